Source: an optimization exercise on an open RTL-to-GDS flow (aim: small area, a short achievable clock period and few clock cycles). Production flows keep margins and buffers that such runs may drop.
Where RTL was checked, it was by simulation tests only, not by an equivalence proof against the original.
Runs are listed by start time; runs that overlapped did not see each other's results, and the first one shown may already differ from the original design.
Not every run is shown, and edits may drop behaviour that the tests do not exercise.
Only the layout flow was run in runs 1 to 3, 5, 7 and 8; the RTL was not checked for function there.
Power is estimated from default activity; no workload was simulated.

===== flow/run.sh =====
#!/bin/bash
# synth_recipe.tcl (not shown) runs the flow's synth.tcl, then flattens the netlist and writes it again
# the make line also repeats each setting of config.mk as NAME=value (left out here)
make -C /OpenROAD-flow-scripts/flow DESIGN_CONFIG=/design/flow/config.mk WORK_HOME=/design/flow/orfs CLKGATE_MAP_FILE= SYNTH_SCRIPT=/design/flow/synth_recipe.tcl finish

===== flow/config.mk =====
export PLATFORM = sky130hd
export DESIGN_NAME = top_module
export DESIGN_NICKNAME = top_module
export VERILOG_FILES = /design/flow/design.v
export SDC_FILE = /design/flow/constraint.sdc
export NUM_CORES = 4
export LEC_CHECK = 0
export ABC_CLOCK_PERIOD_IN_PS = 3000
export CAP_MARGIN = 20
export CORE_MARGIN = 2
export CORE_UTILIZATION = 40
export PLACE_DENSITY = 0.6
export SETUP_SLACK_MARGIN = 5
export SLEW_MARGIN = 20

===== flow/constraint.sdc =====
create_clock -name core_clock -period 9.0 [get_ports {clk}]
set_input_delay 1.8000 -clock core_clock [delete_from_list [all_inputs] [get_ports {clk}]]
set_output_delay 1.8000 -clock core_clock [all_outputs]
set_load 0.01 [all_outputs]

===== flow/design.v =====
`timescale 1ns / 1ps
module ALU (
    input  [31:0] a,
    input  [31:0] b,
    input         sub,
    input         op_and,
    input         op_or,
    output [31:0] y
);
wire [31:0] sum = a + (b ^ {32{sub}}) + {31'b0, sub};
assign y = op_and ? (a & b) : op_or ? (a | b) : sum;
endmodule
`timescale 1ns / 1ps
module RegFile (
    input         clk,
    input  [4:0]  ra1,
    input  [4:0]  ra2,
    output [31:0] rd1,
    output [31:0] rd2,
    input         we,
    input  [4:0]  wa,
    input  [31:0] wd
);
reg [31:0] regmemory [0:31];
assign rd1 = regmemory[ra1];
assign rd2 = regmemory[ra2];
always @(posedge clk)
    if (we) regmemory[wa] <= wd;
endmodule
`timescale 1ns / 1ps
module top_module(
    input clk,
    input reset,
    output [9:0] mem_addr,
    output [31:0] mem_wdata,
    output mem_we,
    input [31:0] mem_rdata
    );
reg  [9:0]  addr;       
reg  [9:0]  rpc;        
reg         mcyc;       
reg         we;         
reg  [31:0] wd;         
reg         m_lw;       
reg  [4:0]  m_dest;     
reg         x_wb;       
reg         x_lw, x_sw, x_beq;
reg         x_sub, x_and, x_or;
reg         x_bimm;     
reg  [4:0]  x_dest, x_rs, x_rt;
reg  [9:0]  x_imm;
reg  [9:0]  x_btgt;
reg  [31:0] A, B;
assign mem_addr  = addr;
assign mem_we    = we;
assign mem_wdata = wd;
wire [31:0] ins  = mem_rdata;
wire [5:0]  op   = ins[31:26];
wire [4:0]  f_rs = ins[25:21];
wire [4:0]  f_rt = ins[20:16];
wire [4:0]  f_rd = ins[15:11];
wire [5:0]  fn   = ins[5:0];
wire f_r    = (op == 6'b000000);
wire f_addi = (op == 6'b001000);
wire f_lw   = (op == 6'b100011);
wire f_sw   = (op == 6'b101011);
wire f_beq  = (op == 6'b000100);
wire f_j    = (op == 6'b000010);
wire [31:0] alu;
ALU alu_u (.a(A), .b(B), .sub(x_sub), .op_and(x_and), .op_or(x_or), .y(alu));
wire        x_eq     = (A == B);
wire        redirect = x_beq & x_eq;
wire        x_mem    = x_lw | x_sw;
wire [9:0]  daddr    = A[9:0] + x_imm;
wire [31:0] rf1, rf2;
wire        rf_we = mcyc ? m_lw : x_wb;
wire [4:0]  rf_wa = mcyc ? m_dest : x_dest;
wire [31:0] rf_wd = mcyc ? mem_rdata : alu;
RegFile regfile (.clk(clk), .ra1(f_rs), .ra2(f_rt), .rd1(rf1), .rd2(rf2),
                 .we(rf_we), .wa(rf_wa), .wd(rf_wd));
wire        byp1 = x_wb & (x_dest == f_rs);
wire        byp2 = x_wb & (x_dest == f_rt);
wire [31:0] f_a  = byp1 ? alu : rf1;
wire [31:0] f_b  = f_addi ? {{16{ins[15]}}, ins[15:0]} : (byp2 ? alu : rf2);
wire [9:0]  addr_p1 = addr + 10'd1;
wire [9:0]  f_next  = f_j ? ins[9:0] : addr_p1;
always @(posedge clk) begin
    wd     <= B;
    m_dest <= x_dest;
    m_lw   <= x_lw;
    if (reset) begin
        addr  <= 10'd0;
        mcyc  <= 1'b0;
        we    <= 1'b0;
        x_wb  <= 1'b0;
        x_lw  <= 1'b0;
        x_sw  <= 1'b0;
        x_beq <= 1'b0;
    end else if (mcyc) begin
        addr <= rpc;
        mcyc <= 1'b0;
        we   <= 1'b0;
        if (m_lw && m_dest == x_rs) A <= mem_rdata;
        if (m_lw && m_dest == x_rt && !x_bimm) B <= mem_rdata;
    end else begin
        if (redirect) begin
            addr <= x_btgt;
        end else if (x_mem) begin
            addr <= daddr;
            rpc  <= f_next;
        end else begin
            addr <= f_next;
        end
        mcyc  <= x_mem;
        we    <= x_sw;
        x_wb  <= ~redirect & (f_r | f_addi);
        x_lw  <= ~redirect & f_lw;
        x_sw  <= ~redirect & f_sw;
        x_beq <= ~redirect & f_beq;
        x_sub <= f_r & (fn == 6'b100010);
        x_and <= f_r & (fn == 6'b100100);
        x_or  <= f_r & (fn != 6'b100000) & (fn != 6'b100010) & (fn != 6'b100100);
        x_bimm <= f_addi;
        x_dest <= f_r ? f_rd : f_rt;
        x_rs   <= f_rs;
        x_rt   <= f_rt;
        x_imm  <= ins[9:0];
        x_btgt <= addr_p1 + ins[9:0];
        A <= f_a;
        B <= f_b;
    end
end
endmodule

==> results of run 1 <==
## kinds of logic (layout without fill, tap and decap cells)
family | Yosys count | count (layout) | synth area share [%]
XOR/XNOR | 93 | 93 | 1.39
flip-flops | 1191 | 1191 | 60.2
adder cells (fa/ha/maj) | 119 | 119 | 2.58
buffers and inverters | 315 | 520 | 2.24
AO/OA/AOI/OAI | 367 | 377 | 3.93
other | 0 | 3 | 0
AND/OR/NAND/NOR | 417 | 417 | 3.25
multiplexers | 737 | 737 | 26.4
## layout make-up
| class | count | area [um^2] |
|---|---|---|
| flip-flops and latches | 1191 | 35200 |
| inverters | 93 | 350 |
| diodes | 3 | 7.51 |
| multi-input cells | 1743 | 22800 |
| well taps | 1917 | 2400 |
| fillers | 12199 | 78200 |
| repair buffers | 205 | 2410 |
| clock inverters | 79 | 810 |
| clock buffers | 143 | 3200 |
## final timing paths
kind	startpoint	to	slack (ns)
worst max-delay path	x_sub$_DFFE_PP_	regfile.regmemory[19][19]$_DFFE_PP_	4.98
worst min-delay path	x_lw$_SDFFE_PP0N_	m_lw$_DFF_P_	0.45
worst max register to register	x_sub$_DFFE_PP_	regfile.regmemory[19][19]$_DFFE_PP_	4.98
worst min register to register	x_lw$_SDFFE_PP0N_	m_lw$_DFF_P_	0.45
## through the flow
stage,hold WS (ns),power [mW],instances,util [%]
floorplan,0.359,7.69,3239,-
global placement,0.437,8.27,5092,42.5
detailed placement,0.440,8.29,5094,42.6
CTS,0.451,13.5,5346,45.8
global route,0.456,13.9,5371,46.2
finish,0.450,13.5,5374,46.2
## power breakdown
part	total [mW]	internal (mW)	switching, mW
combinational	1.89	0.753	1.14
sequential	6.49	6.41	0.0829
clock	5.14	2.96	2.18
## flip-flops by register name, summed over array words and instances (netlist names), 5 cells and up
signal             cells
x_rs                   5
A                     32
x_btgt                10
x_imm                 10
B                     32
m_dest                 5
wd                    32
addr                  10
x_dest                 5
x_rt                   5
rpc                   10
regfile.regmemory   1024
## per-layer routing
layer	vias to the layer above	global-route usage (%)	share of wire, %
li1	13808	-	-
met1	18462	33.7	39
met2	2048	38.6	47
met3	340	4.84	10
met4	0	8.55	3.5
met5	-	0	0
## worst max-delay path, delay by kind of cell, from the launching register on
kind | cells | cell delay [ns]
fa+ha+maj | 1 | 0.36
simple gates | 1 | 0.12
compound gates | 4 | 1.50
flops | 1 | 0.43
mux | 2 | 0.87
buf+inv | 1 | 0.20
xor+xnor | 1 | 0.18
## repair_timing
action	in CTS	in global routing
setup endpoints to repair	956	901
setup buffers	19	17
resized for setup	63	48
gates cloned	11	6
pin swaps	19	15
## cells in the final DEF, fill, tap and decap left out, types with 17 or more instances in the layout
cell type,count
ha_1,115
xor2_1,53
o21ai_4,21
nand3_1,21
nor2_4,32
mux2_2,38
nor2_1,88
inv_1,91
dfxtp_1,53
clkinv_1,28
xnor2_1,40
edfxtp_1,1137
buf_12,23
a21oi_1,100
o21ai_0,85
buf_6,17
nand2_1,153
clkdlybuf4s50_1,62
clkbuf_16,126
buf_4,77
mux4_2,640
nor3_1,19
mux2i_1,57
==> summary.txt, run 1 <==
Die
  • Chip width: 386 um
  • Core Footprint: 0.145 mm^2
  • Rows: 140
  • Starting Density: 40.2%
  • Die height: 386 um
  • Die ar.: 0.149 mm^2
  • I/O pin count: 77

Pwr
  • Max IR drop VDD: 0.000156 V
  • Standby leakage power: 21.8 nW
  • Power per Cell Area: 201 mW/mm^2

Run
  • Max Cap Violations: 0

Setup path
  • Data required time of the critical path: 9.41 ns
  • CP max FO: 32
  • WP data arrival: 4.43 ns
  • Slowest CP cell: mux2_2
  • Critical path class: reg -> reg
  • CP Cell Sequence: buf_12, xor2_1, ha_1, nand2_1, o41ai_1, a22oi_1, a21boi_1, mux2i_1, o311ai_2, mux2_2
  • CP endpoint kind: flop
  • Worst path max stage delay: 0.58 ns
  • CP startpoint kind: flop
  • FF-to-FF path depth: 10

Synth
  • Synthesized area per cell: 18.1 um^2
  • Yosys warns: 2
  • Area leader, netlist: edfxtp_1
  • Synth unique cells: 78
  • Top cells by area, synth: edfxtp_1, mux4_2, ha_1
  • Mapped Nets: 3392
  • Post-synth EDFFs: 1137
  • Synth Register Bits: 1191
  • Synth top area share: 58.4%
  • Synth Instances: 3239
  • Register area share after synthesis: 60.2%
  • Fraction of registers with async set or reset after synthesis: 0%
  • Top cells by count, synth: edfxtp_1, mux4_2, nand2_1
  • Primary FF master, synth: edfxtp_1
  • Count leader, synth: edfxtp_1
  • Post-Synthesis Cell Area: 0.0585 mm^2

Timing
  • Final Hold Viols: 0
  • Worst rel slew slack: 26.3%
  • Unrepaired setup endpoints after global routing: true
  • Fmax: 249 MHz
  • Setup Skew: 0.0377 ns
  • Fin crit share: 44.6%
  • Final setup margin: 4.98 ns
  • Setup_tns: 0 ns
  • Worst slew pin tran: 1.11 ns
  • # setup viols final: 0
  • Period minus WS final: 4.02 ns
  • Slew Limit Fails: 0

Finish
  • Area delta synth->final: 14.9%
  • # nets final: 3504
  • Ratio of cells with drive above 1 in the final layout: 32.1%
  • Post-Layout Inst Area: 0.0672 mm^2

Detailed routing
  • Vias per cell: 6.45
  • Starting DRT DRC Count: 4966
  • Wire length per cell: 34.6 um
  • DR vias: 34658
  • Antenna Violating Nets Remaining: 0
  • Residual DRC: 0
  • Total Wirelength: 186000 um
  • DRT Pass-1 Iters: 6

Clocking
  • Reg clk slew, reported paths: 0.07 ns
  • CTS sink count: 1191
  • CTS max path bufs: 3
  • Hold Buf Count CTS: 0
  • Root buffer cell: clkbuf_16
  • Skew-Pair Late Insertion Delay: 0.76 ns
  • H-Tree Depth: 3
  • CTS tree: built
  • TritonCTS buffer count: 117

Min path
  • Worst hold path type: reg -> reg
  • Hold depth: 0

GRT
  • Initial antenna violation count: 3
  • Vias in the first global route: 33679
  • GRT overflow: 0
  • Largest net degree at the start of global routing: 82
  • First-pass GRT wire length: 258000 um
  • Tot GR Track Use: 24.4%

Placement
  • PortBufs: 76
  • DP Worst Slack: 3.63 ns
  • Placement Cell Area: 0.0619 mm^2
  • Post-DP HPWL: 103000 um
  • GPL Wtd Cong: 0.911

Run status
  • Status: complete, no violations
==> run 2, diff against run 1 <==
==> flow/design.v (replaced) <==
`timescale 1ns / 1ps
module ALU (
    input  [31:0] a,
    input  [31:0] b,
    input         sub,
    input         op_and,
    input         op_or,
    output [31:0] y
);
wire [31:0] sum = a + (b ^ {32{sub}}) + {31'b0, sub};
assign y = op_and ? (a & b) : op_or ? (a | b) : sum;
endmodule
`timescale 1ns / 1ps
module RegFile (
    input         clk,
    input  [4:0]  ra1,
    input  [4:0]  ra2,
    output [31:0] rd1,
    output [31:0] rd2,
    input         we,
    input  [4:0]  wa,
    input  [31:0] wd
);
reg [31:0] regmemory [0:31];
wire [31:0] sel1 = 32'b1 << ra1;
wire [31:0] sel2 = 32'b1 << ra2;
reg  [31:0] r1, r2;
integer i;
always @(*) begin
    r1 = 32'b0;
    r2 = 32'b0;
    for (i = 0; i < 32; i = i + 1) begin
        r1 = r1 | ({32{sel1[i]}} & regmemory[i]);
        r2 = r2 | ({32{sel2[i]}} & regmemory[i]);
    end
end
assign rd1 = r1;
assign rd2 = r2;
always @(posedge clk)
    if (we) regmemory[wa] <= wd;
endmodule
`timescale 1ns / 1ps
module top_module(
    input clk,
    input reset,
    output [9:0] mem_addr,
    output [31:0] mem_wdata,
    output mem_we,
    input [31:0] mem_rdata
    );
reg  [9:0]  addr;       
reg  [9:0]  rpc;        
reg         mcyc;       
reg         we;         
reg  [31:0] wd;         
reg         m_lw;       
reg  [4:0]  m_dest;     
reg         x_wb;       
reg         x_lw, x_sw, x_beq;
reg         x_sub, x_and, x_or;
reg         x_fa, x_fb;  
reg  [4:0]  x_dest;
reg  [9:0]  x_imm;
reg  [9:0]  x_btgt;
reg  [31:0] A, B;
reg         w_v;
reg  [4:0]  w_dest;
reg  [31:0] WR;
assign mem_addr  = addr;
assign mem_we    = we;
assign mem_wdata = wd;
wire [31:0] ins  = mem_rdata;
wire [5:0]  op   = ins[31:26];
wire [4:0]  f_rs = ins[25:21];
wire [4:0]  f_rt = ins[20:16];
wire [4:0]  f_rd = ins[15:11];
wire [5:0]  fn   = ins[5:0];
wire f_r    = (op == 6'b000000);
wire f_addi = (op == 6'b001000);
wire f_lw   = (op == 6'b100011);
wire f_sw   = (op == 6'b101011);
wire f_beq  = (op == 6'b000100);
wire f_j    = (op == 6'b000010);
wire [31:0] opa = x_fa ? WR : A;
wire [31:0] opb = x_fb ? WR : B;
wire [31:0] alu;
ALU alu_u (.a(opa), .b(opb), .sub(x_sub), .op_and(x_and), .op_or(x_or), .y(alu));
wire        x_eq     = (opa == opb);
wire        redirect = x_beq & x_eq;
wire        x_mem    = x_lw | x_sw;
wire [9:0]  daddr    = opa[9:0] + x_imm;
wire [31:0] rf1, rf2;
RegFile regfile (.clk(clk), .ra1(f_rs), .ra2(f_rt), .rd1(rf1), .rd2(rf2),
                 .we(w_v), .wa(w_dest), .wd(WR));
wire        x_prod = x_wb | x_lw;           
wire        wbyp1  = w_v & (w_dest == f_rs);
wire        wbyp2  = w_v & (w_dest == f_rt);
wire [31:0] f_a    = wbyp1 ? WR : rf1;
wire [31:0] f_b    = f_addi ? {{16{ins[15]}}, ins[15:0]} : (wbyp2 ? WR : rf2);
wire [9:0]  addr_p1 = addr + 10'd1;
wire [9:0]  f_next  = f_j ? ins[9:0] : addr_p1;
always @(posedge clk) begin
    m_dest <= x_dest;
    m_lw   <= x_lw;
    if (reset) begin
        addr  <= 10'd0;
        mcyc  <= 1'b0;
        we    <= 1'b0;
        x_wb  <= 1'b0;
        x_lw  <= 1'b0;
        x_sw  <= 1'b0;
        x_beq <= 1'b0;
        w_v   <= 1'b0;
    end else if (mcyc) begin
        addr   <= rpc;
        mcyc   <= 1'b0;
        we     <= 1'b0;
        w_v    <= m_lw;
        w_dest <= m_dest;
        WR     <= mem_rdata;
    end else begin
        if (redirect) begin
            addr <= x_btgt;
        end else if (x_mem) begin
            addr <= daddr;
            rpc  <= f_next;
        end else begin
            addr <= f_next;
        end
        mcyc   <= x_mem;
        we     <= x_sw;
        wd     <= opb;
        w_v    <= x_wb;
        w_dest <= x_dest;
        WR     <= alu;
        x_wb   <= ~redirect & (f_r | f_addi);
        x_lw   <= ~redirect & f_lw;
        x_sw   <= ~redirect & f_sw;
        x_beq  <= ~redirect & f_beq;
        x_sub  <= f_r & (fn == 6'b100010);
        x_and  <= f_r & (fn == 6'b100100);
        x_or   <= f_r & (fn != 6'b100000) & (fn != 6'b100010) & (fn != 6'b100100);
        x_fa   <= x_prod & (x_dest == f_rs);
        x_fb   <= x_prod & (x_dest == f_rt) & ~f_addi;
        x_dest <= f_r ? f_rd : f_rt;
        x_imm  <= ins[9:0];
        x_btgt <= addr_p1 + ins[9:0];
        A <= f_a;
        B <= f_b;
    end
end
endmodule
==> run 2 against run 1 <==
Compared with the run above:
- synthesized area decreased by 5.6%
- sequential power grew 2%
- flip-flop and latch count rose by 29
- largest power group unchanged
- critical endpoint is now B[12]$_DFFE_PP_
- critical path depth up 2
- utilization rose by 1.3 points
- still clean on timing, DRC and antenna
- highest routed layer is now met5
- routed wire length grew 44%
- power is 2.8% higher
- via count up 35%
- clock power increased by 5.6%
- combinational power is essentially flat
==> summary.txt, run 2 <==
Finish
  • Most common cell after layout, fill and taps aside: edfxtp_1
  • Final Util: 47.6% (+1.3 points)
  • Most flops, register: regfile.regmemory
  • Max FFs per register: 1024 (unchanged)
  • Commonest non-fill, non-tap cells in the layout: edfxtp_1, a22oi_1, a22o_1
  • Fillers: 11699 (-4.1%)
  • # nets final: 4344 (+24%)
  • Area delta synth->final: 18.3%
  • Ratio of cells with drive above 1 in the final layout: 16.4% (-16 points)

Pwr
  • Clk network pwr share: 39.0% (+1.0 points)
  • Power per Cell Area: 213 mW/mm^2 (+5.8%)
  • Switch share: 26.3% (+1.1 points)
  • Combinational power share: 13.5% (-0.5 points)
  • Sequential power share: 47.4% (-0.6 points)
  • P_sw: 3.66 mW (+7.3%)
  • Max IR drop VDD: 0.000186 V (+19%)
  • Standby leakage power: 21.6 nW (-0.48%)
  • Cell internal pwr: 10.3 mW (+1.3%)

Clocking
  • Reg clk slew, reported paths: 0.06 ns (about the same)
  • Root buffer cell: clkbuf_16
  • Hold Buf Count CTS: 0 (unchanged)
  • CTS sink count: 1220 (+2.4%)
  • TritonCTS buffer count: 132 (+13%)
  • H-Tree Depth: 4 (+1)
  • CTS tree: built
  • CTS max path bufs: 3 (unchanged)
  • Skew-Pair Late Insertion Delay: 0.80 ns (+0.04 ns)

Synth
  • Synth top area share: 65.1% (+6.7 points)
  • Synthesized area per cell: 13.9 um^2 (-23%)
  • Top cells by area, synth: edfxtp_1, a22oi_1, a22o_1
  • Yosys warns: 2 (unchanged)
  • Synth unique cells: 65 (-17%)
  • Area leader, netlist: edfxtp_1
  • Post-Synthesis Cell Area: 0.0552 mm^2 (-5.6%)
  • Synth Register Bits: 1220 (+2.4%)
  • Top cells by count, synth: edfxtp_1, a22oi_1, a22o_1
  • Synth Instances: 3977 (+23%)
  • Fraction of registers with async set or reset after synthesis: 0% (unchanged)
  • Mapped Nets: 4127 (+22%)
  • Post-synth EDFFs: 1197 (+5.3%)
  • Register area share after synthesis: 65.9% (+5.7 points)
  • Primary FF master, synth: edfxtp_1
  • Count leader, synth: edfxtp_1

Timing
  • Fmax: 240 MHz (-3.5%)
  • Period minus WS final: 4.16 ns (+0.144 ns)
  • Final Hold Viols: 0 (unchanged)
  • Setup_tns: 0 ns (unchanged)
  • Worst rel slew slack: 22.3% (-3.9 points)
  • Unrepaired setup endpoints after global routing: true
  • Setup Skew: 0.0315 ns (-0.00620 ns)
  • Worst slew pin tran: 1.16 ns (+0.0561 ns)
  • Fin crit share: 46.2% (+1.6 points)
  • Min Hold Slack: 0.397 ns (-0.0527 ns)
  • # setup viols final: 0 (unchanged)
  • Slew Limit Fails: 0 (unchanged)

Die
  • Chip width: 376 um (-2.8%)
  • Core Footprint: 0.137 mm^2 (-5.5%)
  • Die height: 376 um (-2.8%)
  • Rows: 136 (-2.9%)
  • Die ar.: 0.141 mm^2 (-5.5%)
  • I/O pin count: 77 (unchanged)
  • Starting Density: 40.2% (about the same)

Detailed routing
  • Wire length per cell: 44.0 um (+27%)
  • Met2 Wirelength: 104000 um (+19%)
  • Routed met1 length: 87100 um (+19%)
  • Total Wirelength: 268000 um (+44%)
  • Vias per cell: 7.67 (+19%)
  • DR vias: 46771 (+35%)
  • DR WL met3: 51800 um (+170%)
  • DRT Pass-1 Iters: 17 (+11)
  • Antenna Violating Nets Remaining: 0 (unchanged)
  • Starting DRT DRC Count: 12449 (+150%)
  • Residual DRC: 0 (unchanged)
  • Highest Signal Layer: met5

Setup path
  • CP startpoint: mem_rdata[16]
  • CP max FO: 20 (-38%)
  • WP data arrival: 4.79 ns (+0.36 ns)
  • Data required time of the critical path: 9.63 ns (+0.22 ns)
  • Worst r2r src: x_fa$_DFFE_PP_
  • CP startpoint kind: primary input
  • CP endpoint kind: flop
  • Critical path class: in -> reg

GRT
  • Initial antenna violation count: 26 (+23)
  • First-pass GRT wire length: 357000 um (+38%)
  • GRT overflow: 0 (unchanged)
  • Tot GR Track Use: 36.9% (+12 points)
  • Largest net degree at the start of global routing: 65 (-21%)
  • Vias in the first global route: 43151 (+28%)

Placement
  • Post-DP HPWL: 149000 um (+45%)
  • GPL Wtd Cong: 1.00 (+9.8%)
  • PortBufs: 76 (unchanged)

Run status
  • Status: complete, no violations

Min path
  • Worst hold path type: reg -> reg
  • Hold path start: x_lw$_SDFFE_PP0N_

Run
  • Max Cap Violations: 0 (unchanged)
-- run 2: changes by cell type in the layout (fill, tap and decap cells not counted), moves of 28 or more --
| cell | previous run | this run |
|---|---|---|
| nor2_1 | 88 | 119 |
| edfxtp_1 | 1137 | 1197 |
| buf_4 | 77 | 226 |
| a22o_1 | 1 | 246 |
| mux2i_1 | 57 | 102 |
| xnor2_1 | 40 | 75 |
| nand4_1 | 14 | 174 |
| nor2_4 | 32 | 94 |
| xor2_1 | 53 | 25 |
| mux4_2 | 640 | 0 |
| dfxtp_1 | 53 | 22 |
| a221oi_1 | 5 | 242 |
| nand2_1 | 153 | 95 |
| a22oi_1 | 2 | 457 |
-- run 2: kinds of logic after synthesis --
logic type,count (synthesis),synth area share [%]
xor+xnor,100,1.59
simple gates,698,6.31
compound gates,1340,18.5
fa+ha+maj,116,2.67
buf+inv,365,2.49
mux,138,2.56
flops,1220,65.9
-- run 2: per-stage QoR --
step | total power, mW | std cells | worst slack (ns) | area (um^2)
2_1_floorplan | 7.68 | 3977 | 3.82 | 55300
4_1_cts | 13.7 | 6065 | 4.97 | 64800
3_5_place_dp | 8.35 | 5740 | 2.78 | 59300
6_report | 13.9 | 6098 | 4.84 | 65400
3_3_place_gp | 8.33 | 5736 | 2.88 | 59200
5_1_grt | 14.2 | 6089 | 4.91 | 65300
-- run 2: metal layers --
layer,vias up,track usage (%)
met1,22294,43.9
li1,16921,-
met3,1847,21.5
met5,-,0.823
met2,5681,50.4
met4,28,23.1
-- run 2: area by class of cell --
type	count	area, um^2	share of cell area, %
Tap cell	1794	2240	3.43
Inverter	93	357	0.546
Multi-Input combinational cell	2393	18800	28.7
Clock inverter	78	733	1.12
Sequential cell	1220	36400	55.7
Clock buffer	156	3480	5.32
Antenna cell	10	25.0	0.0383
Timing Repair Buffer	354	3340	5.11
-- run 2: worst paths after layout --
| path | end | depth (start not counted) | slack (ns) |
|---|---|---|---|
| max | B[12]$_DFFE_PP_ | 12 | 4.84 |
| min | m_lw$_DFF_P_ | 0 | 0.40 |
| max reg2reg | WR[24]$_DFFE_PN_ | 13 | 5.01 |
| min reg2reg | m_lw$_DFF_P_ | 0 | 0.40 |
-- run 2: critical path: stages --
cell and delay [ns]:
buf_6 0.30, buf_16 0.25, or3b_4 0.47, buf_4 0.17
nor2_4 0.39, buf_4 0.40, a221oi_1 0.14, nand4_1 0.15
nor3_2 0.09, nand2_1 0.20, o21ai_0 0.18, o21ai_0 0.19
-- run 2: what timing repair did --
item	in CTS	in global routing
setup endpoints to repair	167	86
setup buffers	89	14
pin swaps	41	10
gates cloned	2	5
gates resized for setup	131	65
-- run 2: power groups by stage --
stage                     Clock [mW]  Combinational, mW  Sequential (mW)
after floorplan                    0              0.887             6.80
after global placement             0               1.56             6.77
after detailed placement           0               1.58             6.77
after CTS                       5.41               1.71             6.61
after global routing            5.63               1.97             6.60
final                           5.43               1.88             6.60
==> run 3, diff against run 2 <==
--- a/flow/design.v
+++ b/flow/design.v
@@ -7,8 +7,40 @@
     input         op_or,
     output [31:0] y
 );
-wire [31:0] sum = a + (b ^ {32{sub}}) + {31'b0, sub};
-assign y = op_and ? (a & b) : op_or ? (a | b) : sum;
+wire [31:0] bb = b ^ {32{sub}};
+wire [31:0] s;
+KSAdd #(.W(32)) add_u (.a(a), .b(bb), .ci(sub), .s(s));
+wire op_sum = ~op_and & ~op_or;
+assign y = ({32{op_and}} & (a & b)) | ({32{op_or}} & (a | b)) | ({32{op_sum}} & s);
+endmodule
+module KSAdd #(parameter W = 32) (
+    input  [W-1:0] a,
+    input  [W-1:0] b,
+    input          ci,
+    output [W-1:0] s
+);
+localparam L = $clog2(W + 1);
+wire [W:0] g0 = {a & b, ci};
+wire [W:0] p0 = {a ^ b, 1'b0};
+wire [W:0] g [0:L];
+wire [W:0] p [0:L];
+assign g[0] = g0;
+assign p[0] = p0;
+genvar k, i;
+generate
+    for (k = 0; k < L; k = k + 1) begin : lvl
+        for (i = 0; i <= W; i = i + 1) begin : bit_
+            if (i >= (1 << k)) begin : comb
+                assign g[k+1][i] = g[k][i] | (p[k][i] & g[k][i - (1 << k)]);
+                assign p[k+1][i] = p[k][i] & p[k][i - (1 << k)];
+            end else begin : pass
+                assign g[k+1][i] = g[k][i];
+                assign p[k+1][i] = p[k][i];
+            end
+        end
+    end
+endgenerate
+assign s = p0[W:1] ^ g[L][W-1:0];
 endmodule
 `timescale 1ns / 1ps
 module RegFile (
@@ -22,20 +54,8 @@
     input  [31:0] wd
 );
 reg [31:0] regmemory [0:31];
-wire [31:0] sel1 = 32'b1 << ra1;
-wire [31:0] sel2 = 32'b1 << ra2;
-reg  [31:0] r1, r2;
-integer i;
-always @(*) begin
-    r1 = 32'b0;
-    r2 = 32'b0;
-    for (i = 0; i < 32; i = i + 1) begin
-        r1 = r1 | ({32{sel1[i]}} & regmemory[i]);
-        r2 = r2 | ({32{sel2[i]}} & regmemory[i]);
-    end
-end
-assign rd1 = r1;
-assign rd2 = r2;
+assign rd1 = regmemory[ra1];
+assign rd2 = regmemory[ra2];
 always @(posedge clk)
     if (we) regmemory[wa] <= wd;
 endmodule
@@ -98,7 +118,19 @@
 wire [31:0] f_a    = wbyp1 ? WR : rf1;
 wire [31:0] f_b    = f_addi ? {{16{ins[15]}}, ins[15:0]} : (wbyp2 ? WR : rf2);
 wire [9:0]  addr_p1 = addr + 10'd1;
-wire [9:0]  f_next  = f_j ? ins[9:0] : addr_p1;
+wire [9:0]  f_btgt;
+KSAdd #(.W(10)) btgt_u (.a(addr), .b(ins[9:0]), .ci(1'b1), .s(f_btgt));
+wire        f_bsame = f_beq & (f_rs == f_rt);    
+wire [9:0]  f_next  = f_j ? ins[9:0] : f_bsame ? f_btgt : addr_p1;
+always @(posedge clk) begin
+    if (mcyc) begin
+        w_dest <= m_dest;
+        WR     <= mem_rdata;
+    end else begin
+        w_dest <= x_dest;
+        WR     <= alu;
+    end
+end
 always @(posedge clk) begin
     m_dest <= x_dest;
     m_lw   <= x_lw;
@@ -116,8 +148,6 @@
         mcyc   <= 1'b0;
         we     <= 1'b0;
         w_v    <= m_lw;
-        w_dest <= m_dest;
-        WR     <= mem_rdata;
     end else begin
         if (redirect) begin
             addr <= x_btgt;
@@ -131,12 +161,10 @@
         we     <= x_sw;
         wd     <= opb;
         w_v    <= x_wb;
-        w_dest <= x_dest;
-        WR     <= alu;
         x_wb   <= ~redirect & (f_r | f_addi);
         x_lw   <= ~redirect & f_lw;
         x_sw   <= ~redirect & f_sw;
-        x_beq  <= ~redirect & f_beq;
+        x_beq  <= ~redirect & f_beq & ~f_bsame;
         x_sub  <= f_r & (fn == 6'b100010);
         x_and  <= f_r & (fn == 6'b100100);
         x_or   <= f_r & (fn != 6'b100000) & (fn != 6'b100010) & (fn != 6'b100100);
@@ -144,7 +172,7 @@
         x_fb   <= x_prod & (x_dest == f_rt) & ~f_addi;
         x_dest <= f_r ? f_rd : f_rt;
         x_imm  <= ins[9:0];
-        x_btgt <= addr_p1 + ins[9:0];
+        x_btgt <= f_btgt;
         A <= f_a;
         B <= f_b;
     end
==> flow/flow/run.sh (new file) <==
#!/bin/bash
set -euo pipefail
bash standard.sh SETUP_SLACK_MARGIN=5.6 finish > make.log 2>&1
==> flow/standard.sh (new file) <==
#!/bin/bash
# synth_recipe.tcl (not shown) runs the flow's synth.tcl, then flattens the netlist and writes it again
# the make line also repeats each setting of config.mk as NAME=value (left out here)
make -C /OpenROAD-flow-scripts/flow DESIGN_CONFIG=/design/flow/config.mk WORK_HOME=/design/flow/orfs CLKGATE_MAP_FILE= SYNTH_SCRIPT=/design/flow/synth_recipe.tcl "${@:-finish}"
removed: flow/run.sh
==> run 3 against run 2 <==
Compared with the run above:
- critical path depth up 5
- first-iteration DRC count down 63%
- count of clock-buffer cells in the layout up 6
- hold slack better by 0.018 ns
- still clean
- synthesized cell count down 14%
- die area up 8.8%
==> summary.txt, run 3 <==
Run status
  • Status: complete, no violations

Setup path
  • Largest delay share family, worst path: compound AO/OA/AOI/OAI gates
  • CP Cell Sequence: buf_12, buf_12, mux2i_4, xnor2_2, ha_4, nand2_2, a311o_1, o21bai_2, a41oi_2, nor3_4, buf_6, a21oi_4, o41ai_4, buf_4, xnor2_2, nor2_1, o22a_1
  • FF-to-FF path depth: 17 (+4)
  • CP startpoint kind: flop
  • CP endpoint kind: flop
  • Critical path class: reg -> reg
  • Worst Path Buf+Inv: 4 (unchanged)
  • Data required time of the critical path: 9.65 ns (+0.02 ns)
  • Reg2Reg Capture Point: WR[22]$_DFF_P_
  • WP data arrival: 4.27 ns (-0.52 ns)
  • Slowest CP cell: edfxtp_1
  • Worst path max stage delay: 0.41 ns (-0.06 ns)
  • CP max FO: 5 (-75%)
  • FF-to-FF setup slack: 5.38 ns (+0.37 ns)
  • Worst r2r src: x_fb$_DFFE_PP_

GRT
  • Initial antenna violation count: 3 (-88%)
  • Layer carrying the most global-route usage: met2
  • First-pass GRT wire length: 271000 um (-24%)
  • Vias in the first global route: 35586 (-18%)
  • Grt met2 use: 39.9% (-11 points)
  • GR Layer Usage met1: 35.3% (-8.6 points)
  • GRT overflow: 0 (unchanged)
  • Tot GR Track Use: 25.3% (-12 points)
  • Global-route met3 utilization: 5.09% (-16 points)
  • Largest net degree at the start of global routing: 128 (+97%)

Placement
  • PortBufs: 76 (unchanged)
  • GPL Wtd Cong: 0.825 (-17%)
  • Post-DP HPWL: 101000 um (-33%)

Synth
  • Synth Area in Compound Gates: 3.87% (-15 points)
  • Synth Instances: 3406 (-14%)
  • Synthesized area per cell: 17.7 um^2 (+27%)
  • Mapped Nets: 3555 (-14%)
  • Synth top area share: 57.9% (-7.2 points)
  • Synth unique cells: 83 (+28%)
  • Top cells by count, synth: edfxtp_1, mux4_2, nand2_1
  • Primary FF master, synth: edfxtp_1
  • Top cells by area, synth: edfxtp_1, mux4_2, ha_1
  • Post-synth EDFFs: 1160 (-3.1%)
  • Area leader, netlist: edfxtp_1
  • Synth Register Bits: 1220 (unchanged)
  • Synth Area in Simple Gates: 3.43% (-2.9 points)
  • Mux cell area share after synthesis: 26.2% (+24 points)
  • Adder-cell share of the synthesized area: 2.41% (-0.26 points)
  • Register area share after synthesis: 59.9% (-6.0 points)
  • Count leader, synth: edfxtp_1
  • Yosys warns: 4 (+2)
  • Post-Synthesis Cell Area: 0.0601 mm^2 (+8.9%)
  • XOR/XNOR Fraction of Synth Area: 2.01% (+0.42 points)
  • Largest family of logic cells by synthesized area: multiplexers
  • Fraction of registers with async set or reset after synthesis: 0% (unchanged)

Finish
  • Ratio of cells with drive above 1 in the final layout: 34.5% (+18 points)
  • Most flops, register: regfile.regmemory
  • # nets final: 3724 (-14%)
  • Area delta synth->final: 17.3%
  • Most common cell after layout, fill and taps aside: edfxtp_1
  • Commonest non-fill, non-tap cells in the layout: edfxtp_1, mux4_2, nand2_1
  • # diodes: 0 (-10)
  • Max FFs per register: 1024 (unchanged)

Pwr
  • Standby leakage power: 23.2 nW (+7.1%)
  • Power per Cell Area: 222 mW/mm^2 (+4.5%)
  • Tot Pwr: 15.7 mW (+13%)
  • Max IR drop VDD: 0.000227 V (+22%)

Timing
  • Slew Limit Fails: 0 (unchanged)
  • Final Hold Viols: 0 (unchanged)
  • Setup Skew: 0.0297 ns (-0.00180 ns)
  • Setup_tns: 0 ns (unchanged)
  • Period minus WS final: 3.62 ns (-0.541 ns)
  • # setup viols final: 0 (unchanged)
  • Fmax: 276 MHz (+15%)
  • Worst slew pin tran: 1.09 ns (-0.0733 ns)
  • Worst rel slew slack: 27.4% (+5.1 points)
  • Fin crit share: 40.2% (-6.0 points)
  • Unrepaired setup endpoints after global routing: true

Detailed routing
  • Residual DRC: 0 (unchanged)
  • Wire length per cell: 34.2 um (-22%)
  • Vias per cell: 6.36 (-17%)
  • DR vias: 36189 (-23%)
  • DRT Pass-1 Iters: 5 (-12)
  • Antenna Violating Nets Remaining: 0 (unchanged)
  • Starting DRT DRC Count: 4598 (-63%)
  • Total Wirelength: 195000 um (-27%)

Clocking
  • CTS sink count: 1220 (unchanged)
  • H-Tree Depth: 4 (unchanged)
  • TritonCTS buffer count: 131 (-0.76%)
  • Skew-Pair Late Insertion Delay: 0.79 ns (about the same)
  • Reg clk slew, reported paths: 0.06 ns (about the same)
  • CTS max path bufs: 3 (unchanged)
  • CTS tree: built
  • Root buffer cell: clkbuf_16

Min path
  • Hold depth: 0 (unchanged)
  • Worst hold path type: reg -> reg
  • Hold path start: x_lw$_SDFFE_PP0N_
  • Hold path endpoint: m_lw$_DFF_P_

Die
  • Die ar.: 0.153 mm^2 (+8.8%)
  • I/O pin count: 77 (unchanged)
  • Rows: 142 (+4.4%)
  • Die height: 392 um (+4.3%)
  • Core Footprint: 0.150 mm^2 (+8.9%)
  • Chip width: 392 um (+4.3%)
  • Starting Density: 40.2% (about the same)

Run
  • Max Cap Violations: 0 (unchanged)
run 3: cell count changes in the layout (fill, tap and decap cells not counted), sizes merged, moves of 88 or more:
| cell | before | now |
|---|---|---|
| mux4 | 0 | 640 |
| a22oi | 457 | 1 |
| a22o | 246 | 0 |
| a221oi | 245 | 5 |
| nand4 | 174 | 12 |
| nor2 | 216 | 111 |
| nand2 | 101 | 192 |
| buf | 274 | 186 |
run 3: cell type report:
class                   count  area, um^2
flip-flops and latches   1220       36100
inverters                  93         364
fillers                 12569       79000
clock buffers             162        3530
multi-input cells        1857       24000
well taps                2016        2520
clock inverters            73         656
repair buffers            272        3400
run 3: worst register-to-register path, cell delays in order, from the launching register on:
cell      delay [ns]
edfxtp_1        0.41
buf_12          0.16
buf_12          0.14
mux2i_4         0.21
xnor2_2         0.18
ha_4            0.31
nand2_2         0.05
a311o_1         0.32
o21bai_2        0.22
a41oi_2         0.16
nor3_4          0.19
buf_6           0.15
a21oi_4         0.09
o41ai_4         0.34
buf_4           0.20
xnor2_2         0.10
nor2_1          0.07
o22a_1          0.22
run 3: metrics by stage:
step / std cells / area [um^2] / setup slack (ns) / utilization (%) / hold WS, ns
floorplan: 3406 / 61300 / 4.77 / - / 0.371
global placement: 5360 / 63800 / 3.73 / 42.7 / 0.397
detailed placement: 5360 / 63800 / 3.72 / 42.7 / 0.400
CTS: 5657 / 69800 / 5.39 / 46.7 / 0.407
global route: 5693 / 70600 / 5.25 / 47.2 / 0.429
finish: 5693 / 70600 / 5.38 / 47.2 / 0.415
run 3: worst max path at each step:
stage / startpoint / to / depth (start not counted)
after floorplan: reset / A[0]$_DFFE_PP_ / 2
after CTS: x_fb$_DFFE_PP_ / WR[22]$_DFF_P_ / 17
final: x_fb$_DFFE_PP_ / WR[22]$_DFF_P_ / 17
after global routing: x_fb$_DFFE_PP_ / WR[30]$_DFF_P_ / 16
after detailed placement: mem_rdata[17] / addr[5]$_SDFF_PP0_ / 12
after global placement: mem_rdata[17] / addr[0]$_SDFF_PP0_ / 12
run 3: where the power goes:
part           switching, mW  internal, mW
Clock                   2.30          3.05
Combinational           1.92          1.24
Sequential             0.191          6.98
Total                   4.42          11.3
run 3: cells by family (layout without fill, tap and decap cells):
family / Yosys count / after routing
DFF: 1220 / 1220
muxes: 772 / 772
and+or+nand+nor: 447 / 449
AOI/OAI and AO/OA: 385 / 385
buffers and inverters: 331 / 600
xor gates and xnor gates: 136 / 136
adders and majority gates: 115 / 115
run 3: repair_timing:
| item | 4_1_cts | 5_1_grt |
|---|---|---|
| buffers inserted | 37 | 26 |
| endpoints found under the setup margin | 169 | 124 |
| gates cloned | 25 | 10 |
| pin swaps | 29 | 28 |
| gates resized for setup | 245 | 72 |
| hold buffers | 0 | 0 |
run 3: metal layers:
| metal | vias up | share of wire, % |
|---|---|---|
| li1 | 14385 | - |
| met1 | 19375 | 39 |
| met2 | 2097 | 47 |
| met3 | 332 | 10 |
| met4 | 0 | 3.2 |
| met5 | - | 0 |
==> run 4, diff against run 3 <==
--- a/flow/design.v
+++ b/flow/design.v
@@ -7,40 +7,8 @@
     input         op_or,
     output [31:0] y
 );
-wire [31:0] bb = b ^ {32{sub}};
-wire [31:0] s;
-KSAdd #(.W(32)) add_u (.a(a), .b(bb), .ci(sub), .s(s));
-wire op_sum = ~op_and & ~op_or;
-assign y = ({32{op_and}} & (a & b)) | ({32{op_or}} & (a | b)) | ({32{op_sum}} & s);
-endmodule
-module KSAdd #(parameter W = 32) (
-    input  [W-1:0] a,
-    input  [W-1:0] b,
-    input          ci,
-    output [W-1:0] s
-);
-localparam L = $clog2(W + 1);
-wire [W:0] g0 = {a & b, ci};
-wire [W:0] p0 = {a ^ b, 1'b0};
-wire [W:0] g [0:L];
-wire [W:0] p [0:L];
-assign g[0] = g0;
-assign p[0] = p0;
-genvar k, i;
-generate
-    for (k = 0; k < L; k = k + 1) begin : lvl
-        for (i = 0; i <= W; i = i + 1) begin : bit_
-            if (i >= (1 << k)) begin : comb
-                assign g[k+1][i] = g[k][i] | (p[k][i] & g[k][i - (1 << k)]);
-                assign p[k+1][i] = p[k][i] & p[k][i - (1 << k)];
-            end else begin : pass
-                assign g[k+1][i] = g[k][i];
-                assign p[k+1][i] = p[k][i];
-            end
-        end
-    end
-endgenerate
-assign s = p0[W:1] ^ g[L][W-1:0];
+wire [31:0] sum = a + (b ^ {32{sub}}) + {31'b0, sub};
+assign y = op_and ? (a & b) : op_or ? (a | b) : sum;
 endmodule
 `timescale 1ns / 1ps
 module RegFile (
@@ -118,8 +86,7 @@
 wire [31:0] f_a    = wbyp1 ? WR : rf1;
 wire [31:0] f_b    = f_addi ? {{16{ins[15]}}, ins[15:0]} : (wbyp2 ? WR : rf2);
 wire [9:0]  addr_p1 = addr + 10'd1;
-wire [9:0]  f_btgt;
-KSAdd #(.W(10)) btgt_u (.a(addr), .b(ins[9:0]), .ci(1'b1), .s(f_btgt));
+wire [9:0]  f_btgt  = addr_p1 + ins[9:0];
 wire        f_bsame = f_beq & (f_rs == f_rt);    
 wire [9:0]  f_next  = f_j ? ins[9:0] : f_bsame ? f_btgt : addr_p1;
 always @(posedge clk) begin
==> run 4 against run 3 <==
Compared with the run above:
- still clean
- setup slack got worse by 0.019 ns
- non-clock buffer count rose by 11
- utilization rose by 0.34 points
- global-route usage fell by 0.22 points
- sequential share of layout area rose by 0.35 points
- first-iteration DRC count rose by 8.5%
- clock power fell by 4.1%
- via count fell by 2.9%
- flip-flop and latch count did not move
- largest cell class unchanged
==> summary.txt, run 4 <==
Finish
  • Commonest non-fill, non-tap cells in the layout: edfxtp_1, mux4_2, clkbuf_16
  • Most flops, register: regfile.regmemory
  • Max FFs per register: 1024 (unchanged)
  • Ratio of cells with drive above 1 in the final layout: 36.0% (+1.5 points)
  • # nets final: 3618 (-2.8%)
  • Area delta synth->final: 18.0%
  • # diodes: 0 (unchanged)
  • Most common cell after layout, fill and taps aside: edfxtp_1

Run
  • Max Cap Violations: 0 (unchanged)

Synth
  • Synth top area share: 58.6% (+0.67 points)
  • Fraction of registers with async set or reset after synthesis: 0% (unchanged)
  • Yosys warns: 2 (-2)
  • Top cells by count, synth: edfxtp_1, mux4_2, clkbuf_1
  • Count leader, synth: edfxtp_1
  • Synth unique cells: 63 (-24%)
  • Post-Synthesis Cell Area: 0.0594 mm^2 (-1.2%)
  • Primary FF master, synth: edfxtp_1
  • Synth Instances: 3284 (-3.6%)
  • Synthesized area per cell: 18.1 um^2 (+2.5%)
  • Register area share after synthesis: 60.6% (+0.70 points)
  • Post-synth EDFFs: 1160 (unchanged)
  • Mapped Nets: 3434 (-3.4%)
  • Synth Register Bits: 1220 (unchanged)
  • Area leader, netlist: edfxtp_1
  • Top cells by area, synth: edfxtp_1, mux4_2, ha_1

Placement
  • PortBufs: 76 (unchanged)
  • Post-DP HPWL: 102000 um (+1.8%)
  • GPL Wtd Cong: 0.853 (+3.3%)

Min path
  • Worst hold path type: reg -> reg

Timing
  • Worst rel slew slack: 21.7% (-5.7 points)
  • Fin crit share: 40.4% (+0.21 points)
  • Setup Skew: 0.0349 ns (+0.00520 ns)
  • Unrepaired setup endpoints after global routing: true
  • Setup_tns: 0 ns (unchanged)
  • # setup viols final: 0 (unchanged)
  • Worst slew pin tran: 1.17 ns (+0.0825 ns)
  • Period minus WS final: 3.64 ns (+0.0191 ns)
  • Fmax: 275 MHz (-0.53%)
  • Final Hold Viols: 0 (unchanged)
  • Slew Limit Fails: 0 (unchanged)

Die
  • Rows: 141 (-0.70%)
  • I/O pin count: 77 (unchanged)
  • Starting Density: 40.3% (+0.058 points)
  • Die height: 389 um (-0.57%)
  • Core Footprint: 0.148 mm^2 (-1.3%)
  • Chip width: 389 um (-0.57%)
  • Die ar.: 0.152 mm^2 (-1.1%)

Setup path
  • Data required time of the critical path: 9.59 ns (-0.06 ns)
  • CP startpoint kind: flop
  • Critical path class: reg -> reg
  • WP data arrival: 4.23 ns (-0.04 ns)
  • CP endpoint kind: flop
  • CP max FO: 6 (+1)

Clocking
  • CTS max path bufs: 3 (unchanged)
  • Reg clk slew, reported paths: 0.07 ns (about the same)
  • Hold Buf Count CTS: 0 (unchanged)
  • TritonCTS buffer count: 121 (-7.6%)
  • CTS sink count: 1220 (unchanged)
  • CTS tree: built
  • H-Tree Depth: 3 (-1)
  • Root buffer cell: clkbuf_16
  • Skew-Pair Late Insertion Delay: 0.77 ns (-0.02 ns)

Detailed routing
  • Wire length per cell: 35.3 um (+3.0%)
  • Starting DRT DRC Count: 4991 (+8.5%)
  • Vias per cell: 6.39 (+0.57%)
  • DRT Pass-1 Iters: 7 (+2)
  • DR vias: 35141 (-2.9%)
  • Residual DRC: 0 (unchanged)
  • Antenna Violating Nets Remaining: 0 (unchanged)
  • Total Wirelength: 194000 um (-0.56%)

GRT
  • Largest net degree at the start of global routing: 72 (-44%)
  • Vias in the first global route: 34264 (-3.7%)
  • Tot GR Track Use: 25.0% (-0.22 points)
  • Initial antenna violation count: 3 (unchanged)
  • First-pass GRT wire length: 267000 um (-1.7%)
  • GRT overflow: 0 (unchanged)

Pwr
  • Power per Cell Area: 218 mW/mm^2 (-1.7%)
  • Standby leakage power: 23.0 nW (-0.83%)
  • Tot Pwr: 15.3 mW (-2.3%)
  • Max IR drop VDD: 0.000163 V (-28%)

Run status
  • Status: complete, no violations
[run 4: cell types whose count changed after synthesis, moves of 9 or more]
cell,previous run,this run
mux2i_1,103,125
nand2_1,192,123
nor2_1,111,130
xnor2_1,95,75
o21ai_0,128,119
a21oi_1,141,128
clkbuf_1,151,139
[run 4: cell type report]
type,instances,area (um^2)
clock inverter,75,785
inverter,96,377
multi-input combinational,1746,23600
timing repair buffer,283,3760
sequential,1220,36100
fill,12144,77500
clock buffer,147,3150
tap,1930,2410
[run 4: through the flow]
stage / area [um^2] / setup WS [ns] / std cells / hold slack, ns / util (%)
3_3_place_gp: 62900 / 3.60 / 5148 / 0.390 / 42.6
2_1_floorplan: 60500 / 4.72 / 3284 / 0.371 / -
3_5_place_dp: 62900 / 3.54 / 5149 / 0.398 / 42.6
6_report: 70100 / 5.36 / 5497 / 0.414 / 47.5
4_1_cts: 68700 / 5.40 / 5433 / 0.407 / 46.5
5_1_grt: 70100 / 5.26 / 5497 / 0.424 / 47.5
[run 4: logic make-up after synthesis]
| kind of cell | count (synthesis) | share of synthesized area, % |
|---|---|---|
| multiplexers | 797 | 27.0 |
| AND/OR/NAND/NOR | 376 | 2.90 |
| XOR/XNOR | 108 | 1.59 |
| flip-flops | 1220 | 60.6 |
| AO/OA/AOI/OAI | 347 | 3.39 |
| adder cells (fa/ha/maj) | 116 | 2.48 |
| buffers and inverters | 320 | 2.05 |
[run 4: worst paths after layout]
kind	depth (start not counted)	slack (ns)	from	endpoint
min	0	0.41	x_lw$_SDFFE_PP0N_	m_lw$_DFF_P_
max	17	5.36	x_fb$_DFFE_PP_	WR[30]$_DFF_P_
max reg2reg	17	5.36	x_fb$_DFFE_PP_	WR[30]$_DFF_P_
min reg2reg	0	0.41	x_lw$_SDFFE_PP0N_	m_lw$_DFF_P_
[run 4: metal layers]
metal	GRT usage (%)	wire length [um]	vias up
li1	-	-	14026
met1	35.5	76100	18767
met2	39.2	91400	2041
met3	4.41	20100	307
met4	8.50	6250	0
met5	0	0	-
[run 4: worst max-delay path: stages (launching register included)]
cell and delay, ns:
edfxtp_1 0.41, buf_6 0.15, buf_12 0.14, mux2i_4 0.20, xnor2_2 0.18, inv_1 0.07
fa_2 0.38, nor2b_4 0.17, o2111ai_4 0.15, a32oi_2 0.22, buf_4 0.18, a311o_1 0.25
o221ai_2 0.15, o21ai_4 0.22, buf_4 0.16, o21a_1 0.14, xnor2_1 0.12, o221ai_1 0.13
[run 4: repair_timing]
action                                  CTS  global route
buffers inserted                         35            45
resized for setup                       277           144
gates cloned                             27            19
pin swaps                                25            59
hold endpoints to repair                  0             0
endpoints found under the setup margin  280           196
[run 4: power breakdown]
part           switching (mW)  total (mW)  internal (mW)
Combinational            1.64        2.88           1.24
Sequential              0.415        7.32           6.91
Clock                    2.26        5.13           2.86
Testbench counts for the RTL of run 4, summed over its fixed seeds: cycles 50,687.
==> run 5, diff against run 4 <==
--- a/flow/design.v
+++ b/flow/design.v
@@ -7,8 +7,40 @@
     input         op_or,
     output [31:0] y
 );
-wire [31:0] sum = a + (b ^ {32{sub}}) + {31'b0, sub};
-assign y = op_and ? (a & b) : op_or ? (a | b) : sum;
+wire [31:0] bb = b ^ {32{sub}};
+wire [31:0] s;
+KSAdd #(.W(32)) add_u (.a(a), .b(bb), .ci(sub), .s(s));
+wire op_sum = ~op_and & ~op_or;
+assign y = ({32{op_and}} & (a & b)) | ({32{op_or}} & (a | b)) | ({32{op_sum}} & s);
+endmodule
+module KSAdd #(parameter W = 32) (
+    input  [W-1:0] a,
+    input  [W-1:0] b,
+    input          ci,
+    output [W-1:0] s
+);
+localparam L = $clog2(W + 1);
+wire [W:0] g0 = {a & b, ci};
+wire [W:0] p0 = {a ^ b, 1'b0};
+wire [W:0] g [0:L];
+wire [W:0] p [0:L];
+assign g[0] = g0;
+assign p[0] = p0;
+genvar k, i;
+generate
+    for (k = 0; k < L; k = k + 1) begin : lvl
+        for (i = 0; i <= W; i = i + 1) begin : bit_
+            if (i >= (1 << k)) begin : comb
+                assign g[k+1][i] = g[k][i] | (p[k][i] & g[k][i - (1 << k)]);
+                assign p[k+1][i] = p[k][i] & p[k][i - (1 << k)];
+            end else begin : pass
+                assign g[k+1][i] = g[k][i];
+                assign p[k+1][i] = p[k][i];
+            end
+        end
+    end
+endgenerate
+assign s = p0[W:1] ^ g[L][W-1:0];
 endmodule
 `timescale 1ns / 1ps
 module RegFile (
@@ -86,7 +118,8 @@
 wire [31:0] f_a    = wbyp1 ? WR : rf1;
 wire [31:0] f_b    = f_addi ? {{16{ins[15]}}, ins[15:0]} : (wbyp2 ? WR : rf2);
 wire [9:0]  addr_p1 = addr + 10'd1;
-wire [9:0]  f_btgt  = addr_p1 + ins[9:0];
+wire [9:0]  f_btgt;
+KSAdd #(.W(10)) btgt_u (.a(addr), .b(ins[9:0]), .ci(1'b1), .s(f_btgt));
 wire        f_bsame = f_beq & (f_rs == f_rt);    
 wire [9:0]  f_next  = f_j ? ins[9:0] : f_bsame ? f_btgt : addr_p1;
 always @(posedge clk) begin
@@ -99,6 +132,7 @@
     end
 end
 always @(posedge clk) begin
+    wd     <= opb;       
     m_dest <= x_dest;
     m_lw   <= x_lw;
     if (reset) begin
@@ -126,7 +160,6 @@
         end
         mcyc   <= x_mem;
         we     <= x_sw;
-        wd     <= opb;
         w_v    <= x_wb;
         x_wb   <= ~redirect & (f_r | f_addi);
         x_lw   <= ~redirect & f_lw;
--- a/flow/config.mk
+++ b/flow/config.mk
@@ -9,6 +9,8 @@
 export CAP_MARGIN = 20
 export CORE_MARGIN = 2
 export CORE_UTILIZATION = 40
+export CTS_CLUSTER_DIAMETER = 60
+export CTS_CLUSTER_SIZE = 30
 export PLACE_DENSITY = 0.6
 export SETUP_SLACK_MARGIN = 5
 export SLEW_MARGIN = 20
==> run 5 against run 4 <==
Compared with the run above:
- hold slack better by 0.0055 ns
- cell area is 0.66% lower
- register-to-register slack worse by 0.03 ns
- die area is 0.64% higher
- flip-flop and latch count stayed put
- critical path depth stayed put
- first-iteration DRC count is 2.1% lower
- via count is 2.1% higher
- sequential power is 1% lower
- clock power is 6.0% lower
- synthesized cell count is 3.9% higher
- routed wire length is 0.15% lower
- critical endpoint is now WR[28]$_DFF_P_
- largest power group unchanged
- highest routed layer unchanged
==> summary.txt, run 5 <==
Clocking
  • TritonCTS buffer count: 98 (-19%)
  • CTS max path bufs: 3 (unchanged)
  • Root buffer cell: clkbuf_16
  • Reg clk slew, reported paths: 0.08 ns (about the same)
  • H-Tree Depth: 3 (unchanged)
  • Hold Buf Count CTS: 0 (unchanged)
  • Skew-Pair Late Insertion Delay: 0.76 ns (about the same)
  • CTS sink count: 1220 (unchanged)
  • CTS tree: built

GRT
  • GRT overflow: 0 (unchanged)
  • Initial antenna violation count: 5 (+2)
  • Largest net degree at the start of global routing: 72 (unchanged)
  • First-pass GRT wire length: 267000 um (+0.19%)
  • Tot GR Track Use: 24.9% (-0.12 points)
  • Vias in the first global route: 34897 (+1.8%)

Setup path
  • CP endpoint kind: flop
  • Data required time of the critical path: 9.62 ns (+0.03 ns)
  • CP max FO: 5 (-1)
  • FF-to-FF path depth: 17 (unchanged)
  • Worst r2r src: x_fb$_DFFE_PP_
  • Critical path class: reg -> reg
  • WP data arrival: 4.29 ns (+0.06 ns)
  • CP startpoint: x_fb$_DFFE_PP_
  • CP startpoint kind: flop

Finish
  • Commonest non-fill, non-tap cells in the layout: edfxtp_1, mux4_2, nand2_1
  • Most common cell after layout, fill and taps aside: edfxtp_1
  • FF/Latch Area: 0.0358 mm^2 (-0.96%)
  • Most flops, register: regfile.regmemory
  • Area delta synth->final: 16.5%
  • Fillers: 12348 (+1.7%)
  • Max FFs per register: 1024 (unchanged)
  • # nets final: 3707 (+2.5%)
  • Area occupied by multi-input gates: 0.0240 mm^2 (+1.8%)
  • # diodes: 0 (unchanged)
  • Ratio of cells with drive above 1 in the final layout: 35.1% (-0.93 points)

Die
  • Rows: 141 (unchanged)
  • I/O pin count: 77 (unchanged)
  • Chip width: 391 um (+0.32%)
  • Core Footprint: 0.148 mm^2 (+0.36%)
  • Die height: 391 um (+0.32%)
  • Die ar.: 0.153 mm^2 (+0.64%)
  • Starting Density: 40.4% (+0.12 points)

Synth
  • Primary FF master, synth: edfxtp_1
  • Post-Synthesis Cell Area: 0.0598 mm^2 (+0.65%)
  • Synth Register Bits: 1220 (unchanged)
  • Mapped Nets: 3561 (+3.7%)
  • Post-synth EDFFs: 1128 (-2.8%)
  • Synth top area share: 56.6% (-2.0 points)
  • Count leader, synth: edfxtp_1
  • Fraction of registers with async set or reset after synthesis: 0% (unchanged)
  • Yosys warns: 4 (+2)
  • Top cells by count, synth: edfxtp_1, mux4_2, nand2_1
  • Synth unique cells: 76 (+21%)
  • Synth Instances: 3412 (+3.9%)
  • Register area share after synthesis: 59.7% (-0.93 points)
  • Top cells by area, synth: edfxtp_1, mux4_2, dfxtp_1
  • Area leader, netlist: edfxtp_1
  • Synthesized area per cell: 17.5 um^2 (-3.1%)

Pwr
  • Max IR drop VDD: 0.000154 V (-5.8%)
  • Standby leakage power: 23.0 nW (-0.15%)
  • Power per Cell Area: 219 mW/mm^2 (about the same)
  • Tot Pwr: 15.2 mW (-0.64%)

Timing
  • Worst slew pin tran: 1.11 ns (-0.0644 ns)
  • Period minus WS final: 3.67 ns (+0.0317 ns)
  • Fmax: 272 MHz (-0.86%)
  • Setup Skew: 0.0368 ns (+0.00185 ns)
  • Worst rel slew slack: 25.9% (+4.2 points)
  • Slew Limit Fails: 0 (unchanged)
  • # setup viols final: 0 (unchanged)
  • Setup_tns: 0 ns (unchanged)
  • Unrepaired setup endpoints after global routing: true
  • Final Hold Viols: 0 (unchanged)
  • Fin crit share: 40.8% (+0.35 points)

Detailed routing
  • Antenna Violating Nets Remaining: 0 (unchanged)
  • DR vias: 35871 (+2.1%)
  • Total Wirelength: 194000 um (-0.15%)
  • DRT Pass-1 Iters: 5 (-2)
  • Vias per cell: 6.44 (+0.67%)
  • Residual DRC: 0 (unchanged)
  • Starting DRT DRC Count: 4887 (-2.1%)
  • Wire length per cell: 34.7 um (-1.5%)

Run
  • Max Cap Violations: 0 (unchanged)

Min path
  • Hold depth: 0 (unchanged)
  • Worst hold path type: reg -> reg
  • Hold path start: x_lw$_SDFFE_PP0N_

Placement
  • Post-DP HPWL: 97800 um (-4.4%)
  • PortBufs: 76 (unchanged)
  • GPL Wtd Cong: 0.830 (-2.7%)

Run status
  • Status: complete, no violations
-- run 5: cell count changes in the layout (fill, tap and decap cells not counted), moves of 25 or more --
cell	delta
clkbuf_16	-28
clkinv_1	-31
dfxtp_1	+35
edfxtp_1	-32
nand2_1	+85
nor2_1	-30
xnor2_1	+25
-- run 5: timing repair --
item | CTS | global route
resized for setup | 245 | 98
cloned | 27 | 12
pin swaps | 45 | 50
buffers inserted | 39 | 41
setup endpoints to repair | 238 | 221
-- run 5: routing by layer --
metal / track usage (%) / routed length (um)
met5: 0 / 0
met4: 7.32 / 5940
met3: 5.56 / 20900
met2: 39.0 / 89900
met1: 35.0 / 76900
-- run 5: worst paths after layout --
kind	endpoint	slack, ns
setup / recovery	WR[28]$_DFF_P_	5.33
hold reg to reg	m_lw$_DFF_P_	0.42
hold / removal	m_lw$_DFF_P_	0.42
setup reg to reg	WR[28]$_DFF_P_	5.33
-- run 5: critical path: stages, from the launching register on --
cell and delay, ns:
edfxtp_1 0.42, buf_12 0.16, buf_12 0.14, mux2i_4 0.19, xnor2_2 0.20, ha_4 0.24, a21o_1 0.19, a21oi_2 0.15
o21ai_2 0.08, o31a_1 0.31, a31oi_4 0.25, a2bb2oi_4 0.18, buf_12 0.14, o211ai_2 0.13, a21oi_4 0.19, o21ai_2 0.08
and3_1 0.17, or3_1 0.32
-- run 5: logic make-up after synthesis --
logic type      Yosys count  synth area share (%)
xor+xnor                133                  1.95
fa+ha+maj               115                  2.42
mux                     776                  26.4
simple gates            437                  3.33
buf+inv                 338                  2.16
compound gates          393                  4.01
flops                  1220                  59.7
-- run 5: report_power, final --
part / total, mW / internal [mW] / switching (mW)
Clock: 4.82 / 2.35 / 2.47
Combinational: 3.19 / 1.27 / 1.92
Sequential: 7.22 / 6.97 / 0.251
Total: 15.2 / 10.6 / 4.63
-- run 5: layout make-up --
class	count	share of cell area, %
Inverter	93	0.528
Sequential cell	1220	51.3
Tap cell	1930	3.47
Multi-Input combinational cell	1860	34.4
Clock buffer	105	3.59
Clock inverter	81	1.59
Timing Repair Buffer	285	5.09
-- run 5: per-stage QoR --
| stage | cell area, um^2 | utilization [%] | hold slack (ns) | worst slack, ns | cells |
|---|---|---|---|---|---|
| 6_report | 69700 | 47.0 | 0.419 | 5.33 | 5574 |
| 5_1_grt | 69700 | 47.0 | 0.426 | 5.24 | 5574 |
| 4_1_cts | 68800 | 46.4 | 0.415 | 5.32 | 5521 |
| 3_5_place_dp | 63300 | 42.7 | 0.403 | 3.82 | 5269 |
| 3_3_place_gp | 63300 | 42.7 | 0.387 | 3.85 | 5269 |
| 2_1_floorplan | 61000 | - | 0.371 | 4.67 | 3412 |
==> run 6, diff against run 5 <==
--- a/flow/design.v
+++ b/flow/design.v
@@ -7,40 +7,8 @@
     input         op_or,
     output [31:0] y
 );
-wire [31:0] bb = b ^ {32{sub}};
-wire [31:0] s;
-KSAdd #(.W(32)) add_u (.a(a), .b(bb), .ci(sub), .s(s));
-wire op_sum = ~op_and & ~op_or;
-assign y = ({32{op_and}} & (a & b)) | ({32{op_or}} & (a | b)) | ({32{op_sum}} & s);
-endmodule
-module KSAdd #(parameter W = 32) (
-    input  [W-1:0] a,
-    input  [W-1:0] b,
-    input          ci,
-    output [W-1:0] s
-);
-localparam L = $clog2(W + 1);
-wire [W:0] g0 = {a & b, ci};
-wire [W:0] p0 = {a ^ b, 1'b0};
-wire [W:0] g [0:L];
-wire [W:0] p [0:L];
-assign g[0] = g0;
-assign p[0] = p0;
-genvar k, i;
-generate
-    for (k = 0; k < L; k = k + 1) begin : lvl
-        for (i = 0; i <= W; i = i + 1) begin : bit_
-            if (i >= (1 << k)) begin : comb
-                assign g[k+1][i] = g[k][i] | (p[k][i] & g[k][i - (1 << k)]);
-                assign p[k+1][i] = p[k][i] & p[k][i - (1 << k)];
-            end else begin : pass
-                assign g[k+1][i] = g[k][i];
-                assign p[k+1][i] = p[k][i];
-            end
-        end
-    end
-endgenerate
-assign s = p0[W:1] ^ g[L][W-1:0];
+wire [31:0] sum = a + (b ^ {32{sub}}) + {31'b0, sub};
+assign y = op_and ? (a & b) : op_or ? (a | b) : sum;
 endmodule
 `timescale 1ns / 1ps
 module RegFile (
@@ -54,8 +22,20 @@
     input  [31:0] wd
 );
 reg [31:0] regmemory [0:31];
-assign rd1 = regmemory[ra1];
-assign rd2 = regmemory[ra2];
+wire [31:0] sel1 = 32'b1 << ra1;
+wire [31:0] sel2 = 32'b1 << ra2;
+reg  [31:0] r1, r2;
+integer i;
+always @(*) begin
+    r1 = 32'b0;
+    r2 = 32'b0;
+    for (i = 0; i < 32; i = i + 1) begin
+        r1 = r1 | ({32{sel1[i]}} & regmemory[i]);
+        r2 = r2 | ({32{sel2[i]}} & regmemory[i]);
+    end
+end
+assign rd1 = r1;
+assign rd2 = r2;
 always @(posedge clk)
     if (we) regmemory[wa] <= wd;
 endmodule
@@ -118,8 +98,7 @@
 wire [31:0] f_a    = wbyp1 ? WR : rf1;
 wire [31:0] f_b    = f_addi ? {{16{ins[15]}}, ins[15:0]} : (wbyp2 ? WR : rf2);
 wire [9:0]  addr_p1 = addr + 10'd1;
-wire [9:0]  f_btgt;
-KSAdd #(.W(10)) btgt_u (.a(addr), .b(ins[9:0]), .ci(1'b1), .s(f_btgt));
+wire [9:0]  f_btgt  = addr_p1 + ins[9:0];
 wire        f_bsame = f_beq & (f_rs == f_rt);    
 wire [9:0]  f_next  = f_j ? ins[9:0] : f_bsame ? f_btgt : addr_p1;
 always @(posedge clk) begin
@@ -132,7 +111,6 @@
     end
 end
 always @(posedge clk) begin
-    wd     <= opb;       
     m_dest <= x_dest;
     m_lw   <= x_lw;
     if (reset) begin
@@ -160,6 +138,7 @@
         end
         mcyc   <= x_mem;
         we     <= x_sw;
+        wd     <= opb;
         w_v    <= x_wb;
         x_wb   <= ~redirect & (f_r | f_addi);
         x_lw   <= ~redirect & f_lw;
--- a/flow/config.mk
+++ b/flow/config.mk
@@ -9,8 +9,6 @@
 export CAP_MARGIN = 20
 export CORE_MARGIN = 2
 export CORE_UTILIZATION = 40
-export CTS_CLUSTER_DIAMETER = 60
-export CTS_CLUSTER_SIZE = 30
 export PLACE_DENSITY = 0.6
 export SETUP_SLACK_MARGIN = 5
 export SLEW_MARGIN = 20
==> run 6 against run 5 <==
Compared with the run above:
- still clean on timing, DRC and antenna
- combinational power decreased by 8.5%
- setup slack better by 0.10 ns
- die area down 8.2%
- synthesized area decreased by 8.3%
- utilization up 3.6 points
- largest power group unchanged
==> summary.txt, run 6 <==
Synth
  • Register area share after synthesis: 65.7% (+6.0 points)
  • Mapped Nets: 4143 (+16%)
  • Synth Instances: 3993 (+17%)
  • Synthesized area per cell: 13.7 um^2 (-22%)
  • Top cells by count, synth: edfxtp_1, a22oi_1, nor2_1
  • Synth top area share: 63.5% (+6.9 points)
  • Area leader, netlist: edfxtp_1
  • Fraction of registers with async set or reset after synthesis: 0% (unchanged)
  • Top cells by area, synth: edfxtp_1, a22oi_1, a221oi_1
  • Primary FF master, synth: edfxtp_1
  • Post-synth EDFFs: 1160 (+2.8%)
  • Post-Synthesis Cell Area: 0.0549 mm^2 (-8.3%)
  • Count leader, synth: edfxtp_1
  • Synth Register Bits: 1220 (unchanged)
  • Synth unique cells: 71 (-6.6%)
  • Yosys warns: 2 (-2)

Finish
  • Post-Layout Inst Area: 0.0687 mm^2 (-1.4%)
  • Max FFs per register: 1024 (unchanged)
  • Most common cell after layout, fill and taps aside: edfxtp_1
  • Ratio of cells with drive above 1 in the final layout: 25.3% (-9.8 points)
  • Commonest non-fill, non-tap cells in the layout: edfxtp_1, a22oi_1, buf_4
  • # nets final: 4518 (+22%)
  • Area delta synth->final: 25.3%
  • Most flops, register: regfile.regmemory

Setup path
  • Data required time of the critical path: 9.54 ns (-0.08 ns)
  • Worst r2r src: x_fb$_DFFE_PP_
  • CP endpoint kind: flop
  • CP startpoint kind: primary input
  • FF-to-FF setup slack: 5.45 ns (+0.12 ns)
  • Critical path class: in -> reg
  • WP data arrival: 4.10 ns (-0.19 ns)
  • CP max FO: 2 (-3)
  • Reg2Reg Capture Point: WR[29]$_DFF_P_
  • FF-to-FF path depth: 14 (-3)

GRT
  • GR Layer Usage met1: 44.5% (+9.5 points)
  • First-pass GRT wire length: 365000 um (+37%)
  • Layer carrying the most global-route usage: met2
  • Global-route met3 utilization: 19.7% (+14 points)
  • Initial antenna violation count: 9 (+4)
  • Largest net degree at the start of global routing: 108 (+50%)
  • Grt met2 use: 53.0% (+14 points)
  • Tot GR Track Use: 37.8% (+13 points)
  • GRT overflow: 0 (unchanged)
  • Vias in the first global route: 43798 (+26%)

Clocking
  • Root buffer cell: clkbuf_16
  • Hold Buf Count CTS: 0 (unchanged)
  • Skew-Pair Late Insertion Delay: 0.80 ns (+0.04 ns)
  • CTS sink count: 1220 (unchanged)
  • CTS max path bufs: 3 (unchanged)
  • Reg clk slew, reported paths: 0.06 ns (-0.02 ns)
  • H-Tree Depth: 4 (+1)
  • CTS tree: built
  • TritonCTS buffer count: 131 (+34%)

Die
  • Rows: 135 (-4.3%)
  • Core Footprint: 0.136 mm^2 (-8.4%)
  • I/O pin count: 77 (unchanged)
  • Die height: 374 um (-4.2%)
  • Chip width: 374 um (-4.2%)
  • Die ar.: 0.140 mm^2 (-8.2%)
  • Starting Density: 40.4% (about the same)

Placement
  • DP Worst Slack: 3.02 ns (-0.800 ns)
  • Post-DP HPWL: 143000 um (+46%)
  • Placement Cell Area: 0.0595 mm^2 (-6.0%)
  • GPL Wtd Cong: 0.975 (+18%)
  • PortBufs: 76 (unchanged)

Pwr
  • Standby leakage power: 22.8 nW (-0.70%)
  • Max IR drop VDD: 0.000206 V (+34%)
  • Cell internal pwr: 11.2 mW (+5.3%)
  • Tot Pwr: 15.7 mW (+3.0%)
  • Power per Cell Area: 228 mW/mm^2 (+4.4%)
  • Clk network pwr share: 35.2% (+3.6 points)
  • Switch share: 28.9% (-1.6 points)
  • Sequential power share: 46.2% (-1.2 points)
  • Combinational power share: 18.6% (-2.3 points)
  • P_sw: 4.53 mW (-2.3%)

Min path
  • Worst hold path type: reg -> reg
  • Hold path start: x_lw$_SDFFE_PP0N_
  • Hold path endpoint: m_lw$_DFF_P_
  • Hold depth: 0 (unchanged)

Timing
  • Fin crit share: 39.6% (-1.2 points)
  • # setup viols final: 0 (unchanged)
  • Final setup margin: 5.43 ns (+0.105 ns)
  • Period minus WS final: 3.57 ns (-0.105 ns)
  • Fmax: 280 MHz (+2.9%)
  • Worst rel slew slack: 21.1% (-4.8 points)
  • Final Hold Viols: 0 (unchanged)
  • Worst slew pin tran: 1.18 ns (+0.0767 ns)
  • Setup_tns: 0 ns (unchanged)
  • Setup Skew: 0.0416 ns (+0.00486 ns)
  • Slew Limit Fails: 0 (unchanged)
  • Unrepaired setup endpoints after global routing: true

Detailed routing
  • Vias per cell: 7.66 (+19%)
  • DR vias: 47912 (+34%)
  • Wire length per cell: 44.5 um (+28%)
  • Total Wirelength: 278000 um (+44%)
  • DRT Pass-1 Iters: 14 (+9)
  • Residual DRC: 0 (unchanged)
  • Antenna Violating Nets Remaining: 0 (unchanged)
  • Starting DRT DRC Count: 11055 (+130%)

Run
  • Max Cap Violations: 0 (unchanged)

Run status
  • Status: complete, no violations
[run 6: cell types whose count changed in the layout (fill, tap and decap cells not counted), moves of 61 or more]
cell and change:
a22oi_1 +545, nand2_1 -101, a221oi_1 +153, a22o_1 +210, buf_4 +168, nand4_1 +189, mux4_2 -640, nor2_4 +61
[run 6: cell families (layout without fill, tap and decap cells)]
| group | after synthesis | count (layout) | synth area share [%] |
|---|---|---|---|
| XOR/XNOR | 100 | 100 | 1.60 |
| flip-flops | 1220 | 1220 | 65.7 |
| buffers and inverters | 357 | 824 | 2.60 |
| adder cells (fa/ha/maj) | 116 | 116 | 2.69 |
| AND/OR/NAND/NOR | 753 | 756 | 6.92 |
| AO/OA/AOI/OAI | 1351 | 1351 | 18.7 |
| multiplexers | 96 | 96 | 1.79 |
| other | 0 | 7 | 0 |
[run 6: critical path, cell delays in order]
cell and delay (ns):
buf_12 0.10, ha_4 0.16, fa_2 0.36, a21o_1 0.19, a211o_1 0.32, a2111oi_4 0.33, nor3_2 0.07, xor2_1 0.18
mux2i_1 0.23, a21oi_2 0.11, buf_4 0.15, buf_6 0.10
[run 6: worst max-delay path by stage]
stage	from	end
after detailed placement	mem_rdata[18]	B[2]$_DFFE_PP_
after CTS	mem_rdata[0]	addr[8]$_SDFF_PP0_
after global routing	mem_rdata[0]	addr[8]$_SDFF_PP0_
after global placement	mem_rdata[18]	B[2]$_DFFE_PP_
final	mem_rdata[0]	rpc[8]$_DFFE_PP_
after floorplan	reset	addr[5]$_SDFF_PP0_
[run 6: routing by layer]
metal	vias to the layer above	wire length, um	share of wire [%]
li1	17325	-	-
met1	22852	87900	32
met2	5786	110000	40
met3	1922	51000	18
met4	27	28400	10
met5	-	709	0.26
[run 6: power by group through the flow]
| stage | clock network, mW | logic [mW] | registers, mW |
|---|---|---|---|
| floorplan | 0 | 1.15 | 7.47 |
| global placement | 0 | 2.24 | 7.33 |
| detailed placement | 0 | 2.26 | 7.33 |
| CTS | 5.49 | 2.45 | 7.22 |
| global route | 5.71 | 3.03 | 7.26 |
| finish | 5.52 | 2.92 | 7.25 |
[run 6: cell type report]
| cell class | instances | area, um^2 |
|---|---|---|
| tap | 1781 | 2230 |
| multi-input combinational | 2419 | 20500 |
| inverter | 82 | 308 |
| sequential | 1220 | 36100 |
| antenna | 7 | 17.5 |
| timing repair buffer | 514 | 5400 |
| fill | 11239 | 67100 |
| clock inverter | 76 | 803 |
| clock buffer | 152 | 3460 |
[run 6: per-stage QoR]
stage               std cells  hold WS, ns  util, %
global placement         5740        0.394     43.8
detailed placement       5741        0.399     43.8
CTS                      6140        0.406     49.0
global route             6245        0.423     50.6
floorplan                3993        0.373        -
finish                   6251        0.411     50.6
[run 6: timing repair]
item                                   in CTS  in global routing
resized for setup                         395                245
gates cloned                                6                 12
endpoints found under the hold margin       0                  0
pin swaps                                  93                123
buffers inserted                          165                 92
setup endpoints to repair                 282                 95
Testbench counts for the RTL of run 6, summed over its fixed seeds: cycles 50,687.
==> run 7, diff against run 6 <==
==> flow/design.v: back to that of run 5 <==
==> flow/flow/run.sh (replaced) <==
#!/bin/bash
set -euo pipefail
bash standard.sh SETUP_SLACK_MARGIN=5.9 finish > make.log 2>&1
==> run 7 against run 6 <==
Compared with the run above:
- via count is 23% lower
- synthesized area rose by 9.1%
- routed wire length fell by 26%
- cell area grew 6.3%
- non-clock buffer count decreased by 100
- power up 2.4%
- count of clock-buffer cells in the layout increased by 15
- clock power decreased by 2%
- final cell count fell by 8.0%
- largest cell class unchanged
- largest power group unchanged
==> summary.txt, run 7 <==
Setup path
  • WP data arrival: 4.20 ns (+0.10 ns)
  • CP Cell Sequence: buf_12, mux2i_4, xnor2_2, ha_4, a21o_1, a21oi_2, o21ai_2, o31a_1, a31oi_4, a2bb2oi_4, buf_6, o21bai_4, a211oi_2, xnor2_1, a211o_1, o21a_1
  • Worst Path Buf+Inv: 2 (-1)
  • Slowest CP cell: edfxtp_1
  • CP startpoint: x_fb$_DFFE_PP_
  • CP startpoint kind: flop
  • Worst r2r src: x_fb$_DFFE_PP_
  • Critical path class: reg -> reg
  • Worst path max stage delay: 0.46 ns (+0.10 ns)
  • FF-to-FF setup slack: 5.46 ns (about the same)
  • Largest delay share family, worst path: compound AO/OA/AOI/OAI gates
  • CP endpoint kind: flop
  • Data required time of the critical path: 9.66 ns (+0.12 ns)
  • CP max FO: 6 (+4)

Synth
  • Synth Instances: 3412 (-15%)
  • Synth unique cells: 76 (+7.0%)
  • Register area share after synthesis: 59.7% (-6.0 points)
  • Area leader, netlist: edfxtp_1
  • Synthesized area per cell: 17.5 um^2 (+28%)
  • Top cells by count, synth: edfxtp_1, mux4_2, nand2_1
  • Synth top area share: 56.6% (-6.9 points)
  • Post-synth EDFFs: 1128 (-2.8%)
  • Post-Synthesis Cell Area: 0.0598 mm^2 (+9.1%)
  • Top cells by area, synth: edfxtp_1, mux4_2, dfxtp_1
  • Fraction of registers with async set or reset after synthesis: 0% (unchanged)
  • Yosys warns: 4 (+2)
  • Synth Register Bits: 1220 (unchanged)
  • Count leader, synth: edfxtp_1
  • Mapped Nets: 3561 (-14%)
  • Primary FF master, synth: edfxtp_1

Min path
  • Worst hold path type: reg -> reg
  • Hold path start: x_lw$_SDFFE_PP0N_

Run status
  • Status: complete, no violations

Finish
  • Final Util: 49.3% (-1.3 points)
  • Max FFs per register: 1024 (unchanged)
  • Most common cell after layout, fill and taps aside: edfxtp_1
  • Post-Layout Inst Area: 0.0731 mm^2 (+6.3%)
  • Ratio of cells with drive above 1 in the final layout: 40.9% (+16 points)
  • Area delta synth->final: 22.2%
  • # nets final: 3864 (-14%)
  • Most flops, register: regfile.regmemory
  • Commonest non-fill, non-tap cells in the layout: edfxtp_1, mux4_2, nand2_1

GRT
  • Initial antenna violation count: 4 (-5)
  • Vias in the first global route: 36134 (-17%)
  • GRT overflow: 0 (unchanged)
  • Tot GR Track Use: 26.5% (-11 points)
  • First-pass GRT wire length: 280000 um (-23%)
  • Largest net degree at the start of global routing: 61 (-44%)

Die
  • I/O pin count: 77 (unchanged)
  • Die height: 391 um (+4.4%)
  • Die ar.: 0.153 mm^2 (+9.0%)
  • Starting Density: 40.4% (about the same)
  • Chip width: 391 um (+4.4%)
  • Core Footprint: 0.148 mm^2 (+9.1%)
  • Rows: 141 (+4.4%)

Timing
  • Setup Skew: 0.0285 ns (-0.0131 ns)
  • Setup_tns: 0 ns (unchanged)
  • Fin crit share: 39.3% (-0.28 points)
  • # setup viols final: 0 (unchanged)
  • Period minus WS final: 3.54 ns (-0.0251 ns)
  • Fmax: 282 MHz (+0.71%)
  • Worst rel slew slack: 29.0% (+7.9 points)
  • Min Hold Slack: 0.403 ns (-0.00757 ns)
  • Final Hold Viols: 0 (unchanged)
  • Unrepaired setup endpoints after global routing: true
  • Worst slew pin tran: 1.06 ns (-0.123 ns)
  • Slew Limit Fails: 0 (unchanged)

Pwr
  • Max IR drop VDD: 0.000207 V (+0.57%)
  • Standby leakage power: 24.5 nW (+7.4%)
  • P_sw: 4.57 mW (+1.0%)
  • Tot Pwr: 16.1 mW (+2.4%)
  • Combinational power share: 21.0% (+2.4 points)
  • Sequential power share: 45.1% (-1.1 points)
  • Power per Cell Area: 220 mW/mm^2 (-3.7%)
  • Switch share: 28.5% (-0.39 points)
  • Cell internal pwr: 11.5 mW (+3.0%)
  • Clk network pwr share: 33.8% (-1.4 points)

Detailed routing
  • Starting DRT DRC Count: 5392 (-51%)
  • DRT Pass-1 Iters: 7 (-7)
  • Vias per cell: 6.42 (-16%)
  • DR vias: 36905 (-23%)
  • Wire length per cell: 35.6 um (-20%)
  • Total Wirelength: 204000 um (-26%)
  • Antenna Violating Nets Remaining: 0 (unchanged)
  • Residual DRC: 0 (unchanged)

Clocking
  • Root buffer cell: clkbuf_16
  • CTS tree: built
  • TritonCTS buffer count: 131 (unchanged)
  • CTS sink count: 1220 (unchanged)
  • CTS max path bufs: 3 (unchanged)
  • Reg clk slew, reported paths: 0.06 ns (about the same)
  • Skew-Pair Late Insertion Delay: 0.78 ns (-0.02 ns)
  • H-Tree Depth: 4 (unchanged)

Placement
  • Post-DP HPWL: 103000 um (-28%)
  • Placement Cell Area: 0.0635 mm^2 (+6.7%)
  • PortBufs: 76 (unchanged)
  • GPL Wtd Cong: 0.836 (-14%)

Run
  • Max Cap Violations: 0 (unchanged)
run 7: changes by cell type after synthesis, sizes merged, moves of 31 or more:
cell    change
a221oi    -209
a22o      -210
a22oi     -602
dfxtp      +32
edfxtp     -32
mux4      +640
nand2      +93
nand3      -36
nand4     -189
nor2      -123
nor3       -43
o21ai      +61
xnor2      +31
run 7: layer usage:
| metal | track usage, % | vias to the layer above | routed length (um) |
|---|---|---|---|
| met1 | 37.3 | 19555 | 80000 |
| met4 | 7.24 | 2 | 5570 |
| met2 | 40.5 | 2346 | 94000 |
| met5 | 0 | - | 8 |
| met3 | 7.24 | 346 | 25000 |
| li1 | - | 14656 | - |
run 7: final timing paths:
path | end | cells after the start
hold / removal | m_lw$_DFF_P_ | 0
hold reg to reg | m_lw$_DFF_P_ | 0
setup reg to reg | WR[18]$_DFF_P_ | 16
setup / recovery | WR[18]$_DFF_P_ | 16
run 7: cells by family after synthesis:
| kind of cell | count (synthesis) | share of synthesized area (%) |
|---|---|---|
| compound gates | 393 | 4.01 |
| xor+xnor | 133 | 1.95 |
| fa+ha+maj | 115 | 2.42 |
| buf+inv | 338 | 2.16 |
| flops | 1220 | 59.7 |
| mux | 776 | 26.4 |
| simple gates | 437 | 3.33 |
run 7: final cells by class:
cell class              count  area [um^2]
diodes                      1         2.50
clock buffers             167         3510
clock inverters            70          741
fillers                 12011        75100
inverters                  93          365
multi-input cells        1855        24500
flip-flops and latches   1220        35800
well taps                1930         2410
repair buffers            414         5790
run 7: what timing repair did:
action,CTS,global route
setup endpoints to repair,461,378
pin swaps,82,79
setup buffers,118,41
resized for setup,574,146
hold buffers,0,0
gates cloned,61,17
run 7: through the flow:
| stage | cells | setup WS (ns) |
|---|---|---|
| finish | 5750 | 5.46 |
| global route | 5750 | 5.33 |
| CTS | 5691 | 5.38 |
| detailed placement | 5275 | 3.77 |
| global placement | 5275 | 3.77 |
| floorplan | 3412 | 4.67 |
run 7: power groups by stage:
stage	clock, mW	combinational [mW]	sequential [mW]
floorplan	0	1.65	7.50
global placement	0	2.78	7.35
detailed placement	0	2.80	7.35
CTS	5.48	3.21	7.24
global route	5.70	3.60	7.28
finish	5.43	3.38	7.25
==> run 8, diff against run 7 <==
--- a/flow/design.v
+++ b/flow/design.v
@@ -79,6 +79,7 @@
 reg         x_lw, x_sw, x_beq;
 reg         x_sub, x_and, x_or;
 reg         x_fa, x_fb;  
+reg         x_la, x_lb;  
 reg  [4:0]  x_dest;
 reg  [9:0]  x_imm;
 reg  [9:0]  x_btgt;
@@ -110,9 +111,12 @@
 wire        x_mem    = x_lw | x_sw;
 wire [9:0]  daddr    = opa[9:0] + x_imm;
 wire [31:0] rf1, rf2;
+wire        rf_we = mcyc ? m_lw : w_v;
+wire [4:0]  rf_wa = mcyc ? m_dest : w_dest;
+wire [31:0] rf_wd = mcyc ? mem_rdata : WR;
 RegFile regfile (.clk(clk), .ra1(f_rs), .ra2(f_rt), .rd1(rf1), .rd2(rf2),
-                 .we(w_v), .wa(w_dest), .wd(WR));
-wire        x_prod = x_wb | x_lw;           
+                 .we(rf_we), .wa(rf_wa), .wd(rf_wd));
+wire        x_prod = x_wb;                  
 wire        wbyp1  = w_v & (w_dest == f_rs);
 wire        wbyp2  = w_v & (w_dest == f_rt);
 wire [31:0] f_a    = wbyp1 ? WR : rf1;
@@ -123,13 +127,8 @@
 wire        f_bsame = f_beq & (f_rs == f_rt);    
 wire [9:0]  f_next  = f_j ? ins[9:0] : f_bsame ? f_btgt : addr_p1;
 always @(posedge clk) begin
-    if (mcyc) begin
-        w_dest <= m_dest;
-        WR     <= mem_rdata;
-    end else begin
-        w_dest <= x_dest;
-        WR     <= alu;
-    end
+    w_dest <= x_dest;
+    WR     <= alu;
 end
 always @(posedge clk) begin
     wd     <= opb;       
@@ -148,7 +147,9 @@
         addr   <= rpc;
         mcyc   <= 1'b0;
         we     <= 1'b0;
-        w_v    <= m_lw;
+        w_v    <= 1'b0;
+        if (x_la) A <= mem_rdata;
+        if (x_lb) B <= mem_rdata;
     end else begin
         if (redirect) begin
             addr <= x_btgt;
@@ -170,6 +171,8 @@
         x_or   <= f_r & (fn != 6'b100000) & (fn != 6'b100010) & (fn != 6'b100100);
         x_fa   <= x_prod & (x_dest == f_rs);
         x_fb   <= x_prod & (x_dest == f_rt) & ~f_addi;
+        x_la   <= x_lw & (x_dest == f_rs);
+        x_lb   <= x_lw & (x_dest == f_rt) & ~f_addi;
         x_dest <= f_r ? f_rd : f_rt;
         x_imm  <= ins[9:0];
         x_btgt <= f_btgt;
==> flow/flow/run.sh (replaced) <==
#!/bin/bash
set -euo pipefail
bash standard.sh SETUP_SLACK_MARGIN=5.6 finish > make.log 2>&1
==> run 8 against run 7 <==
Compared with the run above:
- critical path type unchanged
- still clean on timing, DRC and antenna
- setup slack worse by 0.12 ns
- clock power down 3%
- synthesized area is 0.42% higher
- clock skew is 0.0077 ns higher
- via count fell by 1.3%
- fmax decreased by 3.4%
- cell area shrank 1.3%
- highest routed layer is now met4
- non-clock buffer count decreased by 75
- combinational power about the same
==> summary.txt, run 8 <==
Die
  • Rows: 142 (+0.71%)
  • Die ar.: 0.153 mm^2 (+0.42%)
  • Chip width: 392 um (+0.21%)
  • Core Footprint: 0.149 mm^2 (+0.83%)
  • I/O pin count: 77 (unchanged)
  • Die height: 392 um (+0.21%)
  • Starting Density: 40.2% (-0.16 points)

Synth
  • Synth Instances: 3427 (+0.44%)
  • Synth unique cells: 77 (+1.3%)
  • Synth Register Bits: 1217 (-0.25%)
  • Top cells by area, synth: edfxtp_1, mux4_2, dfxtp_1
  • Fraction of registers with async set or reset after synthesis: 0% (unchanged)
  • Top cells by count, synth: edfxtp_1, mux4_2, nand2_1
  • Post-Synthesis Cell Area: 0.0601 mm^2 (+0.42%)
  • Primary FF master, synth: edfxtp_1
  • Mapped Nets: 3576 (+0.42%)
  • Post-synth EDFFs: 1130 (+0.18%)
  • Register area share after synthesis: 59.4% (-0.32 points)
  • Synthesized area per cell: 17.5 um^2 (about the same)
  • Count leader, synth: edfxtp_1
  • Yosys warns: 4 (unchanged)
  • Synth top area share: 56.5% (-0.14 points)
  • Area leader, netlist: edfxtp_1

Pwr
  • Standby leakage power: 24.1 nW (-1.7%)
  • Power per Cell Area: 221 mW/mm^2 (+0.39%)
  • Max IR drop VDD: 0.000172 V (-17%)

Finish
  • Most flops, register: regfile.regmemory
  • Most common cell after layout, fill and taps aside: edfxtp_1
  • Commonest non-fill, non-tap cells in the layout: edfxtp_1, mux4_2, nand2_1
  • Fillers: 12269 (+2.1%)
  • Max FFs per register: 1024 (unchanged)
  • # nets final: 3800 (-1.7%)
  • Ratio of cells with drive above 1 in the final layout: 36.4% (-4.5 points)
  • Area delta synth->final: 20.1%

Setup path
  • Most Frequent Cell on Critical Path: a31oi_4
  • Largest delay share family, worst path: compound AO/OA/AOI/OAI gates
  • CP endpoint kind: flop
  • CP startpoint kind: flop
  • WP data arrival: 4.27 ns (+0.07 ns)
  • FF-to-FF path depth: 15 (-1)
  • CP max FO: 4 (-2)
  • CP Capture Point: WR[22]$_DFF_P_
  • CP Cell Sequence: buf_12, buf_6, mux2i_4, xnor2_1, ha_2, or3b_4, o32ai_4, nor2_4, a31oi_4, nor3_4, a31oi_4, nor2b_4, o41ai_4, xor2_1, o221ai_1
  • Worst r2r src: x_fb$_DFFE_PP_
  • Slowest CP cell: edfxtp_1
  • FF-to-FF setup slack: 5.34 ns (-0.12 ns)
  • Data required time of the critical path: 9.61 ns (-0.05 ns)
  • Worst Path Buf+Inv: 2 (unchanged)
  • Worst path max stage delay: 0.50 ns (+0.04 ns)
  • Critical path class: reg -> reg
  • CP Depth: 15 (-1)
  • Reg2Reg Capture Point: WR[22]$_DFF_P_
  • CP startpoint: x_fb$_DFFE_PP_

Detailed routing
  • Wire length per cell: 34.4 um (-3.3%)
  • Starting DRT DRC Count: 5311 (-1.5%)
  • Total Wirelength: 199000 um (-2.9%)
  • Antenna Violating Nets Remaining: 0 (unchanged)
  • Vias per cell: 6.31 (-1.7%)
  • DR vias: 36428 (-1.3%)
  • DRT Pass-1 Iters: 8 (+1)
  • Residual DRC: 0 (unchanged)

Placement
  • GPL Wtd Cong: 0.842 (+0.75%)
  • Post-DP HPWL: 104000 um (+0.47%)
  • PortBufs: 76 (unchanged)

Min path
  • Hold path start: x_dest[1]$_DFFE_PP_
  • Worst hold path type: reg -> reg

Clocking
  • Reg clk slew, reported paths: 0.07 ns (about the same)
  • CTS tree: built
  • CTS max path bufs: 3 (unchanged)
  • H-Tree Depth: 3 (-1)
  • Root buffer cell: clkbuf_16
  • CTS sink count: 1217 (-0.25%)
  • TritonCTS buffer count: 121 (-7.6%)
  • Skew-Pair Late Insertion Delay: 0.77 ns (about the same)

Timing
  • Fmax: 273 MHz (-3.4%)
  • Worst slew pin tran: 1.12 ns (+0.0613 ns)
  • Setup Skew: 0.0362 ns (+0.00769 ns)
  • Worst rel slew slack: 25.2% (-3.8 points)
  • # setup viols final: 0 (unchanged)
  • Slew Limit Fails: 0 (unchanged)
  • Unrepaired setup endpoints after global routing: true
  • Fin crit share: 40.7% (+1.4 points)
  • Setup_tns: 0 ns (unchanged)
  • Min Hold Slack: 0.451 ns (+0.0485 ns)
  • Period minus WS final: 3.66 ns (+0.123 ns)
  • Final Hold Viols: 0 (unchanged)

Run status
  • Status: complete, no violations

GRT
  • Tot GR Track Use: 25.1% (-1.4 points)
  • First-pass GRT wire length: 269000 um (-4.2%)
  • Largest net degree at the start of global routing: 74 (+21%)
  • Vias in the first global route: 35226 (-2.5%)
  • GRT overflow: 0 (unchanged)
  • Initial antenna violation count: 2 (-2)

Run
  • Max Cap Violations: 0 (unchanged)
-- run 8: per-layer routing --
layer / global-route usage [%] / part of all wire (%)
met1: 33.8 / 38
met2: 41.5 / 49
met3: 4.48 / 9.9
met4: 7.81 / 3.3
met5: 0 / 0
-- run 8: how the worst min path moves through the flow --
| stage | endpoint | slack, ns | cells after the start |
|---|---|---|---|
| global placement | w_dest[1]$_DFF_P_ | 0.44 | 0 |
| global route | w_dest[1]$_DFF_P_ | 0.48 | 0 |
| floorplan | m_lw$_DFF_P_ | 0.39 | 0 |
| finish | w_dest[1]$_DFF_P_ | 0.45 | 0 |
| detailed placement | w_dest[1]$_DFF_P_ | 0.43 | 0 |
| CTS | w_dest[1]$_DFF_P_ | 0.45 | 0 |
-- run 8: what timing repair did --
| action | in CTS | in global routing |
|---|---|---|
| hold buffers | 0 | 0 |
| setup buffers | 53 | 73 |
| setup endpoints to repair | 215 | 708 |
| gates cloned | 35 | 27 |
| gates resized for setup | 243 | 164 |
| pin swaps | 44 | 69 |
-- run 8: logic make-up after synthesis --
| logic type | Yosys count | share of synthesized area, % |
|---|---|---|
| buffers and inverters | 355 | 2.28 |
| xor gates and xnor gates | 137 | 2.00 |
| muxes | 804 | 26.8 |
| AOI/OAI and AO/OA | 369 | 3.84 |
| DFF | 1217 | 59.4 |
| and+or+nand+nor | 430 | 3.27 |
| adders and majority gates | 115 | 2.41 |
-- run 8: final cells by class --
cell class | count | area (um^2) | share of cell area, %
sequential | 1217 | 35700 | 49.5
multi-input combinational | 1859 | 24800 | 34.4
timing repair buffer | 339 | 4630 | 6.41
clock buffer | 139 | 3130 | 4.33
tap | 2016 | 2520 | 3.49
clock inverter | 88 | 971 | 1.35
inverter | 113 | 437 | 0.605
antenna | 1 | 2.50 | 0.00347
-- run 8: metrics by stage --
step	setup WS [ns]	power (mW)	utilization, %	cell area, um^2	cells
floorplan	5.19	9.18	-	61300	3427
global placement	3.72	10.1	42.6	63700	5356
detailed placement	3.70	10.1	42.6	63700	5356
CTS	5.30	15.6	46.9	70100	5671
global route	5.21	16.5	48.3	72200	5772
finish	5.34	15.9	48.3	72200	5772
-- run 8: worst register-to-register path, stage by stage (launching register included) --
cell      delay, ns
edfxtp_1       0.50
buf_12         0.19
buf_6          0.12
mux2i_4        0.18
xnor2_1        0.16
ha_2           0.24
or3b_4         0.42
o32ai_4        0.30
nor2_4         0.08
a31oi_4        0.23
nor3_4         0.09
a31oi_4        0.20
nor2b_4        0.08
o41ai_4        0.42
xor2_1         0.21
o221ai_1       0.13
-- run 8: power by group --
part	internal [mW]	total, mW	switching (mW)
Sequential	6.99	7.27	0.288
Combinational	1.37	3.37	2.00
Clock	3.01	5.29	2.28
Total	11.4	15.9	4.57
==> run 9, diff against run 8 <==
--- a/flow/design.v
+++ b/flow/design.v
@@ -7,40 +7,8 @@
     input         op_or,
     output [31:0] y
 );
-wire [31:0] bb = b ^ {32{sub}};
-wire [31:0] s;
-KSAdd #(.W(32)) add_u (.a(a), .b(bb), .ci(sub), .s(s));
-wire op_sum = ~op_and & ~op_or;
-assign y = ({32{op_and}} & (a & b)) | ({32{op_or}} & (a | b)) | ({32{op_sum}} & s);
-endmodule
-module KSAdd #(parameter W = 32) (
-    input  [W-1:0] a,
-    input  [W-1:0] b,
-    input          ci,
-    output [W-1:0] s
-);
-localparam L = $clog2(W + 1);
-wire [W:0] g0 = {a & b, ci};
-wire [W:0] p0 = {a ^ b, 1'b0};
-wire [W:0] g [0:L];
-wire [W:0] p [0:L];
-assign g[0] = g0;
-assign p[0] = p0;
-genvar k, i;
-generate
-    for (k = 0; k < L; k = k + 1) begin : lvl
-        for (i = 0; i <= W; i = i + 1) begin : bit_
-            if (i >= (1 << k)) begin : comb
-                assign g[k+1][i] = g[k][i] | (p[k][i] & g[k][i - (1 << k)]);
-                assign p[k+1][i] = p[k][i] & p[k][i - (1 << k)];
-            end else begin : pass
-                assign g[k+1][i] = g[k][i];
-                assign p[k+1][i] = p[k][i];
-            end
-        end
-    end
-endgenerate
-assign s = p0[W:1] ^ g[L][W-1:0];
+wire [31:0] sum = a + (b ^ {32{sub}}) + {31'b0, sub};
+assign y = op_and ? (a & b) : op_or ? (a | b) : sum;
 endmodule
 `timescale 1ns / 1ps
 module RegFile (
@@ -54,8 +22,20 @@
     input  [31:0] wd
 );
 reg [31:0] regmemory [0:31];
-assign rd1 = regmemory[ra1];
-assign rd2 = regmemory[ra2];
+wire [31:0] sel1 = 32'b1 << ra1;
+wire [31:0] sel2 = 32'b1 << ra2;
+reg  [31:0] r1, r2;
+integer i;
+always @(*) begin
+    r1 = 32'b0;
+    r2 = 32'b0;
+    for (i = 0; i < 32; i = i + 1) begin
+        r1 = r1 | ({32{sel1[i]}} & regmemory[i]);
+        r2 = r2 | ({32{sel2[i]}} & regmemory[i]);
+    end
+end
+assign rd1 = r1;
+assign rd2 = r2;
 always @(posedge clk)
     if (we) regmemory[wa] <= wd;
 endmodule
@@ -79,7 +59,6 @@
 reg         x_lw, x_sw, x_beq;
 reg         x_sub, x_and, x_or;
 reg         x_fa, x_fb;  
-reg         x_la, x_lb;  
 reg  [4:0]  x_dest;
 reg  [9:0]  x_imm;
 reg  [9:0]  x_btgt;
@@ -111,24 +90,39 @@
 wire        x_mem    = x_lw | x_sw;
 wire [9:0]  daddr    = opa[9:0] + x_imm;
 wire [31:0] rf1, rf2;
-wire        rf_we = mcyc ? m_lw : w_v;
-wire [4:0]  rf_wa = mcyc ? m_dest : w_dest;
-wire [31:0] rf_wd = mcyc ? mem_rdata : WR;
 RegFile regfile (.clk(clk), .ra1(f_rs), .ra2(f_rt), .rd1(rf1), .rd2(rf2),
-                 .we(rf_we), .wa(rf_wa), .wd(rf_wd));
-wire        x_prod = x_wb;                  
+                 .we(w_v), .wa(w_dest), .wd(WR));
+wire        x_prod = x_wb | x_lw;           
 wire        wbyp1  = w_v & (w_dest == f_rs);
 wire        wbyp2  = w_v & (w_dest == f_rt);
 wire [31:0] f_a    = wbyp1 ? WR : rf1;
-wire [31:0] f_b    = f_addi ? {{16{ins[15]}}, ins[15:0]} : (wbyp2 ? WR : rf2);
+wire [31:0] f_bo   = f_addi ? {{16{ins[15]}}, ins[15:0]} : WR;
+wire [31:0] f_b    = (f_addi | wbyp2) ? f_bo : rf2;
 wire [9:0]  addr_p1 = addr + 10'd1;
-wire [9:0]  f_btgt;
-KSAdd #(.W(10)) btgt_u (.a(addr), .b(ins[9:0]), .ci(1'b1), .s(f_btgt));
+wire [9:0]  f_btgt  = addr_p1 + ins[9:0];
 wire        f_bsame = f_beq & (f_rs == f_rt);    
-wire [9:0]  f_next  = f_j ? ins[9:0] : f_bsame ? f_btgt : addr_p1;
+reg         jf_v;
+reg  [9:0]  jf_src, jf_tgt;
+wire        jf_hit   = jf_v & (jf_src == addr);
+wire [9:0]  seq_next = jf_hit ? jf_tgt : addr_p1;
+wire [9:0]  f_next   = f_j ? ins[9:0] : f_bsame ? f_btgt : seq_next;
 always @(posedge clk) begin
-    w_dest <= x_dest;
-    WR     <= alu;
+    if (reset) begin
+        jf_v <= 1'b0;
+    end else if (!mcyc && f_j) begin
+        jf_v   <= 1'b1;
+        jf_src <= addr - 10'd1;
+        jf_tgt <= ins[9:0];
+    end
+end
+always @(posedge clk) begin
+    if (mcyc) begin
+        w_dest <= m_dest;
+        WR     <= mem_rdata;
+    end else begin
+        w_dest <= x_dest;
+        WR     <= alu;
+    end
 end
 always @(posedge clk) begin
     wd     <= opb;       
@@ -147,9 +141,7 @@
         addr   <= rpc;
         mcyc   <= 1'b0;
         we     <= 1'b0;
-        w_v    <= 1'b0;
-        if (x_la) A <= mem_rdata;
-        if (x_lb) B <= mem_rdata;
+        w_v    <= m_lw;
     end else begin
         if (redirect) begin
             addr <= x_btgt;
@@ -171,8 +163,6 @@
         x_or   <= f_r & (fn != 6'b100000) & (fn != 6'b100010) & (fn != 6'b100100);
         x_fa   <= x_prod & (x_dest == f_rs);
         x_fb   <= x_prod & (x_dest == f_rt) & ~f_addi;
-        x_la   <= x_lw & (x_dest == f_rs);
-        x_lb   <= x_lw & (x_dest == f_rt) & ~f_addi;
         x_dest <= f_r ? f_rd : f_rt;
         x_imm  <= ins[9:0];
         x_btgt <= f_btgt;
==> run 9 against run 8 <==
Compared with the run above:
- clock power shrank 0.9%
- die area shrank 7.7%
- clock skew shrank 0.0069 ns
- fmax grew 4.4%
- first-iteration DRC count grew 120%
- setup slack gained 0.16 ns
- largest cell class unchanged
- highest routed layer is now met5
==> summary.txt, run 9 <==
Run status
  • Status: complete, no violations

Finish
  • Max FFs per register: 1024 (unchanged)
  • Most common cell after layout, fill and taps aside: edfxtp_1
  • # nets final: 4490 (+18%)
  • Final Util: 49.0% (+0.71 points)
  • FF/Latch Area: 0.0364 mm^2 (+1.9%)
  • Area occupied by multi-input gates: 0.0200 mm^2 (-19%)
  • Area delta synth->final: 21.6%
  • Fillers: 11660 (-5.0%)
  • Most flops, register: regfile.regmemory
  • Commonest non-fill, non-tap cells in the layout: edfxtp_1, a22oi_1, buf_4
  • Ratio of cells with drive above 1 in the final layout: 21.9% (-15 points)

Die
  • Core Footprint: 0.137 mm^2 (-8.0%)
  • Rows: 136 (-4.2%)
  • Starting Density: 40.3% (+0.093 points)
  • I/O pin count: 77 (unchanged)
  • Die height: 376 um (-3.9%)
  • Die ar.: 0.142 mm^2 (-7.7%)
  • Chip width: 376 um (-3.9%)

Clocking
  • H-Tree Depth: 4 (+1)
  • TritonCTS buffer count: 130 (+7.4%)
  • CTS tree: built
  • Hold Buf Count CTS: 0 (unchanged)
  • Reg clk slew, reported paths: 0.06 ns (about the same)
  • CTS max path bufs: 3 (unchanged)
  • Skew-Pair Late Insertion Delay: 0.79 ns (+0.02 ns)
  • Root buffer cell: clkbuf_16
  • CTS sink count: 1241 (+2.0%)

Timing
  • Worst slew pin tran: 1.22 ns (+0.0999 ns)
  • Min Hold Slack: 0.456 ns (+0.00489 ns)
  • Setup_tns: 0 ns (unchanged)
  • Worst rel slew slack: 18.5% (-6.7 points)
  • Fmax: 285 MHz (+4.4%)
  • Setup Skew: 0.0293 ns (-0.00692 ns)
  • Final Hold Viols: 0 (unchanged)
  • Final setup margin: 5.49 ns (+0.156 ns)
  • # setup viols final: 0 (unchanged)
  • Fin crit share: 39.0% (-1.7 points)
  • Slew Limit Fails: 0 (unchanged)
  • Period minus WS final: 3.51 ns (-0.156 ns)
  • Unrepaired setup endpoints after global routing: true

Setup path
  • CP startpoint kind: flop
  • Critical path class: reg -> reg
  • CP Cell Sequence: buf_4, mux2i_1, inv_1, ha_1, a21oi_1, o21bai_4, a22oi_2, buf_4, nand2_4, a21bo_1, a221oi_2, mux2_4, nor3_4, nor2_1
  • Data required time of the critical path: 9.66 ns (+0.05 ns)
  • Slowest CP cell: buf_4
  • WP data arrival: 4.16 ns (-0.11 ns)
  • Worst r2r src: WR[2]$_DFF_P_
  • CP max FO: 36 (+32)
  • FF-to-FF path depth: 14 (-1)
  • FF-to-FF setup slack: 5.49 ns (+0.16 ns)
  • Most Frequent Cell on Critical Path: buf_4
  • CP endpoint kind: flop
  • Largest delay share family, worst path: compound AO/OA/AOI/OAI gates
  • Worst Path Buf+Inv: 3 (+1)
  • Worst path max stage delay: 0.41 ns (-0.09 ns)
  • Reg2Reg Capture Point: WR[17]$_DFF_P_

Synth
  • Synthesized area per cell: 13.8 um^2 (-21%)
  • Top cells by area, synth: edfxtp_1, a22oi_1, a221oi_1
  • Synth Instances: 4025 (+17%)
  • Area leader, netlist: edfxtp_1
  • Synth unique cells: 69 (-10%)
  • Synth Register Bits: 1241 (+2.0%)
  • Synth top area share: 62.2% (+5.7 points)
  • Primary FF master, synth: edfxtp_1
  • Register area share after synthesis: 65.6% (+6.2 points)
  • Post-Synthesis Cell Area: 0.0554 mm^2 (-7.8%)
  • Mapped Nets: 4176 (+17%)
  • Count leader, synth: edfxtp_1
  • Fraction of registers with async set or reset after synthesis: 0% (unchanged)
  • Yosys warns: 2 (-2)
  • Post-synth EDFFs: 1148 (+1.6%)
  • Top cells by count, synth: edfxtp_1, a22oi_1, a221oi_1

GRT
  • Vias in the first global route: 43484 (+23%)
  • Tot GR Track Use: 36.6% (+12 points)
  • GRT overflow: 0 (unchanged)
  • Initial antenna violation count: 9 (+7)
  • Largest net degree at the start of global routing: 65 (-12%)
  • First-pass GRT wire length: 356000 um (+33%)

Placement
  • GPL Wtd Cong: 0.972 (+15%)
  • DP Worst Slack: 3.26 ns (-0.440 ns)
  • PortBufs: 76 (unchanged)
  • Post-DP HPWL: 142000 um (+37%)

Detailed routing
  • Starting DRT DRC Count: 11488 (+120%)
  • Residual DRC: 0 (unchanged)
  • Wire length per cell: 42.8 um (+24%)
  • DRT Pass-1 Iters: 14 (+6)
  • DR vias: 46859 (+29%)
  • Antenna Violating Nets Remaining: 0 (unchanged)
  • Vias per cell: 7.53 (+19%)
  • Total Wirelength: 266000 um (+34%)

Run
  • Max Cap Violations: 0 (unchanged)

Pwr
  • Sequential power share: 47.5% (+1.8 points)
  • Power per Cell Area: 230 mW/mm^2 (+4.3%)
  • Max IR drop VDD: 0.000207 V (+21%)
  • Tot Pwr: 15.5 mW (-2.7%)
  • Standby leakage power: 22.4 nW (-6.9%)
  • Cell internal pwr: 11.0 mW (-2.8%)
  • Combinational power share: 18.7% (-2.4 points)
  • Clk network pwr share: 33.8% (+0.6 points)
  • P_sw: 4.46 mW (-2.3%)
  • Switch share: 28.8% (+0.11 points)

Min path
  • Worst hold path type: reg -> reg
  • Hold depth: 1 (+1)
  • Hold path endpoint: w_dest[4]$_DFF_P_
  • Hold path start: m_dest[4]$_DFF_P_
==> run 9: changes by cell type after synthesis, moves of 56 or more <==
cell      before  now
nor3_1        19   75
nand4_1       10  187
mux4_2       640    0
o21ai_0      145   68
a22o_1         1  249
a22oi_1        0  532
buf_2          5   83
nand2_1      156   89
buf_1         88   15
a221oi_1       2  252
nor2_1       134  215
==> run 9: cells by family after synthesis <==
logic type / after synthesis / synth area share [%]
compound gates: 1349 / 18.5
xor+xnor: 123 / 1.94
fa+ha+maj: 117 / 2.68
buf+inv: 369 / 2.71
flops: 1241 / 65.6
mux: 112 / 2.09
simple gates: 714 / 6.51
==> run 9: power groups by stage <==
| stage | sequential (mW) | combinational, mW | clock (mW) |
|---|---|---|---|
| after floorplan | 7.58 | 1.16 | 0 |
| after global placement | 7.44 | 2.29 | 0 |
| after detailed placement | 7.44 | 2.31 | 0 |
| after CTS | 7.33 | 2.57 | 5.24 |
| after global routing | 7.38 | 3.04 | 5.45 |
| final | 7.36 | 2.90 | 5.24 |
==> run 9: per-layer routing <==
metal  global-route usage, %  part of all wire (%)  up-vias
met1                    44.6                    33    22534
met4                    23.7                   9.0       20
met2                    51.0                    40     5347
met3                    18.2                    18     1719
met5                    1.03                  0.13        -
li1                        -                     -    17239
==> run 9: how the worst max path moves through the flow <==
stage	start	endpoint	cells past startpoint
after CTS	x_fb$_DFFE_PP_	WR[30]$_DFF_P_	15
after floorplan	reset	addr[9]$_SDFF_PP0_	8
after detailed placement	mem_rdata[19]	B[2]$_DFFE_PP_	9
after global routing	x_fb$_DFFE_PP_	WR[31]$_DFF_P_	16
final	WR[2]$_DFF_P_	WR[17]$_DFF_P_	14
after global placement	mem_rdata[19]	B[2]$_DFFE_PP_	9
==> run 9: what timing repair did <==
action | in CTS | in global routing
setup endpoints to repair | 242 | 103
pin swaps | 87 | 98
gates resized for setup | 369 | 191
gates cloned | 8 | 1
setup buffers | 133 | 70
==> run 9: area by class of cell <==
| type | instances | share of cell area, % |
|---|---|---|
| timing repair buffer | 455 | 6.49 |
| inverter | 96 | 0.540 |
| clock buffer | 160 | 5.10 |
| sequential | 1241 | 54.0 |
| antenna | 3 | 0.0111 |
| clock inverter | 62 | 0.852 |
| tap | 1794 | 3.33 |
| multi-input combinational | 2415 | 29.7 |
==> run 9: per-stage QoR <==
stage / cells / cell area (um^2)
final: 6226 / 67400
after global routing: 6223 / 67400
after CTS: 6152 / 66000
after detailed placement: 5789 / 59700
after global placement: 5789 / 59700
after floorplan: 4025 / 56800
==> run 9: worst reg2reg max path: cells and delay by family, from the launching register on <==
family | cells | cell delay [ns]
multiplexers | 2 | 0.56
flip-flops | 1 | 0.32
adder cells (fa/ha/maj) | 1 | 0.34
buffers and inverters | 3 | 0.80
AO/OA/AOI/OAI | 5 | 1.09
AND/OR/NAND/NOR | 3 | 0.29
Testbench counts for the RTL of run 9, summed over its fixed seeds: cycles 49,825.

==> afterwards: timing with drivers on the ports <==
Ports are ideal in the flow. The routed layouts listed here were re-timed in OpenROAD. Step 1 assumes that a clkbuf_16 drives the clock port and a buf_2 every other input. Step 2 also shifts input and output timing later by t, the mid clock arrival at the registers, as if the neighbouring blocks saw the same clock. Slacks: ideal ports / drivers / drivers and shift; pairs: ideal ports / drivers.
run | t, ns | setup WS [ns] | worst data-port slew with drivers (ns)
run 1 | 0.812 | 4.983 / 4.953 / 4.141 | 0.34
run 2 | 0.865 | 4.840 / 4.754 / 3.889 | 0.28
run 3 | 0.865 | 5.380 / 5.380 / 4.539 | 0.36
run 4 | 0.833 | 5.361 / 5.318 / 4.486 | 0.37
run 5 | 0.828 | 5.330 / 5.330 / 4.589 | 0.38
run 6 | 0.862 | 5.435 / 5.391 / 4.529 | 0.21
run 7 | 0.859 | 5.460 / 5.352 / 4.493 | 0.47
run 8 | 0.840 | 5.337 / 5.326 / 4.486 | 0.37
run 9 | 0.857 | 5.493 / 5.493 / 4.648 | 0.11
After both steps setup and hold are still met in every run listed. For run 7, which loses most, drivers alone change the setup slack by -0.108 ns; drivers and shift together by -0.967 ns.
